Source: an optimization exercise on an open RTL-to-GDS flow (aim: small area). Production flows keep margins and buffers that such runs may drop. At most, simulation tests tie the RTL to the original design; equivalence was not proved. Runs are listed by start time; runs that overlapped did not see each other's results, and the first one shown may already differ from the original design. The series may have gaps, and a smaller design here may also do less where the tests do not look. For runs 1 and 2, only the layout was checked, not whether the RTL still works. In runs 10 to 12 the design's own scripts or RTL, not TritonCTS, make the clock network. No driver is modelled on the clock port, so clock power and skew are understated where the tree is cut down; a real chip needs a root buffer or a tree. Power figures rest on the tool's default switching activity, not on a simulated workload.

==> design.v <==
module sdram_ctrl #(
    parameter CLK_FREQ_MHZ	= 100,	 
    parameter POWERUP_DELAY	= 200,	 
    parameter REFRESH_MS	= 64,	 
    parameter BURST_LENGTH	= 8,	 
    parameter ROW_WIDTH	    = 13,	 
    parameter COL_WIDTH	    = 9,	 
    parameter BA_WIDTH	    = 2,	 
    parameter tCAC		    = 2,	 
    parameter tRAC		    = 5,	 
    parameter tRP		    = 2,	 
    parameter tRC		    = 7,	 
    parameter tMRD		    = 2	     
)
(
    input			        sdram_rst,
    input			        sdram_clk,
    output	[BA_WIDTH-1:0]	ba_o,
    output		            [12:0]  a_o,
    output			        cs_n_o,
    output			        ras_n_o,
    output			        cas_n_o,
    output			        we_n_o,
    output reg	[15:0]	    dq_o,
    output reg	[1:0]	    dqm_o,
    input		[15:0]	    dq_i,
    output reg	        	dq_oe_o,
    output			        cke_o,
    output			        idle_o,
    input		[31:0]	    adr_i,
    output reg	[31:0]	    adr_o,
    input		[15:0]	    dat_i,
    output reg	[15:0]	    dat_o,
    input		[1:0]	    sel_i,
    input			        acc_i,
    output reg		        ack_o,
    input			        we_i
);
    localparam tRCD = tRAC - tCAC;
    localparam POWERUP_CNT = CLK_FREQ_MHZ*POWERUP_DELAY;
    localparam REFRESH_TIMEOUT = (CLK_FREQ_MHZ*REFRESH_MS*1000)/(1<<ROW_WIDTH);
    localparam
        SEQUENTIAL  = 1'b0,
        INTERLEAVED = 1'b1;
    localparam
        PROGRAMMED_BL   = 1'b0,
        SINGLE_LOCATION = 1'b1;
    localparam [3:0]
        INIT_POWERUP  = 4'h0,
        INIT_PRE      = 4'h1,
        INIT_REF      = 4'h2,
        INIT_PGM_MODE = 4'h3,
        IDLE          = 4'h4,
        READ          = 4'h5,
        WRITE         = 4'h6,
        ACTIVATE      = 4'h7,
        PRE           = 4'h8,
        PRE_ALL       = 4'h9,
        REF           = 4'ha;
    localparam [4:0]
        CMD_NOP      = 5'b10111,
        CMD_BST      = 5'b10110,
        CMD_READ     = 5'b10101,
        CMD_READ_AP  = 5'b11101,
        CMD_WRITE    = 5'b10100,
        CMD_WRITE_AP = 5'b11100,
        CMD_ACT      = 5'b00011,
        CMD_PALL     = 5'b11010,
        CMD_PRE      = 5'b10010,
        CMD_REF      = 5'b00001,
        CMD_SELF     = 5'b00000,
        CMD_MRS      = 5'b10000;
    reg  [3:0]			        state;
    reg  [3:0]			        next_state;
    reg  [31:0]			        cycle_count;
    reg  [31:0]			        next_cycle_count;
    reg  [31:0]			        refresh_count;
    reg  [3:0]			        state_count;
    reg  [ROW_WIDTH-1:0]		row_active[(1<<BA_WIDTH)-1:0];
    reg  [(1<<BA_WIDTH)-1:0]	bank_active;
    reg  [12:0]			        a;
    reg  [BA_WIDTH-1:0]	        ba;
    reg  [4:0]			        cmd;
    reg				            we_r;
    wire [2:0]			        bl;
    wire				        a10;
    wire				        a10_oe;
    wire [BA_WIDTH-1:0]	        curr_bank;
    wire				        curr_bank_active;
    wire [ROW_WIDTH-1:0]        curr_row;
    wire				        curr_row_active;
    assign cs_n_o = 1'b0;
    assign cke_o  = 1'b1;
    assign a_o    = a10_oe ? {a[12:11], a10, a[9:0]} : a;
    assign ba_o   = ba;
    assign {a10_oe,a10,ras_n_o,cas_n_o,we_n_o} = cmd;
    assign bl = (BURST_LENGTH == 0) ? 3'b111 :
            (BURST_LENGTH == 1) ? 3'b000 :
            (BURST_LENGTH == 2) ? 3'b001 :
            (BURST_LENGTH == 4) ? 3'b010 :
            (BURST_LENGTH == 8) ? 3'b011 : 3'b00;
    assign curr_bank = adr_i[(BA_WIDTH+ROW_WIDTH+COL_WIDTH):(ROW_WIDTH+COL_WIDTH+1)];
    assign curr_row = adr_i[(ROW_WIDTH+COL_WIDTH):(COL_WIDTH+1)];
    assign curr_bank_active = bank_active[curr_bank];
    assign curr_row_active = (bank_active[curr_bank] &
                 (row_active[curr_bank] == curr_row));
    assign idle_o = (state == IDLE) | (state == REF) | (state == PRE_ALL);
    always @(posedge sdram_clk) begin
        if (sdram_rst) begin
            dq_oe_o <= 1'b0;
            dq_o <= 0;
            dqm_o <= 2'b11;
            cmd <= CMD_NOP;
            state <= INIT_POWERUP;
            a <= 0;
            ba <= 0;
            ack_o <= 1'b0;
            cycle_count <= 0;
            we_r <= 0;
            bank_active <= 0;
        end else begin
            dq_oe_o <= 1'b0;
            dqm_o <= 2'b11;
            cmd <= CMD_NOP;
            ack_o <= 1'b0;
            refresh_count <= refresh_count + 1;
            cycle_count <= cycle_count + 1;
            case (state)
            INIT_POWERUP: begin
                if (cycle_count > POWERUP_CNT) begin
                    cmd <= CMD_PALL;
                    state <= INIT_PRE;
                    cycle_count <= 0;
                end
            end
            INIT_PRE: begin
                if (cycle_count > tRP) begin
                    cmd <= CMD_REF;
                    state <= INIT_REF;
                    state_count <= 0;
                    cycle_count <= 0;
                end
            end
            INIT_REF: begin
                refresh_count <= 0;
                if (cycle_count > tRC) begin
                    cmd <= CMD_REF;
                    state_count <= state_count + 1;
                    cycle_count <= 0;
                end
                if (state_count == 4'd7 & cycle_count == tRC) begin
                    cmd <= CMD_MRS;
                    state <= INIT_PGM_MODE;
                    ba <= 2'b00;
                    a[12:10] <= 0;  
                    a[9] <= SINGLE_LOCATION;
                    a[8:7] <= 0;  
                    a[6:4] <= tCAC;
                    a[3] <= SEQUENTIAL;
                    a[2:0] <= bl;
                    cycle_count <= 0;
                end
            end
            INIT_PGM_MODE: begin
                if (cycle_count > tMRD)
                    state <= IDLE;
            end
            IDLE: begin
                cycle_count <= 0;
                ba <= curr_bank;
                if (REFRESH_TIMEOUT > 0 && refresh_count >= REFRESH_TIMEOUT) begin
                    refresh_count <= 0;
                    if (|bank_active) begin
                        cmd <= CMD_PALL;
                        state <= PRE_ALL;
                    end else begin
                        cmd <= CMD_REF;
                        state <= REF;
                    end
                end else if (acc_i & curr_row_active) begin
                    a[12:11] <= adr_i[12:11];
                    a[9:0] <= adr_i[10:1];
                    adr_o <= adr_i;
                    if (we_i) begin
                        ack_o <= 1'b1;
                        dqm_o <= ~sel_i;
                        dq_oe_o <= 1'b1;
                        dq_o <= dat_i;
                        cmd <= CMD_WRITE;
                        state <= WRITE;
                    end else begin
                        dqm_o <= 2'b00;
                        cmd <= CMD_READ;
                        state <= READ;
                    end
                end else if (acc_i & curr_bank_active) begin
                    cmd <= CMD_PRE;
                    state <= PRE;
                    we_r <= we_i;
                end else if (acc_i) begin
                    a <= curr_row;
                    cmd <= CMD_ACT;
                    state <= ACTIVATE;
                    we_r <= we_i;
                end
            end
            REF: begin
                if (cycle_count >= tRC-1)
                    state <= IDLE;
            end
            PRE: begin
                if (cycle_count >= tRP-1) begin
                    bank_active[curr_bank] <= 1'b0;
                    a <= curr_row;
                    cmd <= CMD_ACT;
                    state <= ACTIVATE;
                    cycle_count <= 0;
                end
            end
            PRE_ALL: begin
                if (cycle_count >= tRP-1) begin
                    bank_active <= 0;
                    cmd <= CMD_REF;
                    state <= REF;
                    cycle_count <= 0;
                end
            end
            ACTIVATE: begin
                if (cycle_count >= tRCD-1) begin
                    bank_active[curr_bank] <= 1'b1;
                    row_active[curr_bank] <= curr_row;
                    a[12:11] <= adr_i[12:11];
                    a[9:0] <= adr_i[10:1];
                    adr_o <= adr_i;
                    if (we_r) begin
                        ack_o <= 1'b1;
                        dq_oe_o <= 1'b1;
                        dq_o <= dat_i;
                        dqm_o <= ~sel_i;
                        cmd <= CMD_WRITE;
                        state <= WRITE;
                    end else begin
                        dqm_o <= 2'b00;
                        cmd <= CMD_READ;
                        state <= READ;
                    end
                    cycle_count <= 0;
                end
            end
            READ: begin
                dqm_o <= 2'b00;
                if (cycle_count == 0) begin
                    next_cycle_count <= 0;
                    next_state <= IDLE;
                end
                if (cycle_count == tCAC) begin
                    ack_o <= 1'b1;
                    adr_o <= adr_i;
                end
                if (cycle_count >= tCAC) begin
                    dat_o <= dq_i;
                end
                if (cycle_count > tCAC) begin
                    if (BURST_LENGTH == 8)
                        adr_o[3:1] <= adr_o[3:1] + 3'b1;
                    else if (BURST_LENGTH == 4)
                        adr_o[2:1] <= adr_o[2:1] + 2'b1;
                    else if (BURST_LENGTH == 2)
                        adr_o[1] <= adr_o[1] + 1'b1;
                end
                if (cycle_count >= (BURST_LENGTH-1 + tCAC - 2) &
                    next_state != READ)
                    dqm_o <= 2'b11;
                if (cycle_count >= (BURST_LENGTH-1) & next_state == IDLE) begin
                    if (acc_i & curr_row_active & !we_i) begin
                        dqm_o <= 2'b00;
                        ba <= curr_bank;
                        a[12:11] <= adr_i[12:11];
                        a[9:0] <= adr_i[10:1];
                        cmd <= CMD_READ;
                        next_cycle_count <= tCAC - (cycle_count - (BURST_LENGTH-1));
                        next_state <= READ;
                    end else if (acc_i & curr_bank_active) begin
                        we_r <= we_i;
                        cmd <= CMD_PRE;
                        next_cycle_count <= tCAC - (cycle_count - (BURST_LENGTH-1));
                        next_state <= PRE;
                    end else if (acc_i) begin
                        we_r <= we_i;
                        a <= curr_row;
                        cmd <= CMD_ACT;
                        next_cycle_count <= tCAC - (cycle_count - (BURST_LENGTH-1));
                        next_state <= ACTIVATE;
                    end
                end
                if (cycle_count >= (tCAC + BURST_LENGTH-1)) begin
                    cycle_count <= next_cycle_count;
                    state <= next_state;
                    next_state <= IDLE;
                    if (next_state == IDLE) begin
                        cycle_count <= 0;
                        if (acc_i & curr_row_active & we_i) begin
                            ack_o <= 1'b1;
                            ba <= curr_bank;
                            a[12:11] <= adr_i[12:11];
                            a[9:0] <= adr_i[10:1];
                            adr_o <= adr_i;
                            dq_o <= dat_i;
                            dqm_o <= ~sel_i;
                            dq_oe_o <= 1'b1;
                            cmd <= CMD_WRITE;
                        end else if (acc_i & curr_row_active & !we_i) begin
                            ba <= curr_bank;
                            a[12:11] <= adr_i[12:11];
                            a[9:0] <= adr_i[10:1];
                            dqm_o <= 2'b00;
                            cmd <= CMD_READ;
                        end else if (acc_i & curr_bank_active) begin
                            we_r <= we_i;
                            cmd <= CMD_PRE;
                            state <= PRE;
                        end else if (acc_i) begin
                            we_r <= we_i;
                            a <= curr_row;
                            cmd <= CMD_ACT;
                            state <= ACTIVATE;
                        end else begin
                            cmd <= CMD_NOP;
                            state <= IDLE;
                        end
                    end
                end
            end
            WRITE: begin
                cycle_count <= 0;
                if (acc_i & curr_row_active & we_i) begin
                    ack_o <= 1'b1;
                    ba <= curr_bank;
                    a[12:11] <= adr_i[12:11];
                    a[9:0] <= adr_i[10:1];
                    adr_o <= adr_i;
                    dq_o <= dat_i;
                    dqm_o <= ~sel_i;
                    dq_oe_o <= 1'b1;
                    cmd <= CMD_WRITE;
                end else if (acc_i & curr_row_active & !we_i) begin
                    ba <= curr_bank;
                    a[12:11] <= adr_i[12:11];
                    a[9:0] <= adr_i[10:1];
                    dqm_o <= 2'b00;
                    cmd <= CMD_READ;
                    state <= READ;
                end else if (acc_i & curr_bank_active) begin
                    we_r <= we_i;
                    cmd <= CMD_PRE;
                    state <= PRE;
                end else if (acc_i) begin
                    we_r <= we_i;
                    a <= curr_row;
                    cmd <= CMD_ACT;
                    state <= ACTIVATE;
                end else begin
                    cmd <= CMD_NOP;
                    state <= IDLE;
                end
            end
            endcase
        end
    end
endmodule
==> run.sh <==
#!/bin/bash
# synth_recipe.tcl (not shown) runs the flow's synth.tcl, then flattens the netlist and writes it again
# the make line also repeats each setting of config.mk as NAME=value (left out here)
make -C /OpenROAD-flow-scripts/flow DESIGN_CONFIG=/design/flow/config.mk WORK_HOME=/design/flow/orfs CLKGATE_MAP_FILE= SYNTH_SCRIPT=/design/flow/synth_recipe.tcl finish
==> config.mk <==
export PLATFORM = sky130hd
export DESIGN_NAME = sdram_ctrl
export DESIGN_NICKNAME = sdram_ctrl
export VERILOG_FILES = /design/flow/design.v
export SDC_FILE = /design/flow/constraint.sdc
export NUM_CORES = 4
export LEC_CHECK = 0
export CAP_MARGIN = 20
export CORE_MARGIN = 2
export CORE_UTILIZATION = 40
export SLEW_MARGIN = 20
==> constraint.sdc <==
create_clock -name core_clock -period 10.0 [get_ports {sdram_clk}]
set_input_delay 2.0000 -clock core_clock [delete_from_list [all_inputs] [get_ports {sdram_clk}]]
set_output_delay 2.0000 -clock core_clock [all_outputs]
set_load 0.01 [all_outputs]
==> run summary, run 1 <==
largest net degree at the start of global routing=47; ANT cells=0; EDFF count, synth=around 170; Max Root-Sink Buffers=3; CP Max Fanout=32; Die X=around 190 um; share of cells above drive strength 1=between 10% and 20%; I/O pin count=around 160; Max Clock Skew=22.45 ps; # hold bufs at CTS=0; Die H=192.2 um; CTS clk-pin slew, worst paths=approximately 60 ps; grt ovf=0; later-pin clock latency in the skew report=580 ps; synthesis-stage register bit count=253; post-route ant nets=0; Synth area leaders=edfxtp_1 36%, dfxtp_1 11%, nor2_1 4.6%, nand2_1 3.7%, xnor2_1 3.6%; post-CTS resize count=0; clock power share=31.0%; initial core utilization=40.82%; Yosys warnings=1; Pint=between 2 and 2.5 mW; Area Growth Syn to Fin=19.81%; worst slew pin tran=between 900 and 1000 ps; Post-Syn Nets=1511; Syn Area/Cell=approximately 9.9 um^2; P_sw=between 1 and 1.5 mW; drt total wl=40.90 mm; post-synthesis sequential area ratio=between 40% and 50%; Area after DPL=approximately 0.016 mm^2; Synth Flop Type=edfxtp_1; RSZ-0062 raised after global routing=no; status=no timing/DRC/antenna violations; LEAKAGE=roughly 5.7 nW; DR vias/cell=between 5 and 6; ys async rst share=0%; final setup fails=0; Post-Synthesis Cells=1429; H-Tree Level Count=1; leading area contributor after synthesis=edfxtp_1; via count=between 10000 and 15000; fmax=157.6 MHz; Crit Path Class=primary input to flip-flop; design area=0.01698 mm^2; crit path DAT=approximately 6500 ps; Sum Neg Setup Slack=0 ps; initial antenna violation count=0; routed length per instance=20.20 um; post-CTS setup buffers=0; Hold WS=between 400 and 500 ps; 1st-iter DRT viols=~1100; MaxCap Viol Count=0; fin. max-slew vios=0; Final Util=between 40% and 50%; CTS tree=built; cell row count=68; First-pass DRT Iterations=7; # nets final=around 1600; Fin. Hold Viols=0; GP Congestion=about 0.96; PD cells=192.8 mW/mm^2; core area=about 0.035 mm^2; CP startpoint kind=primary input; post-layout min period=6345 ps; vias in the first global route=approximately 11000; crit share post-route=a little under two thirds; type of the worst min-delay path=flip-flop to flip-flop; most frequent cells after synthesis=172 x edfxtp_1, 172 x nor2_1, 140 x nand2_1; crit end category=flip-flop; Seq pwr share=approximately two fifths; Port Buf Inserts=approximately 160; Post-Syn Area=0.01417 mm^2; Yosys cell types=89; Root Buffer=clkbuf_16; fillers=roughly 3200; total CTS buffers=29; TritonCTS Sinks=around 250; Peak VDD IR=0.1247 mV; Synth top area share=about 36%; first-pass GRT wire length=between 60 and 70 mm; Total Routing Usage GR=22.24%; switching portion of total power=around 34%; hpwl dp=~28 mm; DRC viols=0; Critical Path RT=10200 ps; headroom to the max-slew limit=roughly a third; combinational power share=between 20% and 30%; full die area=roughly 0.037 mm^2
[final timing paths]
check                              start                    to  slack, ps  cells past startpoint
max                            adr_i[24]   adr_o[20]$_DFFE_PP_       3650                      8
min                 dq_o[2]$_SDFFE_PP0P_  dq_o[2]$_SDFFE_PP0P_        460                      2
max reg2reg  row_active[3][11]$_DFFE_PP_   adr_o[20]$_DFFE_PP_       5750                      7
min reg2reg         dq_o[2]$_SDFFE_PP0P_  dq_o[2]$_SDFFE_PP0P_        460                      2
[registers in the layout (all words and copies together), names as in the netlist]
name and count:
row_active 52, adr_o 32, cycle_count 32, next_cycle_count 32
refresh_count 32, dat_o 16, dq_o 16, a 13
cmd 5, bank_active 4, next_state 4, state 4
state_count 4, ba 2, dqm_o 2, ack_o 1
dq_oe_o 1, we_r 1
[layout by cell type, fill, tap and decap left out, types with 10 or more instances in the layout]
cell type	Yosys	layout
inv_1	30	29
nand4_1	26	26
o211ai_1	14	14
a21oi_1	53	53
mux2i_1	34	34
ha_1	12	12
or3_1	15	15
a22oi_1	27	27
clkdlybuf4s50_1	0	155
nand2_1	140	138
o21ai_0	93	93
dfxtp_1	81	81
edfxtp_1	172	172
nor4_1	20	19
a211oi_1	19	19
xnor2_1	58	58
mux2_2	28	28
a31oi_1	16	16
xor2_1	40	40
nand3_1	72	72
clkbuf_16	0	29
mux4_2	12	12
nor2_1	172	171
buf_4	19	26
nor3_1	43	39
and3_1	10	10
[kinds of logic (layout without fill, tap and decap cells)]
group	after synthesis	count (layout)	share of synthesized area, %
adders and majority gates	12	12	1.059
and+or+nand+nor	553	553	18.71
AOI/OAI and AO/OA	306	306	14.88
other	2	2	0.05300
muxes	74	74	6.534
buffers and inverters	128	269	4.477
xor gates and xnor gates	101	101	6.401
DFF	253	253	47.89
[per-layer routing]
metal	global-route usage (%)	vias to the layer above	part of all wire (%)
li1	-	5510	-
met1	31.89	5690	45
met2	33.37	530	43
met3	3.947	81	8.0
met4	8.426	0	3.2
met5	0	-	0
[worst max-delay path: stages]
cell and delay (ps):
clkdlybuf4s50_1 1110, mux4_2 430, xnor2_1 250, nand4_2 280
a2111oi_4 900, a31oi_1 310, or3_1 440, nor2_4 780
[per-stage QoR]
step	total power [mW]	std cells	setup WS (ps)
2_1_floorplan	1.946	1429	4142
3_3_place_gp	2.256	1970	3158
3_5_place_dp	2.261	1971	3094
4_1_cts	3.289	2024	3672
5_1_grt	3.444	2025	3368
6_report	3.274	2025	3655
[layout make-up]
class	count	area, um^2	area share [%]
inverter	32	120.1	0.7074
clock inverter	12	98.84	0.5822
multi-input combinational	1048	6819	40.16
clock buffer	41	800.8	4.716
tap	455	569.3	3.353
timing repair buffer	184	1784	10.51
sequential	253	6787	39.97
[power by group through the flow]
stage | registers (mW) | clock network, mW | logic, mW
after floorplan | 1.33 | 0 | 0.620
after global placement | 1.35 | 0 | 0.905
after detailed placement | 1.35 | 0 | 0.910
after CTS | 1.33 | 1.04 | 0.915
after global routing | 1.35 | 1.09 | 1.01
final | 1.33 | 1.02 | 0.925
==> run 2: changes to the inputs <==
==> design.v (replaced) <==
module sdram_ctrl #(
    parameter CLK_FREQ_MHZ	= 100,	 
    parameter POWERUP_DELAY	= 200,	 
    parameter REFRESH_MS	= 64,	 
    parameter BURST_LENGTH	= 8,	 
    parameter ROW_WIDTH	    = 13,	 
    parameter COL_WIDTH	    = 9,	 
    parameter BA_WIDTH	    = 2,	 
    parameter tCAC		    = 2,	 
    parameter tRAC		    = 5,	 
    parameter tRP		    = 2,	 
    parameter tRC		    = 7,	 
    parameter tMRD		    = 2	     
)
(
    input			        sdram_rst,
    input			        sdram_clk,
    output	[BA_WIDTH-1:0]	ba_o,
    output		            [12:0]  a_o,
    output			        cs_n_o,
    output			        ras_n_o,
    output			        cas_n_o,
    output			        we_n_o,
    output reg	[15:0]	    dq_o,
    output reg	[1:0]	    dqm_o,
    input		[15:0]	    dq_i,
    output reg	        	dq_oe_o,
    output			        cke_o,
    output			        idle_o,
    input		[31:0]	    adr_i,
    output reg	[31:0]	    adr_o,
    input		[15:0]	    dat_i,
    output reg	[15:0]	    dat_o,
    input		[1:0]	    sel_i,
    input			        acc_i,
    output reg		        ack_o,
    input			        we_i
);
    localparam [3:0]
        INIT_POWERUP  = 4'b0000,
        INIT_PRE      = 4'b0001,
        INIT_REF      = 4'b0010,
        INIT_PGM_MODE = 4'b0011,
        READ          = 4'b0100,
        WRITE         = 4'b0101,
        ACTIVATE      = 4'b0110,
        PRE           = 4'b0111,
        IDLE          = 4'b1000,
        PRE_ALL       = 4'b1001,
        REF           = 4'b1010;
    localparam [1:0]
        N_IDLE = 2'd0,
        N_READ = 2'd1,
        N_PRE  = 2'd2,
        N_ACT  = 2'd3;
    localparam [4:0]
        CMD_NOP      = 5'b10111,
        CMD_READ     = 5'b10101,
        CMD_WRITE    = 5'b10100,
        CMD_ACT      = 5'b00011,
        CMD_PALL     = 5'b11010,
        CMD_PRE      = 5'b10010,
        CMD_REF      = 5'b00001,
        CMD_MRS      = 5'b10000;
    localparam [10:0] RC_START = 11'd243;
    reg  [3:0]			state;
    reg  [1:0]			next_state;
    reg				next_cc2;
    reg  [3:0]			cc;
    reg  [10:0]			rc;
    reg  [12:0]			row_active[3:0];
    reg  [3:0]			bank_active;
    reg  [12:0]			a;
    reg  [1:0]			ba;
    reg  [4:0]			cmd;
    reg				we_r;
    wire				a10;
    wire				a10_oe;
    wire [1:0]			curr_bank;
    wire				curr_bank_active;
    wire [12:0]			curr_row;
    wire				curr_row_active;
    assign cs_n_o = 1'b0;
    assign cke_o  = 1'b1;
    assign a_o    = a10_oe ? {a[12:11], a10, a[9:0]} : a;
    assign ba_o   = ba;
    assign {a10_oe,a10,ras_n_o,cas_n_o,we_n_o} = cmd;
    assign curr_bank = adr_i[24:23];
    assign curr_row = adr_i[22:10];
    assign curr_bank_active = bank_active[curr_bank];
    assign curr_row_active = curr_bank_active & (row_active[curr_bank] == curr_row);
    assign idle_o = state[3];
    always @(posedge sdram_clk) begin
        if (sdram_rst) begin
            dq_oe_o <= 1'b0;
            dq_o <= 0;
            dqm_o <= 2'b11;
            cmd <= CMD_NOP;
            state <= INIT_POWERUP;
            a <= 0;
            ba <= 0;
            ack_o <= 1'b0;
            cc <= 4'd15;
            rc <= 11'd285;
            bank_active <= 0;
        end else begin
            dq_oe_o <= 1'b0;
            dqm_o <= 2'b11;
            cmd <= CMD_NOP;
            ack_o <= 1'b0;
            rc <= rc + {10'd0, ~rc[10]};
            cc <= cc + 4'd1;
            case (state)
            INIT_POWERUP: begin
                rc <= rc + {10'd0, &cc};
                if (rc[10] & rc[9]) begin
                    cmd <= CMD_PALL;
                    state <= INIT_PRE;
                    cc <= 0;
                end
            end
            INIT_PRE: begin
                if (cc > 2) begin
                    cmd <= CMD_REF;
                    state <= INIT_REF;
                    cc <= 0;
                end
            end
            INIT_REF: begin
                rc <= rc + {10'd0, cc > 7};
                if (cc > 7) begin
                    cmd <= CMD_REF;
                    cc <= 0;
                end
                if (rc[2:0] == 3'd7 & cc == 4'd7) begin
                    cmd <= CMD_MRS;
                    state <= INIT_PGM_MODE;
                    ba <= 2'b00;
                    a <= 13'h0223;
                    cc <= 0;
                    rc <= RC_START;
                end
            end
            INIT_PGM_MODE: begin
                if (cc > 2)
                    state <= IDLE;
            end
            IDLE: begin
                cc <= 0;
                ba <= curr_bank;
                if (rc[10]) begin
                    rc <= RC_START;
                    if (|bank_active) begin
                        cmd <= CMD_PALL;
                        state <= PRE_ALL;
                    end else begin
                        cmd <= CMD_REF;
                        state <= REF;
                    end
                end else if (acc_i & curr_row_active) begin
                    a[12:11] <= adr_i[12:11];
                    a[9:0] <= adr_i[10:1];
                    adr_o <= adr_i;
                    if (we_i) begin
                        ack_o <= 1'b1;
                        dqm_o <= ~sel_i;
                        dq_oe_o <= 1'b1;
                        dq_o <= dat_i;
                        cmd <= CMD_WRITE;
                        state <= WRITE;
                    end else begin
                        dqm_o <= 2'b00;
                        cmd <= CMD_READ;
                        state <= READ;
                    end
                end else if (acc_i & curr_bank_active) begin
                    cmd <= CMD_PRE;
                    state <= PRE;
                    we_r <= we_i;
                end else if (acc_i) begin
                    a <= curr_row;
                    cmd <= CMD_ACT;
                    state <= ACTIVATE;
                    we_r <= we_i;
                end
            end
            REF: begin
                if (cc >= 6)
                    state <= IDLE;
            end
            PRE: begin
                if (cc >= 1) begin
                    bank_active[curr_bank] <= 1'b0;
                    a <= curr_row;
                    cmd <= CMD_ACT;
                    state <= ACTIVATE;
                    cc <= 0;
                end
            end
            PRE_ALL: begin
                if (cc >= 1) begin
                    bank_active <= 0;
                    cmd <= CMD_REF;
                    state <= REF;
                    cc <= 0;
                end
            end
            ACTIVATE: begin
                if (cc >= 2) begin
                    bank_active[curr_bank] <= 1'b1;
                    row_active[curr_bank] <= curr_row;
                    a[12:11] <= adr_i[12:11];
                    a[9:0] <= adr_i[10:1];
                    adr_o <= adr_i;
                    if (we_r) begin
                        ack_o <= 1'b1;
                        dq_oe_o <= 1'b1;
                        dq_o <= dat_i;
                        dqm_o <= ~sel_i;
                        cmd <= CMD_WRITE;
                        state <= WRITE;
                    end else begin
                        dqm_o <= 2'b00;
                        cmd <= CMD_READ;
                        state <= READ;
                    end
                    cc <= 0;
                end
            end
            READ: begin
                dqm_o <= 2'b00;
                if (cc == 0)
                    next_state <= N_IDLE;
                if (cc == 2) begin
                    ack_o <= 1'b1;
                    adr_o <= adr_i;
                end
                if (cc >= 2)
                    dat_o <= dq_i;
                if (cc > 2)
                    adr_o[3:1] <= adr_o[3:1] + 3'b1;
                if (cc >= 7 & next_state != N_READ)
                    dqm_o <= 2'b11;
                if (cc >= 7 & next_state == N_IDLE) begin
                    next_cc2 <= (cc == 7);
                    if (acc_i & curr_row_active & !we_i) begin
                        dqm_o <= 2'b00;
                        ba <= curr_bank;
                        a[12:11] <= adr_i[12:11];
                        a[9:0] <= adr_i[10:1];
                        cmd <= CMD_READ;
                        next_state <= N_READ;
                    end else if (acc_i & curr_bank_active) begin
                        we_r <= we_i;
                        cmd <= CMD_PRE;
                        next_state <= N_PRE;
                    end else if (acc_i) begin
                        we_r <= we_i;
                        a <= curr_row;
                        cmd <= CMD_ACT;
                        next_state <= N_ACT;
                    end
                end
                if (cc >= 9) begin
                    cc <= next_cc2 ? 4'd2 : 4'd1;
                    next_state <= N_IDLE;
                    case (next_state)
                    N_READ: state <= READ;
                    N_PRE:  state <= PRE;
                    N_ACT:  state <= ACTIVATE;
                    default: begin
                        state <= IDLE;
                        cc <= 0;
                        if (acc_i & curr_row_active & we_i) begin
                            ack_o <= 1'b1;
                            ba <= curr_bank;
                            a[12:11] <= adr_i[12:11];
                            a[9:0] <= adr_i[10:1];
                            adr_o <= adr_i;
                            dq_o <= dat_i;
                            dqm_o <= ~sel_i;
                            dq_oe_o <= 1'b1;
                            cmd <= CMD_WRITE;
                        end else if (acc_i & curr_row_active & !we_i) begin
                            ba <= curr_bank;
                            a[12:11] <= adr_i[12:11];
                            a[9:0] <= adr_i[10:1];
                            dqm_o <= 2'b00;
                            cmd <= CMD_READ;
                        end else if (acc_i & curr_bank_active) begin
                            we_r <= we_i;
                            cmd <= CMD_PRE;
                            state <= PRE;
                        end else if (acc_i) begin
                            we_r <= we_i;
                            a <= curr_row;
                            cmd <= CMD_ACT;
                            state <= ACTIVATE;
                        end else begin
                            cmd <= CMD_NOP;
                        end
                    end
                    endcase
                end
            end
            WRITE: begin
                cc <= 0;
                if (acc_i & curr_row_active & we_i) begin
                    ack_o <= 1'b1;
                    ba <= curr_bank;
                    a[12:11] <= adr_i[12:11];
                    a[9:0] <= adr_i[10:1];
                    adr_o <= adr_i;
                    dq_o <= dat_i;
                    dqm_o <= ~sel_i;
                    dq_oe_o <= 1'b1;
                    cmd <= CMD_WRITE;
                end else if (acc_i & curr_row_active & !we_i) begin
                    ba <= curr_bank;
                    a[12:11] <= adr_i[12:11];
                    a[9:0] <= adr_i[10:1];
                    dqm_o <= 2'b00;
                    cmd <= CMD_READ;
                    state <= READ;
                end else if (acc_i & curr_bank_active) begin
                    we_r <= we_i;
                    cmd <= CMD_PRE;
                    state <= PRE;
                end else if (acc_i) begin
                    we_r <= we_i;
                    a <= curr_row;
                    cmd <= CMD_ACT;
                    state <= ACTIVATE;
                end else begin
                    cmd <= CMD_NOP;
                    state <= IDLE;
                end
            end
            default: ;
            endcase
        end
    end
endmodule
==> run summary, run 2 <==
headroom to the max-slew limit=25.69% (-8.3 points); Die X=156.2 um (-19%); Crit Path Class=primary input to flip-flop; DR vias/cell=5.930 (+1.7%); top flop regs=row_active (52), adr_o (32); routed length per instance=20.72 um (+2.6%); initial core utilization=40.78% (-0.046 points); Post-Syn Nets=962 (-36%); Max Root-Sink Buffers=2 (-1); RSZ-0062 raised after global routing=no; # nets final=1081 (-34%); CP startpoint kind=primary input; initial antenna violation count=0 (unchanged); Area Growth Syn to Fin=25.29%; cell row count=55 (-19%); type of the worst min-delay path=flip-flop to flip-flop; later-pin clock latency in the skew report=450 ps (-130 ps); Slowest-stage cell, CP=clkdlybuf4s50_1; Die H=156.2 um (-19%); 1st-iter DRT viols=862 (-25%); Synth Flop Type=edfxtp_1; post-CTS setup buffers=0 (unchanged); Max Clock Skew=19.60 ps (-2.859 ps); post-synthesis sequential area ratio=47.34% (-0.54 points); max reg flops=52 (unchanged); ANT cells=0 (unchanged); crit end category=flip-flop; drt total wl=26.85 mm (-34%); # hold bufs at CTS=0 (unchanged); fin. max-slew vios=0 (unchanged); Yosys cell types=80 (-10%); Largest Register=row_active; Yosys warnings=1 (unchanged); most frequent cells after synthesis=104 x edfxtp_1, 89 x nor2_1, 63 x dfxtp_1; H-Tree Level Count=4 (+3); synthesis-stage register bit count=167 (-34%); reg2reg path depth=9 (+2); CP max stage delay=1090 ps (-20 ps); crit path DAT=6540 ps (about the same); Post-Synthesis Cells=879 (-38%); crit share post-route=63.95% (+0.50 points); Crit. path cell count=10 (+2); commonest non-fill, non-tap cell in the layout=clkdlybuf4s50_1; status=no timing/DRC/antenna violations; core area=0.02271 mm^2 (-35%); CTS tree=built; grt ovf=0 (unchanged); Hold Crit Depth=2 (unchanged); via count=7685 (-35%); fillers=2091 (-35%); Post-Syn Area=0.009260 mm^2 (-35%); worst slew pin tran=1106 ps (+119.1 ps); first-pass GRT wire length=41.74 mm (-36%); largest net degree at the start of global routing=47 (unchanged); total CTS buffers=17 (-41%); GP Congestion=0.9282 (-3.4%); MaxCap Viol Count=0 (unchanged); Sum Neg Setup Slack=0 ps (unchanged); I/O pin count=159 (unchanged); Root Buffer=clkbuf_16; leading area contributor after synthesis=edfxtp_1; post-layout min period=6395 ps (+50.05 ps); Peak VDD IR=0.09651 mV (-23%); LEAKAGE=3.914 nW (-31%); Synth area leaders=edfxtp_1 34%, dfxtp_1 14%, mux2i_1 3.7%, nor2_1 3.6%, mux2_2 3.2%; DRC viols=0 (unchanged); final setup fails=0 (unchanged); multi-input logic area=0.004448 mm^2 (-35%); ys async rst share=0% (unchanged); TritonCTS Sinks=167 (-34%); post-CTS resize count=0 (unchanged); PD cells=215.4 mW/mm^2 (+12%); CP Max Fanout=23 (-28%); EDFF count, synth=104 (-40%); Critical Path RT=10140 ps (-60 ps); commonest cells after routing, fill and taps aside=155 x clkdlybuf4s50_1, 104 x edfxtp_1, 88 x nor2_1; Syn Area/Cell=10.53 um^2 (+6.2%); First-pass DRT Iterations=6 (-1); Top Family by Delay on Critical Path=buffers and inverters; crit path buf inv count=2 (+1); share of cells above drive strength 1=10.39% (about the same); top-count cell post-synth=edfxtp_1; Reg area=0.004384 mm^2 (-35%); Fin. Hold Viols=0 (unchanged); post-route ant nets=0 (unchanged); fmax=156.4 MHz (-0.78%); Total Routing Usage GR=21.99% (-0.25 points); Synth top area share=33.73% (-2.7 points); hpwl dp=17.87 mm (-36%); CTS clk-pin slew, worst paths=70 ps (about the same); Design Power=2.499 mW (-24%); crit-path cells=clkdlybuf4s50_1 > mux4_2 > xor2_1 > nor4_4 > o2111a_1 > nand2_1 > nor2_1 > o21ai_0 > a21oi_4 > buf_16; vias in the first global route=7260 (-36%); full die area=0.02438 mm^2 (-34%); Port Buf Inserts=156 (unchanged)
[run 2: cell types whose count changed after synthesis, moves of 44 or more]
cell and change:
nor2_1 -83, nand3_1 -47, nand2_1 -84, edfxtp_1 -68, o21ai_0 -44, xnor2_1 -44
[run 2: stage by stage]
| step | util, % | std cells | instance area, um^2 | hold slack [ps] | worst slack [ps] |
|---|---|---|---|---|---|
| finish | 51.09 | 1296 | 11600 | 497.6 | 3605 |
| global route | 51.09 | 1296 | 11600 | 535.4 | 3322 |
| CTS | 50.96 | 1295 | 11570 | 500.8 | 3271 |
| detailed placement | 48.13 | 1263 | 10930 | 486.6 | 2807 |
| global placement | 48.10 | 1263 | 10920 | 473.1 | 2964 |
| floorplan | - | 879 | 9260 | 452.3 | 4001 |
[run 2: kinds of logic (layout without fill, tap and decap cells)]
logic type               after synthesis  count (layout)  share of synthesized area, %
AND/OR/NAND/NOR                      253             253                         13.42
multiplexers                          77              77                         10.61
XOR/XNOR                              30              30                         2.837
buffers and inverters                 88             220                         5.053
adder cells (fa/ha/maj)               13              13                         1.757
AO/OA/AOI/OAI                        249             249                         18.90
other                                  2               2                       0.08110
flip-flops                           167             167                         47.35
[run 2: where the power goes]
part	internal, mW	switching [mW]	total, mW
combinational	0.368	0.514	0.882
clock	0.350	0.358	0.708
sequential	0.825	0.0835	0.908
[run 2: final timing paths]
| path | start | slack, ps | endpoint |
|---|---|---|---|
| hold reg to reg | dq_o[0]$_SDFFE_PP0P_ | 500 | dq_o[0]$_SDFFE_PP0P_ |
| hold / removal | dq_o[0]$_SDFFE_PP0P_ | 500 | dq_o[0]$_SDFFE_PP0P_ |
| setup / recovery | adr_i[24] | 3600 | adr_o[23]$_DFFE_PP_ |
| setup reg to reg | row_active[1][2]$_DFFE_PP_ | 5800 | adr_o[23]$_DFFE_PP_ |
[run 2: worst reg2reg max path, stage by stage (launching register included)]
cell,delay (ps)
edfxtp_1,360
mux4_1,530
xor2_1,190
nor4_4,350
o2111a_1,710
nand2_1,620
nor2_1,300
o21ai_0,160
a21oi_4,420
buf_16,240
[run 2: layout make-up]
cell class / count / area share, %
clock buffer: 17 / 3.667
clock inverter: 15 / 1.866
inverter: 12 / 0.3882
multi-input combinational: 624 / 38.34
sequential: 167 / 37.79
tap: 285 / 3.073
timing repair buffer: 176 / 14.88
[run 2: per-layer routing]
metal | GRT usage (%) | vias to the layer above | part of all wire [%]
met3 | 4.944 | 35 | 8.2
met2 | 32.30 | 382 | 43
met5 | 0 | - | 0
met4 | 6.684 | 0 | 1.6
li1 | - | 3587 | -
met1 | 32.24 | 3681 | 47
==> run 3: changes to the inputs <==
==> design.v (replaced) <==
module sdram_ctrl #(
    parameter CLK_FREQ_MHZ	= 100,	 
    parameter POWERUP_DELAY	= 200,	 
    parameter REFRESH_MS	= 64,	 
    parameter BURST_LENGTH	= 8,	 
    parameter ROW_WIDTH	    = 13,	 
    parameter COL_WIDTH	    = 9,	 
    parameter BA_WIDTH	    = 2,	 
    parameter tCAC		    = 2,	 
    parameter tRAC		    = 5,	 
    parameter tRP		    = 2,	 
    parameter tRC		    = 7,	 
    parameter tMRD		    = 2	     
)
(
    input			        sdram_rst,
    input			        sdram_clk,
    output	[BA_WIDTH-1:0]	ba_o,
    output		            [12:0]  a_o,
    output			        cs_n_o,
    output			        ras_n_o,
    output			        cas_n_o,
    output			        we_n_o,
    output reg	[15:0]	    dq_o,
    output reg	[1:0]	    dqm_o,
    input		[15:0]	    dq_i,
    output reg	        	dq_oe_o,
    output			        cke_o,
    output			        idle_o,
    input		[31:0]	    adr_i,
    output reg	[31:0]	    adr_o,
    input		[15:0]	    dat_i,
    output reg	[15:0]	    dat_o,
    input		[1:0]	    sel_i,
    input			        acc_i,
    output reg		        ack_o,
    input			        we_i
);
    localparam [3:0]
        INIT_POWERUP  = 4'b0000,
        INIT_PRE      = 4'b0001,
        INIT_REF      = 4'b0010,
        INIT_PGM_MODE = 4'b0011,
        READ          = 4'b0100,
        WRITE         = 4'b0101,
        ACTIVATE      = 4'b0110,
        PRE           = 4'b0111,
        IDLE          = 4'b1000,
        PRE_ALL       = 4'b1001,
        REF           = 4'b1010;
    reg  [3:0]  state;
    reg  [3:0]  cc;              
    reg  [10:0] rc;
    reg  [1:0]  ns;              
    reg         nc2;             
    reg         we_r;
    reg  [12:0] row_active[3:0];
    reg  [3:0]  bank_active;
    reg  [12:0] a;
    reg  [1:0]  ba;
    reg         ras_n, cas_n, we_n, a10;
    wire s_init  = ~state[3] & ~state[2];
    wire s_pwr   = s_init & ~state[1] & ~state[0];
    wire s_ipre  = s_init & ~state[1] &  state[0];
    wire s_iref  = s_init &  state[1] & ~state[0];
    wire s_ipgm  = s_init &  state[1] &  state[0];
    wire s_read  =  state[2] & ~state[1] & ~state[0];
    wire s_write =  state[2] & ~state[1] &  state[0];
    wire s_act   =  state[2] &  state[1] & ~state[0];
    wire s_pre   =  state[2] &  state[1] &  state[0];
    wire s_idle  =  state[3] & ~state[1] & ~state[0];
    wire s_pall  =  state[3] &  state[0];
    wire s_ref   =  state[3] &  state[1];
    wire c_eq2 = ~cc[2] & cc[1] & ~cc[0];           
    wire c_ge2 = cc[3] | cc[2] | cc[1];             
    wire c_gt2 = c_ge2 & ~c_eq2;                    
    wire c_ge7 = cc[3] | (cc[2] & cc[1] & cc[0]);   
    wire c_9   = cc[3] & cc[0];                     
    wire [1:0]  curr_bank = adr_i[24:23];
    wire [12:0] curr_row = adr_i[22:10];
    wire bact = bank_active[curr_bank];
    wire hit = bact & (row_active[curr_bank] == curr_row);
    wire any_active = |bank_active;
    wire ns_idle   = (ns == 2'd0);
    wire rfsh      = s_idle & rc[10];
    wire rd_end    = s_read & c_9;
    wire disp      = (s_idle & ~rc[10]) | s_write | (rd_end & ns_idle);
    wire chw       = s_read & c_ge7 & ~c_9 & ns_idle;
    wire d_wr      = disp & acc_i & hit & we_i;
    wire d_rd      = disp & acc_i & hit & ~we_i;
    wire d_pre     = disp & acc_i & ~hit & bact;
    wire d_act     = disp & acc_i & ~bact;
    wire ch_rd     = chw & acc_i & hit & ~we_i;
    wire ch_pre    = chw & acc_i & bact & ~(hit & ~we_i);
    wire ch_act    = chw & acc_i & ~bact;
    wire act_done  = s_act & cc[1];
    wire pre_done  = s_pre & (cc[1] | cc[0]);
    wire pall_done = s_pall & (cc[1] | cc[0]);
    wire ref_done  = s_ref & cc[2] & cc[1];
    wire pwr_done  = s_pwr & rc[10] & rc[9];
    wire ipre_done = s_ipre & cc[1] & cc[0];
    wire iref_ref  = s_iref & cc[3];
    wire mrs       = s_iref & (&rc[2:0]) & cc[2] & cc[1] & cc[0];
    wire ipgm_done = s_ipgm & cc[1] & cc[0];
    wire wr_go   = d_wr | (act_done & we_r);
    wire rd_go   = d_rd | (act_done & ~we_r) | ch_rd;
    wire pre_go  = d_pre | ch_pre;
    wire act_go  = d_act | ch_act | pre_done;
    wire pall_go = (rfsh & any_active) | pwr_done;
    wire ref_go  = (rfsh & ~any_active) | pall_done | ipre_done | iref_ref;
    wire dqm_zero = rd_go | (s_read & (~c_ge7 | (ns == 2'd1)));
    wire a10_oe = ras_n | ~we_n;
    assign cs_n_o  = 1'b0;
    assign cke_o   = 1'b1;
    assign ras_n_o = ras_n;
    assign cas_n_o = cas_n;
    assign we_n_o  = we_n;
    assign a_o     = {a[12:11], a10_oe ? a10 : a[10], a[9:0]};
    assign ba_o    = ba;
    assign idle_o  = state[3];
    always @(posedge sdram_clk) begin
        if (sdram_rst) begin
            ras_n <= 1'b1;
            cas_n <= 1'b1;
            we_n <= 1'b1;
            a10 <= 1'b0;
            dq_oe_o <= 1'b0;
            ack_o <= 1'b0;
            dqm_o <= 2'b11;
        end else begin
            ras_n <= ~(act_go | pre_go | pall_go | ref_go | mrs);
            cas_n <= ~(rd_go | wr_go | ref_go | mrs);
            we_n <= ~(wr_go | pre_go | pall_go | mrs);
            a10 <= pall_go;
            dq_oe_o <= wr_go;
            ack_o <= wr_go | (s_read & c_eq2);
            dqm_o <= wr_go ? ~sel_i : {2{~dqm_zero}};
        end
    end
    always @(posedge sdram_clk) begin
        if (sdram_rst)
            dq_o <= 0;
        else if (wr_go)
            dq_o <= dat_i;
    end
    always @(posedge sdram_clk) begin
        if (sdram_rst)
            ba <= 0;
        else if (s_idle | d_wr | d_rd | ch_rd)
            ba <= curr_bank;
    end
    always @(posedge sdram_clk) begin
        if (sdram_rst)
            a <= 0;
        else if (act_go)
            a <= curr_row;
        else if (wr_go | rd_go) begin
            a[12:11] <= adr_i[12:11];
            a[9:0] <= adr_i[10:1];
        end else if (mrs)
            a <= 13'h0223;
    end
    always @(posedge sdram_clk) begin
        if ((disp & acc_i & hit & (s_idle | we_i)) | act_done | (s_read & c_eq2))
            adr_o <= adr_i;
        else if (s_read & c_gt2)
            adr_o[3:1] <= adr_o[3:1] + 3'd1;
    end
    always @(posedge sdram_clk)
        if (s_read & c_ge2)
            dat_o <= dq_i;
    always @(posedge sdram_clk)
        if (disp | chw)
            we_r <= we_i;
    always @(posedge sdram_clk) begin
        if (sdram_rst | pall_done)
            bank_active <= 0;
        else if (pre_done)
            bank_active[curr_bank] <= 1'b0;
        else if (act_done)
            bank_active[curr_bank] <= 1'b1;
    end
    always @(posedge sdram_clk)
        if (act_done)
            row_active[curr_bank] <= curr_row;
    always @(posedge sdram_clk) begin
        if (ch_rd)
            ns <= 2'd1;
        else if (ch_pre)
            ns <= 2'd2;
        else if (ch_act)
            ns <= 2'd3;
        else if (~s_read | c_9)
            ns <= 2'd0;
        if (ns_idle)
            nc2 <= ~cc[3];
    end
    always @(posedge sdram_clk) begin
        if (sdram_rst)
            cc <= 4'd15;
        else if (s_idle | s_write | pwr_done | ipre_done | iref_ref | mrs |
                 pre_done | pall_done | act_done | (rd_end & ns_idle))
            cc <= 4'd0;
        else if (rd_end)
            cc <= {2'b00, nc2, ~nc2};
        else
            cc <= cc + 4'd1;
    end
    always @(posedge sdram_clk) begin
        if (sdram_rst)
            rc <= 11'd285;
        else if (mrs | rfsh)
            rc <= 11'd243;
        else
            rc <= rc + {10'd0, s_pwr ? (&cc) : (~rc[10] | iref_ref)};
    end
    always @(posedge sdram_clk) begin
        if (sdram_rst)
            state <= INIT_POWERUP;
        else if (pwr_done)
            state <= INIT_PRE;
        else if (ipre_done)
            state <= INIT_REF;
        else if (mrs)
            state <= INIT_PGM_MODE;
        else if (ipgm_done | ref_done)
            state <= IDLE;
        else if (rfsh)
            state <= any_active ? PRE_ALL : REF;
        else if (pall_done)
            state <= REF;
        else if (pre_done)
            state <= ACTIVATE;
        else if (act_done)
            state <= we_r ? WRITE : READ;
        else if (rd_end & ~ns_idle)
            state <= (ns == 2'd1) ? READ : (ns == 2'd2) ? PRE : ACTIVATE;
        else if (disp) begin
            if (d_pre)
                state <= PRE;
            else if (d_act)
                state <= ACTIVATE;
            else if (d_wr & ~rd_end)
                state <= WRITE;
            else if (d_rd & ~rd_end)
                state <= READ;
            else
                state <= IDLE;
        end
    end
endmodule
==> run summary, run 3 <==
max reg flops=52 (unchanged); Root Buffer=clkbuf_16; switching portion of total power=26.48% (-12 points); Reg-to-Reg Start=row_active[2][3]$_DFFE_PP_; Worst R2R Setup Slack=6830 ps (+1030 ps); Fin. Hold Viols=0 (unchanged); Synth Flop Type=edfxtp_1; initial antenna violation count=0 (unchanged); CTS clk-pin slew, worst paths=70 ps (about the same); DRC viols=0 (unchanged); leading area contributor after synthesis=edfxtp_1; Placed Cells incl. Taps=866 (-31%); drt total wl=16.35 mm (-39%); H-Tree Level Count=4 (unchanged); # hold bufs at CTS=0 (unchanged); total CTS buffers=17 (unchanged); Design Power=1.826 mW (-27%); Largest Register=row_active; via count=4772 (-38%); CP max stage delay=650 ps (-440 ps); crit path DAT=5080 ps (-1460 ps); Synth area leaders=edfxtp_1 45%, dfxtp_1 19%, mux4_1 4.2%, mux2i_1 3.6%, nor2_1 2.4%; hold_sp=a[10]$_SDFFE_PP0P_; Syn Area/Cell=13.12 um^2 (+25%); full die area=0.01825 mm^2 (-25%); first-pass GRT wire length=25.24 mm (-40%); MaxCap Viol Count=0 (unchanged); hpwl dp=11.62 mm (-35%); Max Clock Skew=10.83 ps (-8.764 ps); Slowest-stage cell, CP=mux4_1; CTS tree=built; EDFF count, synth=102 (-1.9%); top flop regs=row_active (52), adr_o (32); routed length per instance=18.19 um (-12%); crit path buf inv count=3 (+1); later-pin clock latency in the skew report=430 ps (-20 ps); top-count cell post-synth=edfxtp_1; Sum Neg Setup Slack=0 ps (unchanged); ANT cells=0 (unchanged); Area Growth Syn to Fin=33.47%; post-synthesis sequential area ratio=63.20% (+16 points); P_sw=483.4 uW (-49%); Total Routing Usage GR=18.25% (-3.7 points); First-pass DRT Iterations=8 (+2); Crit Path Class=primary input to flip-flop; clock power share=37.3% (+9.0 points); headroom to the max-slew limit=28.97% (+3.3 points); crit end category=flip-flop; Synth top area share=44.56% (+11 points); CP Max Fanout=23 (unchanged); Post-Syn Area=0.006874 mm^2 (-26%); Yosys cell types=60 (-25%); grt ovf=0 (unchanged); status=no timing/DRC/antenna violations; final setup fails=0 (unchanged); Non-Filler Instances=899 (-31%); Die H=135.1 um (-13%); type of the worst min-delay path=flip-flop to flip-flop; combinational power share=17.1% (-18 points); fmax=202.6 MHz (+30%); worst slew pin tran=1065 ps (-40.66 ps); Peak VDD IR=0.1466 mV (+52%); GP Congestion=0.9233 (-0.53%); cell row count=47 (-15%); Critical Path RT=10140 ps (about the same); Post-Syn Nets=600 (-38%); most frequent cells after synthesis=102 x edfxtp_1, 64 x dfxtp_1, 44 x nor2_1; reg2reg end=adr_o[22]$_DFFE_PP_; Final Util=54.94% (+3.8 points); initial core utilization=41.16% (+0.38 points); PD cells=199.0 mW/mm^2 (-7.6%); Die X=135.1 um (-13%); share of cells above drive strength 1=8.689% (-1.7 points); ys async rst share=0% (unchanged); Port Buf Inserts=156 (unchanged); post-route ant nets=0 (unchanged); fin. max-slew vios=0 (unchanged); Yosys warnings=1 (unchanged); post-CTS setup buffers=0 (unchanged); Pint=1.342 mW (-13%); LEAKAGE=3.364 nW (-14%); hold-critical path endpoint=a[10]$_SDFFE_PP0P_; Max Root-Sink Buffers=2 (unchanged); I/O pin count=159 (unchanged); commonest non-fill, non-tap cell in the layout=clkdlybuf4s50_1; post-CTS resize count=0 (unchanged); RSZ-0062 raised after global routing=no; vias in the first global route=4720 (-35%); commonest cells after routing, fill and taps aside=153 x clkdlybuf4s50_1, 102 x edfxtp_1, 64 x dfxtp_1; TritonCTS Sinks=166 (-0.60%); Post-Synthesis Cells=524 (-40%); largest net degree at the start of global routing=59 (+26%); core area=0.01670 mm^2 (-26%); DR vias/cell=5.308 (-10%); 1st-iter DRT viols=346 (-60%); Hold Crit Depth=2 (unchanged); Top Family by Delay on Critical Path=buffers and inverters; Seq pwr share=45.6% (+9.2 points); # nets final=742 (-31%); CP startpoint kind=primary input; post-layout min period=4936 ps (-1459 ps); crit-path cells=buf_2 > mux4_1 > xnor2_1 > nand4_1 > a2111oi_4 > o211ai_1 > and3_1 > clkinv_1 > buf_16; reg2reg path depth=8 (-1); synthesis-stage register bit count=166 (-0.60%); crit share post-route=49.36% (-15 points)
run 3: cell types whose count changed after synthesis, sizes merged, moves of 16 or more:
cell    previous run  this run
nor2              89        44
o21ai             53        11
a21oi             57        28
mux2              31         3
clkbuf            40        16
nand3             26        10
nand2             56        29
run 3: per-layer routing:
layer | GRT usage [%] | vias to the layer above | routed length, um | share of wire (%)
met5 | 0 | - | 0 | 0
met4 | 5.498 | 0 | 201 | 1.2
met3 | 5.068 | 14 | 958 | 5.9
met2 | 30.71 | 155 | 8215 | 50
met1 | 23.06 | 2337 | 6976 | 43
li1 | - | 2266 | - | -
run 3: how the worst max path moves through the flow:
stage	startpoint	to	cells after the start
after floorplan	adr_i[24]	adr_o[0]$_DFFE_PP_	10
after global placement	adr_i[23]	adr_o[11]$_DFFE_PP_	8
after detailed placement	adr_i[23]	adr_o[17]$_DFFE_PP_	8
after CTS	adr_i[23]	adr_o[14]$_DFFE_PP_	8
after global routing	adr_i[23]	a[9]$_SDFFE_PP0P_	8
final	adr_i[23]	adr_o[22]$_DFFE_PP_	9
run 3: layout make-up:
type                    count  area (um^2)
multi-input cells         307         2277
clock buffers              17        425.4
fillers                  1393         7526
repair buffers            163         1619
inverters                  11        41.29
flip-flops and latches    166         4344
well taps                 220        275.3
clock inverters            15        192.7
run 3: through the flow:
step / hold slack [ps] / instance area [um^2] / setup slack [ps]
floorplan: 445.4 / 6874 / 4994
global placement: 463.7 / 8533 / 3486
detailed placement: 469.5 / 8536 / 3343
CTS: 478.2 / 9154 / 3817
global route: 509.4 / 9175 / 4757
finish: 472.4 / 9175 / 5064
run 3: power groups by stage:
stage	Clock, mW	Sequential, mW	Combinational, mW
floorplan	0	0.836	0.192
CTS	0.692	0.832	0.314
global placement	0	0.843	0.307
detailed placement	0	0.847	0.312
global route	0.726	0.840	0.343
finish	0.681	0.833	0.312
run 3: cell families (layout without fill, tap and decap cells):
kind of cell | after synthesis | count (layout) | share of synthesized area [%]
AO/OA/AOI/OAI | 101 | 101 | 10.48
XOR/XNOR | 23 | 23 | 2.930
adder cells (fa/ha/maj) | 6 | 6 | 1.092
buffers and inverters | 51 | 206 | 3.877
flip-flops | 166 | 166 | 63.20
multiplexers | 40 | 40 | 8.773
other | 2 | 2 | 0.1093
AND/OR/NAND/NOR | 135 | 135 | 9.538
run 3: worst register-to-register path: cells and delay by family (launching register included):
kind	cells	cell delay, ps
buffers and inverters	2	490
and+or+nand+nor	2	500
DFF	1	420
muxes	1	470
AOI/OAI and AO/OA	3	1000
==> run 4: changes to the inputs <==
--- a/config.mk
+++ b/config.mk
@@ -7,5 +7,5 @@
 export LEC_CHECK = 0
 export CAP_MARGIN = 20
 export CORE_MARGIN = 2
-export CORE_UTILIZATION = 40
+export CORE_UTILIZATION = 75
 export SLEW_MARGIN = 20
==> run summary, run 4 <==
status=aborted with a tool error; Exit stage=4_1_cts; Stop Error=[ERROR DPL-0038] Utilization greater than 100%, impossible to legalize; I/O pin count=159 (unchanged); Post-Syn Nets=600 (unchanged); Synth top area share=44.56% (unchanged); Port Buf Inserts=156 (unchanged); top-count cell post-synth=edfxtp_1; Die H=99.74 um (-26%); EDFF count, synth=102 (unchanged); Yosys warnings=1 (unchanged); cell row count=34 (-28%); synthesis-stage register bit count=166 (unchanged); leading area contributor after synthesis=edfxtp_1; most frequent cells after synthesis=102 x edfxtp_1, 64 x dfxtp_1, 44 x nor2_1; ys async rst share=0% (unchanged); Area after DPL=0.008402 mm^2 (-1.6%); TritonCTS Sinks=166 (unchanged); total CTS buffers=17 (unchanged); Synth Flop Type=edfxtp_1; Post-Synthesis Cells=524 (unchanged); GP Congestion=1.000 (+8.3%); hpwl dp=15.34 mm (+32%); Root Buffer=clkbuf_8; Syn Area/Cell=13.12 um^2 (unchanged); Die X=99.74 um (-26%); Post-Syn Area=0.006874 mm^2 (unchanged); post-synthesis sequential area ratio=63.20% (unchanged); Synth area leaders=edfxtp_1 45%, dfxtp_1 19%, mux4_1 4.2%, mux2i_1 3.6%, nor2_1 2.4%; H-Tree Level Count=4 (unchanged); Yosys cell types=60 (unchanged); Max Root-Sink Buffers=2 (unchanged); initial core utilization=78.06% (+37 points); Placed Cells incl. Taps=754 (-13%)
-- run 4: cell counts after synthesis --
No cell type changed its count.
-- run 4: cell families after synthesis --
kind of cell | synth area share, %
DFF | 63.20
xor gates and xnor gates | 2.930
and+or+nand+nor | 9.538
AOI/OAI and AO/OA | 10.48
adders and majority gates | 1.092
buffers and inverters | 3.877
other | 0.1093
muxes | 8.773
-- run 4: power by group through the flow --
stage	sequential (mW)	combinational (mW)	clock, mW
after detailed placement	0.852	0.339	0
after global placement	0.843	0.297	0
after floorplan	0.836	0.192	0
-- run 4: worst min-delay path by stage --
stage | start | endpoint | slack [ps] | cells after the start
after detailed placement | dq_o[12]$_SDFFE_PP0P_ | dq_o[12]$_SDFFE_PP0P_ | 500 | 2
after global placement | a[10]$_SDFFE_PP0P_ | a[10]$_SDFFE_PP0P_ | 460 | 2
after floorplan | a[10]$_SDFFE_PP0P_ | a[10]$_SDFFE_PP0P_ | 450 | 2
-- run 4: stage by stage --
| stage | hold WS [ps] | worst slack, ps |
|---|---|---|
| after detailed placement | 495.6 | 3146 |
| after floorplan | 445.4 | 4994 |
| after global placement | 461.3 | 3635 |
==> run 5: changes to the inputs <==
--- a/design.v
+++ b/design.v
@@ -33,7 +33,7 @@
     output reg	[15:0]	    dat_o,
     input		[1:0]	    sel_i,
     input			        acc_i,
-    output reg		        ack_o,
+    output		        ack_o,
     input			        we_i
 );
     localparam [3:0]
@@ -58,7 +58,7 @@
     reg  [3:0]  bank_active;
     reg  [12:0] a;
     reg  [1:0]  ba;
-    reg         ras_n, cas_n, we_n, a10;
+    reg         ras_n, cas_n, we_n;
     wire s_init  = ~state[3] & ~state[2];
     wire s_pwr   = s_init & ~state[1] & ~state[0];
     wire s_ipre  = s_init & ~state[1] &  state[0];
@@ -109,31 +109,27 @@
     wire pall_go = (rfsh & any_active) | pwr_done;
     wire ref_go  = (rfsh & ~any_active) | pall_done | ipre_done | iref_ref;
     wire dqm_zero = rd_go | (s_read & (~c_ge7 | (ns == 2'd1)));
-    wire a10_oe = ras_n | ~we_n;
     assign cs_n_o  = 1'b0;
     assign cke_o   = 1'b1;
     assign ras_n_o = ras_n;
     assign cas_n_o = cas_n;
     assign we_n_o  = we_n;
-    assign a_o     = {a[12:11], a10_oe ? a10 : a[10], a[9:0]};
+    assign a_o     = {a[12:11], ~ras_n & (we_n ? a[10] : cas_n & state[0] & ~state[2]), a[9:0]};
     assign ba_o    = ba;
     assign idle_o  = state[3];
+    assign ack_o   = dq_oe_o | (s_read & ~cc[2] & cc[1] & cc[0]);
     always @(posedge sdram_clk) begin
         if (sdram_rst) begin
             ras_n <= 1'b1;
             cas_n <= 1'b1;
             we_n <= 1'b1;
-            a10 <= 1'b0;
             dq_oe_o <= 1'b0;
-            ack_o <= 1'b0;
             dqm_o <= 2'b11;
         end else begin
             ras_n <= ~(act_go | pre_go | pall_go | ref_go | mrs);
             cas_n <= ~(rd_go | wr_go | ref_go | mrs);
             we_n <= ~(wr_go | pre_go | pall_go | mrs);
-            a10 <= pall_go;
             dq_oe_o <= wr_go;
-            ack_o <= wr_go | (s_read & c_eq2);
             dqm_o <= wr_go ? ~sel_i : {2{~dqm_zero}};
         end
     end
==> flow/run.sh (new file) <==
#!/bin/bash
# Standard ORFS layout with smaller port buffers and small clock buffers
# without dummy loads.
set -euo pipefail
bash standard.sh \
  "BUFFER_PORTS_ARGS=-buffer_cell sky130_fd_sc_hd__buf_1" \
  "CTS_ARGS=-sink_clustering_enable -repair_clock_nets -buf_list {sky130_fd_sc_hd__clkbuf_4 sky130_fd_sc_hd__clkbuf_8} -dont_use_dummy_load" \
  finish > make_finish.log 2>&1
==> standard.sh (new file) <==
#!/bin/bash
# synth_recipe.tcl (not shown) runs the flow's synth.tcl, then flattens the netlist and writes it again
# the make line also repeats each setting of config.mk as NAME=value (left out here)
make -C /OpenROAD-flow-scripts/flow DESIGN_CONFIG=/design/flow/config.mk WORK_HOME=/design/flow/orfs CLKGATE_MAP_FILE= SYNTH_SCRIPT=/design/flow/synth_recipe.tcl "${@:-finish}"
--- a/config.mk
+++ b/config.mk
@@ -7,5 +7,5 @@
 export LEC_CHECK = 0
 export CAP_MARGIN = 20
 export CORE_MARGIN = 2
-export CORE_UTILIZATION = 75
+export CORE_UTILIZATION = 60
 export SLEW_MARGIN = 20
removed: run.sh
==> run summary, run 5 <==
status=no timing/DRC/antenna violations; Yosys warnings=1 (unchanged); Final Util=68.87%; CTS tree=built; hold-critical path endpoint=dq_o[14]$_SDFFE_PP0P_; # nets final=a little under 800; crit end category=flip-flop; First-pass DRT Iterations=6; H-Tree Level Count=4 (unchanged); Crit Path Class=primary input to flip-flop; later-pin clock latency in the skew report=between 400 and 500 ps; Reg-to-Reg Start=state[1]$_SDFFE_PP0P_; adder-cell share of the synthesized area=1.077% (-0.015 points); Peak VDD IR=0.1201 mV; Total Routing Usage GR=about a quarter; Yosys cell types=63 (+5.0%); ys async rst share=0% (unchanged); Max Clock Skew=27.21 ps; Worst R2R Setup Slack=6750 ps; Pint=approximately 1.0 mW; Syn Area/Cell=12.25 um^2 (-6.6%); fillers=between 800 and 900; EDFF count, synth=102 (unchanged); vias in the first global route=4908; DRC viols=0; Design Power=about 1.4 mW; hold_sp=dq_o[14]$_SDFFE_PP0P_; fmax=207.2 MHz; DR vias/cell=5.865; Synth area leaders=edfxtp_1 44%, dfxtp_1 18%, mux4_2 3.9%, nand2_1 3.4%, mux2i_1 3.2%; Largest Register=row_active; reg2reg end=a[9]$_SDFFE_PP0P_; I/O pin count=159 (unchanged); CTS clk-pin slew, worst paths=roughly 70 ps; final setup fails=0; Port Buf Inserts=156 (unchanged); final setup margin=~5200 ps; Root Buffer=clkbuf_8; share of cells above drive strength 1=under 10%; largest net degree at the start of global routing=slightly above 40; core area=~0.011 mm^2; drt total wl=15.62 mm; routed length per instance=about 18 um; Synth top area share=43.94% (-0.62 points); total CTS buffers=17 (unchanged); initial core utilization=61.31% (-17 points); initial antenna violation count=0; multi-input logic area=around 0.0024 mm^2; complex-gate fraction of the synthesized area=10.55% (+0.070 points); dpl ws=4716 ps (+1570 ps); fin. max-slew vios=0; headroom to the max-slew limit=49.63%; top-count cell post-synth=edfxtp_1; Seq pwr share=57.4%; Area Growth Syn to Fin=12.33%; hpwl dp=11.11 mm (-28%); TritonCTS Sinks=164 (-1.2%); commonest non-fill, non-tap cell in the layout=buf_1; Fin. Hold Viols=0; post-route ant nets=0; Hold Crit Depth=2; top flop regs=row_active (52), adr_o (32); post-CTS resize count=0; Sum Neg Setup Slack=0 ps; ANT cells=0; grt ovf=0; post-CTS setup buffers=0; post-layout min period=about 4800 ps; full die area=0.01250 mm^2; RSZ-0062 raised after global routing=no; mux share of post-synthesis cell area=7.198% (-1.6 points); Post-Syn Area=0.006970 mm^2 (+1.4%); largest family of logic cells by synthesized area=simple AND/OR/NAND/NOR gates; Synth Flop Type=edfxtp_1; cell row count=39 (+15%); PD cells=about 180 mW/mm^2; Synth Area in XOR/XNOR=3.141% (+0.21 points); leading area contributor after synthesis=edfxtp_1; switching portion of total power=approximately 28%; CP startpoint kind=primary input; LEAKAGE=approximately 2.7 nW; via count=about 5000; synthesis-stage register bit count=164 (-1.2%); crit share post-route=between 40% and 50%; commonest cells after routing, fill and taps aside=156 x buf_1, 102 x edfxtp_1, 64 x nand2_1; crit path DAT=5010 ps; P_sw=between 400 and 500 uW; first-pass GRT wire length=around 25 mm; Max Root-Sink Buffers=2 (unchanged); post-synthesis sequential area ratio=61.75% (-1.4 points); type of the worst min-delay path=flip-flop to flip-flop; combinational power share=between 10% and 20%; max reg flops=between 50 and 60; Critical Path RT=approximately 10000 ps; Die H=111.8 um (+12%); reg2reg path depth=8; clock power share=a little under a quarter; Post-Syn Nets=645 (+7.5%); CP Max Fanout=35; Die X=111.8 um (+12%); Synth Area in Simple Gates=11.90% (+2.4 points); Reg area=0.004304 mm^2; most frequent cells after synthesis=102 x edfxtp_1, 64 x nand2_1, 62 x dfxtp_1; worst slew pin tran=752.7 ps; MaxCap Viol Count=0; 1st-iter DRT viols=~420; # hold bufs at CTS=0; GP Congestion=0.8903 (-11%); Post-Synthesis Cells=569 (+8.6%)
## run 5: cell types whose count changed after synthesis, moves of 11 or more
cell     change
nor2_1      -14
mux4_2      +11
mux4_1      -11
nand2_1     +35
nand3_1     +14
## run 5: metrics by stage
stage	hold WS, ps	cell area [um^2]	cells
3_3_place_gp	444.3	7589	835
5_1_grt	479.1	7830	852
6_report	459.8	7830	852
2_1_floorplan	448.3	6970	569
3_5_place_dp	450.6	7595	835
4_1_cts	461.9	7829	852
## run 5: critical path, cell delays in order
cell and delay, ps:
buf_1 70, buf_4 320, mux4_2 560, xnor2_1 150
nand4_1 190, a2111o_1 640, o31ai_4 250, buf_4 430
mux2_2 390
## run 5: worst max-delay path by stage
stage | start | to | slack (ps) | depth (start not counted)
after floorplan | adr_i[23] | adr_o[2]$_DFFE_PP_ | 4860 | 7
after global placement | adr_i[23] | adr_o[2]$_DFFE_PP_ | 4820 | 9
after detailed placement | adr_i[23] | adr_o[2]$_DFFE_PP_ | 4720 | 9
after CTS | adr_i[23] | adr_o[2]$_DFFE_PP_ | 5190 | 9
after global routing | adr_i[23] | adr_o[2]$_DFFE_PP_ | 5000 | 9
final | adr_i[23] | adr_o[2]$_DFFE_PP_ | 5170 | 9
## run 5: layer usage
layer	vias to the layer above	part of all wire [%]	global-route usage, %
li1	2355	-	-
met1	2403	40	32.90
met2	215	51	43.31
met3	24	7.6	6.260
met4	0	1.8	7.654
met5	-	0	0
## run 5: cell type report
type                       instances  area share, %
timing repair buffer             166          8.437
inverter                          19         0.9108
tap                              143          2.285
multi-input combinational        343          30.41
sequential                       164          54.97
clock buffer                      17          2.988
## run 5: cells by family after synthesis
group | count (synthesis)
buffers and inverters | 62
muxes | 35
DFF | 164
adders and majority gates | 6
and+or+nand+nor | 172
xor gates and xnor gates | 25
AOI/OAI and AO/OA | 103
other | 2
## run 5: power groups by stage
stage	sequential [mW]	clock (mW)	combinational, mW
floorplan	0.824	0	0.212
global placement	0.838	0	0.261
detailed placement	0.840	0	0.268
CTS	0.825	0.354	0.269
global route	0.833	0.380	0.301
finish	0.828	0.345	0.268
==> run 6: changes to the inputs <==
--- a/config.mk
+++ b/config.mk
@@ -7,5 +7,5 @@
 export LEC_CHECK = 0
 export CAP_MARGIN = 20
 export CORE_MARGIN = 2
-export CORE_UTILIZATION = 60
+export CORE_UTILIZATION = 75
 export SLEW_MARGIN = 20
==> run summary, run 6 <==
status=no timing/DRC/antenna violations; switching portion of total power=28.97% (+0.60 points); clock power share=23.9% (about the same); via count=5242 (+4.9%); MaxCap Viol Count=0 (unchanged); ANT cells=0 (unchanged); post-CTS resize count=0 (unchanged); LEAKAGE=2.715 nW (-0.53%); Area Growth Syn to Fin=11.34%; Pint=1.032 mW (about the same); later-pin clock latency in the skew report=450 ps (about the same); crit share post-route=48.32% (+0.058 points); I/O pin count=159 (unchanged); CP Max Fanout=35 (unchanged); Synth area leaders=edfxtp_1 44%, dfxtp_1 18%, mux4_2 3.9%, nand2_1 3.4%, mux2i_1 3.2%; Sum Neg Setup Slack=0 ps (unchanged); Port Buf Inserts=156 (unchanged); total CTS buffers=17 (unchanged); Peak VDD IR=0.1546 mV (+29%); share of cells above drive strength 1=7.649% (-0.11 points); fillers=503 (-42%); headroom to the max-slew limit=25.96% (-24 points); top flop regs=row_active (52), adr_o (32); Die H=100.4 um (-10%); commonest cells after routing, fill and taps aside=155 x buf_1, 102 x edfxtp_1, 64 x nand2_1; fin. max-slew vios=0 (unchanged); GR Util met3=7.312% (+1.1 points); Root Buffer=clkbuf_8; ys async rst share=0% (unchanged); DRC viols=0 (unchanged); full die area=0.01008 mm^2 (-19%); Seq pwr share=57.0% (-0.4 points); H-Tree Level Count=4 (unchanged); routed length per instance=20.07 um (+9.5%); GP Congestion=1.012 (+14%); drt total wl=16.40 mm (+5.0%); # hold bufs at CTS=0 (unchanged); Synth top area share=43.94% (unchanged); Post-Synthesis Cells=569 (unchanged); DR vias/cell=6.416 (+9.4%); Critical Path RT=10190 ps (about the same); crit path DAT=5030 ps (+20 ps); initial core utilization=76.52% (+15 points); vias in the first global route=5112 (+4.2%); max reg flops=52 (unchanged); # nets final=784 (-0.38%); Max Root-Sink Buffers=2 (unchanged); Yosys warnings=1 (unchanged); fmax=207.0 MHz (-0.12%); top-count cell post-synth=edfxtp_1; largest net degree at the start of global routing=45 (+9.8%); Final Util=85.21% (+16 points); post-CTS setup buffers=0 (unchanged); post-synthesis sequential area ratio=61.75% (unchanged); synthesis-stage register bit count=164 (unchanged); 1st-iter DRT viols=410 (-3.1%); Synth Flop Type=edfxtp_1; leading area contributor after synthesis=edfxtp_1; PD cells=187.2 mW/mm^2 (+1.7%); commonest non-fill, non-tap cell in the layout=buf_1; Syn Area/Cell=12.25 um^2 (unchanged); met2 usage=57.25% (+14 points); EDFF count, synth=102 (unchanged); crit end category=flip-flop; P_sw=420.9 uW (+3.0%); post-layout min period=4832 ps (+5.780 ps); Largest Register=row_active; Post-Syn Area=0.006970 mm^2 (unchanged); final setup fails=0 (unchanged); met1 Use GR=39.75% (+6.8 points); First-pass DRT Iterations=5 (-1); Die X=100.4 um (-10%); core area=0.009109 mm^2 (-20%); Yosys cell types=63 (unchanged); CP startpoint kind=primary input; Reg area=0.004304 mm^2 (unchanged); post-route ant nets=0 (unchanged); multi-input logic area=0.002374 mm^2 (-0.31%); grt ovf=0 (unchanged); Total Routing Usage GR=33.42% (+7.9 points); TritonCTS Sinks=164 (unchanged); first-pass GRT wire length=25.36 mm (+2.1%); CTS tree=built; busiest grt layer=met2; RSZ-0062 raised after global routing=no; most frequent cells after synthesis=102 x edfxtp_1, 64 x nand2_1, 62 x dfxtp_1; hpwl dp=11.64 mm (+4.7%); Crit Path Class=primary input to flip-flop; combinational power share=19.0% (+0.4 points); type of the worst min-delay path=flip-flop to flip-flop; cell row count=35 (-10%); worst slew pin tran=1111 ps (+357.9 ps); initial antenna violation count=0 (unchanged); CTS clk-pin slew, worst paths=80 ps (about the same); Post-Syn Nets=645 (unchanged); Fin. Hold Viols=0 (unchanged); Max Clock Skew=37.63 ps (+10.42 ps)
-- run 6: cell count changes in the layout (fill, tap and decap cells not counted), sizes merged --
cell	before	now
buf	166	162
clkbuf	17	18
clkinv	1	0
inv	18	19
-- run 6: layout make-up --
cell class | instances | share of cell area [%]
Clock buffer | 17 | 3.015
Inverter | 19 | 0.9189
Multi-Input combinational cell | 343 | 30.58
Sequential cell | 164 | 55.46
Tap cell | 111 | 1.789
Timing Repair Buffer | 163 | 8.238
-- run 6: kinds of logic after synthesis --
family,Yosys count,synth area share [%]
fa+ha+maj,6,1.077
buf+inv,62,4.272
other cells,2,0.1077
mux,35,7.198
compound gates,103,10.56
flops,164,61.75
simple gates,172,11.90
xor+xnor,25,3.141
-- run 6: power groups by stage --
stage	Clock (mW)	Combinational (mW)	Sequential [mW]
finish	0.348	0.276	0.829
global route	0.374	0.304	0.834
CTS	0.351	0.274	0.826
detailed placement	0	0.270	0.841
global placement	0	0.255	0.836
floorplan	0	0.212	0.824
-- run 6: critical path, cell delays in order --
cell	delay (ps)
buf_1	70
buf_4	300
mux4_2	570
xnor2_1	160
nand4_1	170
a2111o_1	660
o31ai_4	260
buf_4	430
mux2_2	390
-- run 6: per-layer routing --
layer  wire length [um]  up-vias
met5                  0        -
met4                556        0
met3               1398       56
met2               8538      329
met1               5903     2512
li1                   -     2345
-- run 6: stage by stage --
step / std cells / setup WS (ps) / area (um^2) / power [mW] / hold WS [ps]
after detailed placement: 800 / 4317 / 7526 / 1.111 / 451.1
final: 817 / 5168 / 7761 / 1.453 / 458.1
after global placement: 800 / 4506 / 7521 / 1.091 / 444.0
after floorplan: 569 / 4855 / 6970 / 1.036 / 448.3
after CTS: 817 / 4764 / 7760 / 1.451 / 461.6
after global routing: 817 / 4984 / 7761 / 1.513 / 480.4
-- run 6: path summary, 6_finish.rpt --
kind                                              end                  start  depth (start not counted)  slack (ps)
worst min register to register  dq_o[10]$_SDFFE_PP0P_  dq_o[10]$_SDFFE_PP0P_                          2         460
worst min-delay path            dq_o[10]$_SDFFE_PP0P_  dq_o[10]$_SDFFE_PP0P_                          2         460
worst max register to register      a[0]$_SDFFE_PP0P_  state[1]$_SDFFE_PP0P_                          8        6670
worst max-delay path               adr_o[2]$_DFFE_PP_              adr_i[23]                          9        5170
==> run 7: changes to the inputs <==
--- a/design.v
+++ b/design.v
@@ -24,7 +24,7 @@
     output reg	[15:0]	    dq_o,
     output reg	[1:0]	    dqm_o,
     input		[15:0]	    dq_i,
-    output reg	        	dq_oe_o,
+    output		        	dq_oe_o,
     output			        cke_o,
     output			        idle_o,
     input		[31:0]	    adr_i,
@@ -41,18 +41,20 @@
         INIT_PRE      = 4'b0001,
         INIT_REF      = 4'b0010,
         INIT_PGM_MODE = 4'b0011,
-        READ          = 4'b0100,
         WRITE         = 4'b0101,
         ACTIVATE      = 4'b0110,
         PRE           = 4'b0111,
         IDLE          = 4'b1000,
         PRE_ALL       = 4'b1001,
-        REF           = 4'b1010;
+        REF           = 4'b1010,
+        READ          = 4'b1100,
+        READ_READ     = 4'b1101,
+        READ_PRE      = 4'b1110,
+        READ_ACT      = 4'b1111;
     reg  [3:0]  state;
-    reg  [3:0]  cc;              
+    reg  [3:0]  cc;
     reg  [10:0] rc;
-    reg  [1:0]  ns;              
-    reg         nc2;             
+    reg         rq;              
     reg         we_r;
     reg  [12:0] row_active[3:0];
     reg  [3:0]  bank_active;
@@ -64,14 +66,15 @@
     wire s_ipre  = s_init & ~state[1] &  state[0];
     wire s_iref  = s_init &  state[1] & ~state[0];
     wire s_ipgm  = s_init &  state[1] &  state[0];
-    wire s_read  =  state[2] & ~state[1] & ~state[0];
-    wire s_write =  state[2] & ~state[1] &  state[0];
-    wire s_act   =  state[2] &  state[1] & ~state[0];
-    wire s_pre   =  state[2] &  state[1] &  state[0];
-    wire s_idle  =  state[3] & ~state[1] & ~state[0];
-    wire s_pall  =  state[3] &  state[0];
-    wire s_ref   =  state[3] &  state[1];
-    wire c_eq2 = ~cc[2] & cc[1] & ~cc[0];           
+    wire s_write = ~state[3] & state[2] & ~state[1];
+    wire s_act   = ~state[3] & state[2] &  state[1] & ~state[0];
+    wire s_pre   = ~state[3] & state[2] &  state[1] &  state[0];
+    wire s_idle  =  state[3] & ~state[2] & ~state[1] & ~state[0];
+    wire s_pall  =  state[3] & ~state[2] &  state[0];
+    wire s_ref   =  state[3] & ~state[2] &  state[1];
+    wire s_read  =  state[3] &  state[2];
+    wire [1:0] ns = state[1:0];      
+    wire c_eq2 = ~cc[3] & ~cc[2] & cc[1] & ~cc[0];  
     wire c_ge2 = cc[3] | cc[2] | cc[1];             
     wire c_gt2 = c_ge2 & ~c_eq2;                    
     wire c_ge7 = cc[3] | (cc[2] & cc[1] & cc[0]);   
@@ -81,10 +84,11 @@
     wire bact = bank_active[curr_bank];
     wire hit = bact & (row_active[curr_bank] == curr_row);
     wire any_active = |bank_active;
+    wire tdet      = (rc == 11'd66);
     wire ns_idle   = (ns == 2'd0);
-    wire rfsh      = s_idle & rc[10];
+    wire rfsh      = s_idle & rq;
     wire rd_end    = s_read & c_9;
-    wire disp      = (s_idle & ~rc[10]) | s_write | (rd_end & ns_idle);
+    wire disp      = (s_idle & ~rq) | s_write | (rd_end & ns_idle);
     wire chw       = s_read & c_ge7 & ~c_9 & ns_idle;
     wire d_wr      = disp & acc_i & hit & we_i;
     wire d_rd      = disp & acc_i & hit & ~we_i;
@@ -97,10 +101,10 @@
     wire pre_done  = s_pre & (cc[1] | cc[0]);
     wire pall_done = s_pall & (cc[1] | cc[0]);
     wire ref_done  = s_ref & cc[2] & cc[1];
-    wire pwr_done  = s_pwr & rc[10] & rc[9];
+    wire pwr_done  = s_pwr & tdet & cc[3] & cc[0];
     wire ipre_done = s_ipre & cc[1] & cc[0];
     wire iref_ref  = s_iref & cc[3];
-    wire mrs       = s_iref & (&rc[2:0]) & cc[2] & cc[1] & cc[0];
+    wire mrs       = s_iref & ~rc[4] & cc[2] & cc[1] & cc[0];
     wire ipgm_done = s_ipgm & cc[1] & cc[0];
     wire wr_go   = d_wr | (act_done & we_r);
     wire rd_go   = d_rd | (act_done & ~we_r) | ch_rd;
@@ -116,20 +120,19 @@
     assign we_n_o  = we_n;
     assign a_o     = {a[12:11], ~ras_n & (we_n ? a[10] : cas_n & state[0] & ~state[2]), a[9:0]};
     assign ba_o    = ba;
-    assign idle_o  = state[3];
-    assign ack_o   = dq_oe_o | (s_read & ~cc[2] & cc[1] & cc[0]);
+    assign idle_o  = state[3] & ~state[2];
+    assign ack_o   = dq_oe_o | (s_read & ~cc[3] & ~cc[2] & cc[1] & cc[0]);
+    assign dq_oe_o = ras_n & ~cas_n & ~we_n;
     always @(posedge sdram_clk) begin
         if (sdram_rst) begin
             ras_n <= 1'b1;
             cas_n <= 1'b1;
             we_n <= 1'b1;
-            dq_oe_o <= 1'b0;
             dqm_o <= 2'b11;
         end else begin
             ras_n <= ~(act_go | pre_go | pall_go | ref_go | mrs);
             cas_n <= ~(rd_go | wr_go | ref_go | mrs);
             we_n <= ~(wr_go | pre_go | pall_go | mrs);
-            dq_oe_o <= wr_go;
             dqm_o <= wr_go ? ~sel_i : {2{~dqm_zero}};
         end
     end
@@ -168,47 +171,44 @@
     always @(posedge sdram_clk)
         if (disp | chw)
             we_r <= we_i;
-    always @(posedge sdram_clk) begin
-        if (sdram_rst | pall_done)
-            bank_active <= 0;
-        else if (pre_done)
-            bank_active[curr_bank] <= 1'b0;
-        else if (act_done)
-            bank_active[curr_bank] <= 1'b1;
-    end
+    genvar gb;
+    generate
+        for (gb = 0; gb < 4; gb = gb + 1) begin : g_bank
+            always @(posedge sdram_clk) begin
+                if (sdram_rst | pall_done | (pre_done & (curr_bank == gb)))
+                    bank_active[gb] <= 1'b0;
+                else if (act_done & (curr_bank == gb))
+                    bank_active[gb] <= 1'b1;
+            end
+        end
+    endgenerate
     always @(posedge sdram_clk)
         if (act_done)
             row_active[curr_bank] <= curr_row;
     always @(posedge sdram_clk) begin
-        if (ch_rd)
-            ns <= 2'd1;
-        else if (ch_pre)
-            ns <= 2'd2;
-        else if (ch_act)
-            ns <= 2'd3;
-        else if (~s_read | c_9)
-            ns <= 2'd0;
-        if (ns_idle)
-            nc2 <= ~cc[3];
-    end
-    always @(posedge sdram_clk) begin
-        if (sdram_rst)
-            cc <= 4'd15;
+        if (sdram_rst)
+            cc <= 4'd0;
         else if (s_idle | s_write | pwr_done | ipre_done | iref_ref | mrs |
                  pre_done | pall_done | act_done | (rd_end & ns_idle))
             cc <= 4'd0;
         else if (rd_end)
-            cc <= {2'b00, nc2, ~nc2};
+            cc <= {2'b00, cc[1], ~cc[1]};
+        else if (chw & acc_i & ~cc[3])
+            cc <= 4'd10;
         else
-            cc <= cc + 4'd1;
-    end
-    always @(posedge sdram_clk) begin
-        if (sdram_rst)
-            rc <= 11'd285;
+            cc <= cc + {3'd0, ~s_pwr | tdet};
+    end
+    always @(posedge sdram_clk) begin
+        if (sdram_rst)
+            rc <= 11'd745;
         else if (mrs | rfsh)
-            rc <= 11'd243;
+            rc <= 11'd233;
         else
-            rc <= rc + {10'd0, s_pwr ? (&cc) : (~rc[10] | iref_ref)};
+            rc <= {rc[9:0], rc[10] ^ rc[8]};
+        if (mrs | rfsh)
+            rq <= 1'b0;
+        else if (tdet)
+            rq <= 1'b1;
     end
     always @(posedge sdram_clk) begin
         if (sdram_rst)
@@ -231,6 +231,12 @@
             state <= we_r ? WRITE : READ;
         else if (rd_end & ~ns_idle)
             state <= (ns == 2'd1) ? READ : (ns == 2'd2) ? PRE : ACTIVATE;
+        else if (ch_rd)
+            state <= READ_READ;
+        else if (ch_pre)
+            state <= READ_PRE;
+        else if (ch_act)
+            state <= READ_ACT;
         else if (disp) begin
             if (d_pre)
                 state <= PRE;
==> flow/run.sh (replaced) <==
#!/bin/bash
# The standard layout (standard.sh) with:
#  - the standard flow's synthesis script, but ABC maps for area (flow/abc_area.script)
#  - sky130_fd_sc_hd__buf_1 as the port buffers
#  - a clock tree of clkbuf_4 without dummy loads, with the leaf buffers that
#    drive many flip-flops upsized after CTS (flow/clk_fix.tcl)
# ORFS writes each step's log under orfs/logs; make's output is in make_finish.log.
set -euo pipefail
here=$(pwd)
{
  echo "set ::area_abc_script $here/flow/abc_area.script"
  cat flow/abc_override.tcl
  cat synth_recipe.tcl
} > area_synth.tcl
bash standard.sh \
  "SYNTH_SCRIPT=$here/area_synth.tcl" \
  "BUFFER_PORTS_ARGS=-buffer_cell sky130_fd_sc_hd__buf_1" \
  "CTS_ARGS=-sink_clustering_enable -repair_clock_nets -buf_list sky130_fd_sc_hd__clkbuf_4 -dont_use_dummy_load" \
  "POST_CTS_TCL=$here/flow/clk_fix.tcl" \
  finish > make_finish.log 2>&1
==> flow/abc_area.script (new file) <==
&get -n
&st
&deepsyn -J 200
&dch
&nf -a -R 1000
&put
==> flow/abc_override.tcl (new file) <==
# Run Yosys's abc with an area-oriented ABC script in place of the one the
# ORFS synthesis script passes; everything else in the synthesis is unchanged.
proc abc {args} {
  set i [lsearch -exact $args -script]
  if {$i >= 0} { lset args [expr {$i + 1}] $::area_abc_script }
  yosys abc {*}$args
}
==> flow/clk_fix.tcl (new file) <==
set_propagated_clock [all_clocks]
set cf_limit 0.110
set cf_next [dict create sky130_fd_sc_hd__clkbuf_4 sky130_fd_sc_hd__clkbuf_8 sky130_fd_sc_hd__clkbuf_8 sky130_fd_sc_hd__clkbuf_16]
for {set cf_pass 0} {$cf_pass < 4} {incr cf_pass} {
  estimate_parasitics -placement
  set cf_up {}
  foreach inst [get_cells -filter "ref_name =~ sky130_fd_sc_hd__clkbuf_*"] {
    set out [get_pins -of_objects $inst -filter "direction == output"]
    set leaf 0
    foreach p [get_pins -of_objects [get_nets -of_objects $out] -filter "direction == input"] {
      if {![string match sky130_fd_sc_hd__clkbuf_* [get_property [get_cells -of_objects $p] ref_name]]} { set leaf 1 }
    }
    set slew [get_property $out slew_max]
    set ref [get_property $inst ref_name]
    puts "clk_fix: pass $cf_pass [get_full_name $inst] $ref leaf $leaf estimated slew $slew"
    if {$leaf && $slew > $cf_limit && [dict exists $cf_next $ref]} { lappend cf_up $inst }
  }
  if {[llength $cf_up] == 0} { break }
  foreach inst $cf_up {
    set ref [dict get $cf_next [get_property $inst ref_name]]
    replace_cell $inst $ref
    puts "clk_fix: [get_full_name $inst] -> $ref"
  }
}
detailed_placement
check_placement -verbose
estimate_parasitics -placement
--- a/config.mk
+++ b/config.mk
@@ -7,5 +7,5 @@
 export LEC_CHECK = 0
 export CAP_MARGIN = 20
 export CORE_MARGIN = 2
-export CORE_UTILIZATION = 75
+export CORE_UTILIZATION = 60
 export SLEW_MARGIN = 20
==> run summary, run 7 <==
Synth area leaders=edfxtp_1 50%, dfxtp_1 20%, o22ai_1 3.5%, nor2_1 3.5%, a22o_1 2.6%; crit path DAT=6220 ps (+1190 ps); dpl ws=3727 ps (-590.0 ps); multi-input logic area=0.001669 mm^2 (-30%); worst slew pin tran=1017 ps (-93.76 ps); Post-Syn Nets=544 (-16%); core area=0.009774 mm^2 (+7.3%); leading area contributor after synthesis=edfxtp_1; Die X=104.5 um (+4.1%); headroom to the max-slew limit=31.58% (+5.6 points); initial antenna violation count=0 (unchanged); Placed Cells incl. Taps=748 (-6.5%); DR vias/cell=5.753 (-10%); I/O pin count=159 (unchanged); routed length per instance=17.41 um (-13%); # nets final=708 (-9.7%); Yosys warnings=1 (unchanged); ANT cells=0 (unchanged); adder-cell share of the synthesized area=0.6195% (-0.46 points); later-pin clock latency in the skew report=530 ps (+80 ps); Area Growth Syn to Fin=14.16%; Seq pwr share=63.8% (+6.8 points); status=no timing/DRC/antenna violations; crit-path cells=buf_1 > or2_0 > o22ai_1 > or3_1 > o221ai_1 > nor4b_1 > and3_1 > nor2_1 > and2_0 > nand2b_1 > nor2_1 > a21oi_1 > xor2_1 > nor2_1 > a211oi_1 > nor2_1; Worst R2R Setup Slack=6050 ps (-620 ps); commonest cells after routing, fill and taps aside=156 x buf_1, 101 x edfxtp_1, 60 x dfxtp_1; largest family of logic cells by synthesized area=compound AO/OA/AOI/OAI gates; post-synthesis sequential area ratio=69.87% (+8.1 points); full die area=0.01092 mm^2 (+8.3%); initial core utilization=61.99% (-15 points); final setup margin=4173 ps (-995.1 ps); Reg-to-Reg Start=state[2]$_SDFFE_PP0P_; Fin. Hold Viols=0 (unchanged); largest net degree at the start of global routing=35 (-22%); reg2reg end=state[0]$_SDFFE_PP0P_; hpwl dp=9.368 mm (-20%); CP most frequent cell=nor2_1; fillers=718 (+43%); final setup fails=0 (unchanged); DRC viols=0 (unchanged); Pint=874.6 uW (-15%); max reg flops=52 (unchanged); Reg area=0.004234 mm^2 (-1.6%); vias in the first global route=4339 (-15%); CTS clk-pin slew, worst paths=90 ps (about the same); Largest Register=row_active; PD cells=169.9 mW/mm^2 (-9.2%); most frequent cells after synthesis=101 x edfxtp_1, 60 x dfxtp_1, 56 x nor2_1; Synth top area share=50.05% (+6.1 points); crit path buf inv count=1 (-2); combinational power share=12.7% (-6.3 points); EDFF count, synth=101 (-0.98%); top-count cell post-synth=edfxtp_1; switching portion of total power=25.60% (-3.4 points); CTS tree=built; Syn Area/Cell=12.87 um^2 (+5.0%); Synth Flop Type=edfxtp_1; LEAKAGE=2.253 nW (-17%); fin. max-slew vios=0 (unchanged); CP Max Fanout=16 (-54%); Max Clock Skew=39.72 ps (+2.099 ps); ys async rst share=0% (unchanged); crit share post-route=58.27% (+10 points); commonest non-fill, non-tap cell in the layout=buf_1; Sum Neg Setup Slack=0 ps (unchanged); Yosys cell types=44 (-30%); GP Congestion=0.8710 (-14%); Post-Syn Area=0.006060 mm^2 (-13%); type of the worst min-delay path=flip-flop to flip-flop; Total Routing Usage GR=25.26% (-8.2 points); top flop regs=row_active (52), adr_o (32); Peak VDD IR=0.08827 mV (-43%); Crit Path Class=primary input to flip-flop; complex-gate fraction of the synthesized area=13.38% (+2.8 points); crit end category=flip-flop; Critical path origin=adr_i[24]; Slowest-stage cell, CP=or2_0; grt ovf=0 (unchanged); 1st-iter DRT viols=349 (-15%); mux share of post-synthesis cell area=0.1858% (-7.0 points); Synth Area in XOR/XNOR=1.445% (-1.7 points); P_sw=300.9 uW (-29%); synthesis-stage register bit count=161 (-1.8%); post-layout min period=5827 ps (+995.1 ps); Die H=104.5 um (+4.1%); cell row count=36 (+2.9%); First-pass DRT Iterations=5 (unchanged); Crit. path cell count=16 (+7); reg2reg path depth=15 (+7); clock power share=23.6% (-0.3 points); MaxCap Viol Count=0 (unchanged); Top Family by Delay on Critical Path=simple AND/OR/NAND/NOR gates; Critical Path RT=10390 ps (+200 ps); Non-Filler Instances=766 (-6.2%); TritonCTS Sinks=161 (-1.8%); end point of the critical path=state[0]$_SDFFE_PP0P_; drt total wl=13.34 mm (-19%); Port Buf Inserts=156 (unchanged); via count=4407 (-16%); RSZ-0062 raised after global routing=no; CP max stage delay=800 ps (+140 ps); share of cells above drive strength 1=3.633% (-4.0 points); first-pass GRT wire length=21.25 mm (-16%); CP startpoint kind=primary input; post-route ant nets=0 (unchanged); fmax=171.6 MHz (-17%); Post-Synthesis Cells=471 (-17%); Synth Area in Simple Gates=11.52% (-0.38 points)
run 7: cell types whose count changed after synthesis, sizes merged, moves of 12 or more:
| cell | delta |
|---|---|
| clkinv | +17 |
| mux2i | -22 |
| xnor2 | -14 |
| mux4 | -12 |
| inv | -18 |
| a22o | +18 |
| o22ai | +34 |
| nand2 | -41 |
| nand3 | -17 |
| a21oi | -13 |
| nor2 | +26 |
| clkbuf | -23 |
run 7: per-stage QoR:
| stage | util, % | power [mW] | instance area [um^2] | hold WS (ps) |
|---|---|---|---|---|
| after floorplan | - | 0.8620 | 6060 | 402.0 |
| after global placement | 68.88 | 0.9078 | 6733 | 419.6 |
| after detailed placement | 68.88 | 0.9110 | 6733 | 429.7 |
| after global routing | 70.78 | 1.227 | 6918 | 476.6 |
| final | 70.78 | 1.175 | 6918 | 454.6 |
run 7: kinds of logic after synthesis:
kind of cell / count (synthesis)
adders and majority gates: 3
xor gates and xnor gates: 10
buffers and inverters: 32
other: 2
and+or+nand+nor: 146
AOI/OAI and AO/OA: 116
DFF: 161
muxes: 1
run 7: how the worst min path moves through the flow:
stage,startpoint,to,slack (ps),cells after the start
floorplan,rc[6]$_SDFF_PP1_,rc[7]$_SDFF_PP1_,400,1
global placement,rc[2]$_SDFF_PP0_,rc[3]$_SDFF_PP1_,420,1
detailed placement,rc[6]$_SDFF_PP1_,rc[7]$_SDFF_PP1_,430,1
global route,rc[5]$_SDFF_PP1_,rc[6]$_SDFF_PP1_,480,1
finish,rc[5]$_SDFF_PP1_,rc[6]$_SDFF_PP1_,450,1
run 7: layer usage:
layer / share of wire [%] / track usage [%] / wire length (um)
met4: 1.9 / 10.04 / 257
met5: 0 / 0 / 0
met2: 52 / 42.48 / 6979
met1: 40 / 31.35 / 5325
met3: 5.8 / 6.454 / 776
run 7: power by group through the flow:
stage | logic, mW | registers, mW | clock network [mW]
floorplan | 0.103 | 0.759 | 0
global placement | 0.143 | 0.765 | 0
detailed placement | 0.148 | 0.763 | 0
global route | 0.168 | 0.753 | 0.306
finish | 0.149 | 0.749 | 0.277
run 7: final cells by class:
class	instances	share of cell area, %
well taps	133	2.406
inverters	18	0.9767
multi-input cells	278	24.13
flip-flops and latches	161	61.20
repair buffers	159	9.079
clock buffers	17	2.207
==> run 8: changes to the inputs <==
--- a/config.mk
+++ b/config.mk
@@ -7,5 +7,5 @@
 export LEC_CHECK = 0
 export CAP_MARGIN = 20
 export CORE_MARGIN = 2
-export CORE_UTILIZATION = 60
+export CORE_UTILIZATION = 70
 export SLEW_MARGIN = 20
==> run summary, run 8 <==
status=no timing/DRC/antenna violations; TritonCTS Sinks=161 (unchanged); later-pin clock latency in the skew report=560 ps (+30 ps); mux share of post-synthesis cell area=0.1858% (unchanged); CP Max Fanout=16 (unchanged); crit path DAT=6440 ps (+220 ps); Die H=97.04 um (-7.1%); Non-Filler Instances=738 (-3.7%); drt total wl=14.82 mm (+11%); Sum Neg Setup Slack=0 ps (unchanged); Fin. Hold Viols=0 (unchanged); commonest non-fill, non-tap cell in the layout=buf_1; CTS tree=built; full die area=0.009417 mm^2 (-14%); Design Power=1.193 mW (+1.5%); max reg flops=52 (unchanged); metal3 WL=1.492 mm (+92%); post-route ant nets=0 (unchanged); first-pass GRT wire length=22.69 mm (+6.8%); design area=0.006893 mm^2 (-0.36%); Area Growth Syn to Fin=13.75%; Yosys warnings=1 (unchanged); I/O pin count=159 (unchanged); dpl ws=3779 ps (+52.08 ps); top flop regs=row_active (52), adr_o (32); ys async rst share=0% (unchanged); LEAKAGE=2.258 nW (+0.22%); crit end category=flip-flop; DR vias/cell=6.329 (+10%); 1st-iter DRT viols=546 (+56%); Critical Path RT=10440 ps (+50 ps); Worst R2R Setup Slack=6090 ps (+40 ps); Largest Register=row_active; Crit Path Class=primary input to flip-flop; core area=0.008299 mm^2 (-15%); CP startpoint kind=primary input; worst slew pin tran=1088 ps (+71.41 ps); top-count cell post-synth=edfxtp_1; Max Clock Skew=37.93 ps (-1.796 ps); EDFF count, synth=101 (unchanged); Syn Area/Cell=12.87 um^2 (unchanged); Post-Syn Area=0.006060 mm^2 (unchanged); headroom to the max-slew limit=27.45% (-4.1 points); WL met1=5.214 mm (-2.1%); Port Buf Inserts=156 (unchanged); adder-cell share of the synthesized area=0.6195% (unchanged); Synth area leaders=edfxtp_1 50%, dfxtp_1 20%, o22ai_1 3.5%, nor2_1 3.5%, a22o_1 2.6%; Reg-to-Reg Start=row_active[1][2]$_DFFE_PP_; share of cells above drive strength 1=3.476% (-0.16 points); leading area contributor after synthesis=edfxtp_1; ANT cells=0 (unchanged); # nets final=708 (unchanged); top sig layer=met4; Total Routing Usage GR=31.13% (+5.9 points); type of the worst min-delay path=flip-flop to flip-flop; Synth Flop Type=edfxtp_1; Yosys cell types=44 (unchanged); Hold Crit Depth=1 (unchanged); Critical path origin=adr_i[23]; CTS clk-pin slew, worst paths=100 ps (about the same); fmax=166.7 MHz (-2.9%); most frequent cells after synthesis=101 x edfxtp_1, 60 x dfxtp_1, 56 x nor2_1; routed length per instance=20.08 um (+15%); PD cells=173.1 mW/mm^2 (+1.9%); commonest cells after routing, fill and taps aside=156 x buf_1, 101 x edfxtp_1, 60 x dfxtp_1; Post-Syn Nets=544 (unchanged); Die X=97.04 um (-7.1%); complex-gate fraction of the synthesized area=13.38% (unchanged); Peak VDD IR=0.1412 mV (+60%); Synth Area in Simple Gates=11.52% (unchanged); final setup margin=4000 ps (-173.4 ps); Synth Area in XOR/XNOR=1.445% (unchanged); GP Congestion=0.9428 (+8.2%); largest family of logic cells by synthesized area=compound AO/OA/AOI/OAI gates; vias in the first global route=4471 (+3.0%); initial core utilization=73.01% (+11 points); RSZ-0062 raised after global routing=no; cell row count=33 (-8.3%); post-layout min period=6000 ps (+173.4 ps); met2 routed WL=7.538 mm (+8.0%); hpwl dp=9.941 mm (+6.1%); grt ovf=0 (unchanged); final setup fails=0 (unchanged); via count=4671 (+6.0%); fillers=463 (-36%); end point of the critical path=state[0]$_SDFFE_PP0P_; fin. max-slew vios=0 (unchanged); initial antenna violation count=0 (unchanged); crit share post-route=60.00% (+1.7 points); Synth top area share=50.05% (unchanged); First-pass DRT Iterations=6 (+1); Placed Cells incl. Taps=720 (-3.7%); MaxCap Viol Count=0 (unchanged); largest net degree at the start of global routing=35 (unchanged); reg2reg end=state[0]$_SDFFE_PP0P_; synthesis-stage register bit count=161 (unchanged); Post-Synthesis Cells=471 (unchanged); Area after DPL=0.006698 mm^2 (-0.52%); DRC viols=0 (unchanged); reg2reg path depth=16 (+1); post-synthesis sequential area ratio=69.87% (unchanged)
## run 8: changes by cell type in the layout (fill, tap and decap cells not counted)
cell      change
clkbuf_8      +2
clkbuf_4      -2
nor2_1        +1
nor2_2        -1
## run 8: worst min path at each step
stage                     startpoint          endpoint  slack [ps]
floorplan           rc[6]$_SDFF_PP1_  rc[7]$_SDFF_PP1_         400
global placement    rc[2]$_SDFF_PP0_  rc[3]$_SDFF_PP1_         420
detailed placement  rc[6]$_SDFF_PP1_  rc[7]$_SDFF_PP1_         420
global route        rc[6]$_SDFF_PP1_  rc[7]$_SDFF_PP1_         450
finish              rc[6]$_SDFF_PP1_  rc[7]$_SDFF_PP1_         420
## run 8: critical path, cell delays in order
cell,delay (ps)
buf_1,210
or2_0,870
o22ai_1,310
nor2_1,300
xor2_1,170
nor4_1,70
and4_1,180
and3_1,240
nor2_1,300
and2_0,390
nand2b_1,130
nor2_1,590
a21oi_1,180
xor2_1,160
nor2_1,60
a211oi_1,200
nor2_1,50
## run 8: power by group
group | leakage (nW) | switching [mW] | internal [mW]
clock | 0.0937 | 0.185 | 0.103
sequential | 1.40 | 0.0258 | 0.725
combinational | 0.768 | 0.0991 | 0.0554
## run 8: cells by family after synthesis
| family | after synthesis |
|---|---|
| muxes | 1 |
| AOI/OAI and AO/OA | 116 |
| buffers and inverters | 32 |
| and+or+nand+nor | 146 |
| xor gates and xnor gates | 10 |
| DFF | 161 |
| other | 2 |
| adders and majority gates | 3 |
## run 8: cell type report
cell class / instances / area, um^2 / area share (%)
clock buffer: 17 / 165.2 / 2.396
inverter: 18 / 67.56 / 0.9802
timing repair buffer: 159 / 628.1 / 9.112
sequential: 161 / 4234 / 61.43
tap: 105 / 131.4 / 1.906
multi-input combinational: 278 / 1667 / 24.18
## run 8: through the flow
| step | utilization [%] | hold WS (ps) |
|---|---|---|
| floorplan | - | 402.0 |
| global placement | 80.70 | 420.9 |
| detailed placement | 80.70 | 424.9 |
| global route | 83.05 | 453.5 |
| finish | 83.05 | 420.2 |
## run 8: metal layers
layer | up-vias | track usage [%]
li1 | 2106 | -
met1 | 2151 | 37.22
met2 | 359 | 52.40
met3 | 55 | 8.960
met4 | 0 | 14.30
met5 | - | 0
==> run 9: changes to the inputs <==
--- a/config.mk
+++ b/config.mk
@@ -5,7 +5,7 @@
 export SDC_FILE = /design/flow/constraint.sdc
 export NUM_CORES = 4
 export LEC_CHECK = 0
-export CAP_MARGIN = 20
+export CAP_MARGIN = 0
 export CORE_MARGIN = 2
-export CORE_UTILIZATION = 70
-export SLEW_MARGIN = 20
+export CORE_UTILIZATION = 60
+export SLEW_MARGIN = 0
==> run summary, run 9 <==
EDFF count, synth=101 (unchanged); LEAKAGE=2.242 nW (-0.72%); DR vias/cell=5.784 (-8.6%); CTS tree=built; Synth Flop Type=edfxtp_1; Total Routing Usage GR=25.26% (-5.9 points); top-count cell post-synth=edfxtp_1; post-layout min period=5870 ps (-130.3 ps); Seq pwr share=63.7% (+0.8 points); status=no timing/DRC/antenna violations; Sum Neg Setup Slack=0 ps (unchanged); Placed Cells incl. Taps=748 (+3.9%); routed length per instance=17.61 um (-12%); Max Clock Skew=36.34 ps (-1.593 ps); core area=0.009774 mm^2 (+18%); share of cells above drive strength 1=3.165% (-0.31 points); Post-Syn Area=0.006060 mm^2 (unchanged); combinational power share=12.7% (-0.3 points); final setup margin=4130 ps (+130.3 ps); first-pass GRT wire length=21.25 mm (-6.3%); Critical Path RT=10400 ps (-40 ps); drt total wl=13.47 mm (-9.1%); later-pin clock latency in the skew report=530 ps (-30 ps); Yosys warnings=1 (unchanged); First-pass DRT Iterations=6 (unchanged); full die area=0.01092 mm^2 (+16%); synthesis-stage register bit count=161 (unchanged); crit path DAT=6270 ps (-170 ps); Synth area leaders=edfxtp_1 50%, dfxtp_1 20%, o22ai_1 3.5%, nor2_1 3.5%, a22o_1 2.6%; Post-Syn Nets=544 (unchanged); most frequent cells after synthesis=101 x edfxtp_1, 60 x dfxtp_1, 56 x nor2_1; Area after DPL=0.006733 mm^2 (+0.52%); Synth top area share=50.05% (unchanged); MaxCap Viol Count=0 (unchanged); type of the worst min-delay path=flip-flop to flip-flop; commonest cells after routing, fill and taps aside=156 x buf_1, 101 x edfxtp_1, 60 x dfxtp_1; CP startpoint kind=primary input; Port Buf Inserts=156 (unchanged); design area=0.006885 mm^2 (-0.11%); Design Power=1.177 mW (-1.3%); post-route ant nets=0 (unchanged); I/O pin count=159 (unchanged); initial antenna violation count=0 (unchanged); P_sw=302.5 uW (-2.5%); PD cells=170.9 mW/mm^2 (-1.2%); switching portion of total power=25.70% (-0.31 points); Die H=104.5 um (+7.7%); CTS clk-pin slew, worst paths=90 ps (about the same); largest net degree at the start of global routing=35 (unchanged); crit share post-route=58.70% (-1.3 points); leading area contributor after synthesis=edfxtp_1; vias in the first global route=4339 (-3.0%); final setup fails=0 (unchanged); TritonCTS Sinks=161 (unchanged); top flop regs=row_active (52), adr_o (32); Final Util=70.44% (-13 points); Area Growth Syn to Fin=13.63%; DRC viols=0 (unchanged); initial core utilization=61.99% (-11 points); Peak VDD IR=0.08864 mV (-37%); headroom to the max-slew limit=21.09% (-6.4 points); Pint=874.5 uW (-0.94%); 1st-iter DRT viols=343 (-37%); Fin. Hold Viols=0 (unchanged); cell row count=36 (+9.1%); max reg flops=52 (unchanged); CP Max Fanout=16 (unchanged); Crit Path Class=primary input to flip-flop; worst slew pin tran=1179 ps (+90.96 ps); Hold WS=454.2 ps (+34.02 ps); multi-input logic area=0.001664 mm^2 (-0.15%); Yosys cell types=44 (unchanged); hpwl dp=9.368 mm (-5.8%); grt ovf=0 (unchanged); dpl ws=3727 ps (-52.08 ps); ANT cells=0 (unchanged); # nets final=707 (-0.14%); ys async rst share=0% (unchanged); commonest non-fill, non-tap cell in the layout=buf_1; Largest Register=row_active; crit end category=flip-flop; fmax=170.4 MHz (+2.2%); Non-Filler Instances=765 (+3.7%); Post-Synthesis Cells=471 (unchanged); Die X=104.5 um (+7.7%); Reg area=0.004234 mm^2 (unchanged); post-synthesis sequential area ratio=69.87% (unchanged); GP Congestion=0.8710 (-7.6%); clock power share=23.6% (-0.5 points); RSZ-0062 raised after global routing=no; fin. max-slew vios=0 (unchanged); Syn Area/Cell=12.87 um^2 (unchanged); via count=4425 (-5.3%); fillers=720 (+56%)
## run 9: cell counts after synthesis
No cell type changed its count.
## run 9: cell type report
class,instances,area share [%]
clock buffer,17,2.217
timing repair buffer,158,8.723
multi-input combinational,278,24.17
sequential,161,61.49
tap,133,2.417
inverter,18,0.9813
## run 9: path summary, 6_finish.rpt
check	slack, ps	depth (start not counted)	endpoint	from
max	4130	16	state[0]$_SDFFE_PP0P_	adr_i[24]
min	450	1	rc[6]$_SDFF_PP1_	rc[5]$_SDFF_PP1_
max reg2reg	5980	15	state[0]$_SDFFE_PP0P_	state[2]$_SDFFE_PP0P_
min reg2reg	450	1	rc[6]$_SDFF_PP1_	rc[5]$_SDFF_PP1_
## run 9: power by group through the flow
stage | combinational (mW) | clock [mW] | sequential [mW]
after floorplan | 0.103 | 0 | 0.759
after global routing | 0.168 | 0.306 | 0.753
final | 0.149 | 0.278 | 0.750
after global placement | 0.143 | 0 | 0.765
after detailed placement | 0.148 | 0 | 0.763
## run 9: cells by family after synthesis
group                      after synthesis  share of synthesized area [%]
adders and majority gates                3                         0.6195
and+or+nand+nor                        146                          11.52
buffers and inverters                   32                          2.849
other                                    2                         0.1239
AOI/OAI and AO/OA                      116                          13.38
xor gates and xnor gates                10                          1.445
DFF                                    161                          69.87
muxes                                    1                         0.1858
## run 9: worst max-delay path, stage by stage
cell and delay [ps]:
buf_1 210, or2_0 800, o22ai_1 230, or3_1 430, o221ai_1 100, nor4b_1 100, and3_1 230, nor2_1 300
and2_0 440, nand2b_1 130, nor2_1 630, a21oi_1 180, xor2_1 170, nor2_1 60, a211oi_1 200, nor2_1 50
## run 9: per-layer routing
| layer | vias to the layer above | track usage [%] | share of wire (%) |
|---|---|---|---|
| li1 | 2105 | - | - |
| met1 | 2109 | 31.35 | 40 |
| met2 | 186 | 42.48 | 51 |
| met3 | 25 | 6.454 | 6.7 |
| met4 | 0 | 10.04 | 1.9 |
| met5 | - | 0 | 0 |
==> run 10: changes to the inputs <==
==> flow/run.sh (replaced) <==
#!/bin/bash
# The standard layout (standard.sh) with:
#  - the standard flow's synthesis script, but ABC maps for area (flow/abc_area.script)
#  - sky130_fd_sc_hd__buf_1 as the port buffers
#  - after CTS, a balanced two-level clock tree of clkbuf_4 in place of the
#    one CTS built, with leaf buffers whose slew is high upsized
#    (flow/clk_hook.tcl)
# ORFS writes each step's log under orfs/logs; make's output is in make_finish.log.
set -euo pipefail
here=$(pwd)
{
  echo "set ::area_abc_script $here/flow/abc_area.script"
  cat flow/abc_override.tcl
  cat synth_recipe.tcl
} > area_synth.tcl
bash standard.sh \
  "SYNTH_SCRIPT=$here/area_synth.tcl" \
  "BUFFER_PORTS_ARGS=-buffer_cell sky130_fd_sc_hd__buf_1" \
  "CTS_ARGS=-sink_clustering_enable -repair_clock_nets -buf_list sky130_fd_sc_hd__clkbuf_4 -dont_use_dummy_load" \
  "POST_CTS_TCL=$here/flow/clk_hook.tcl" \
  finish > make_finish.log 2>&1
==> flow/abc_area.script (replaced) <==
&get -n
&st
&deepsyn -J 200
&dch -f
&nf -a -R 1000
&st
&dch
&nf -a -R 1000
&put
==> flow/clk_hook.tcl (new file) <==
# POST_CTS_TCL hook: rebuild the clock tree (flow/clk_tree.tcl), then upsize
# any leaf buffer whose slew is high (flow/clk_fix.tcl).
set ct_levels 4
set ct_leaf sky130_fd_sc_hd__clkbuf_4
set ct_root sky130_fd_sc_hd__clkbuf_4
source [file join [file dirname [info script]] clk_tree.tcl]
source [file join [file dirname [info script]] clk_fix.tcl]
==> flow/clk_tree.tcl (new file) <==
# Replace the clock tree CTS built with a balanced two-level one: the
# flip-flops are split by placement into 2^ct_levels groups of nearly equal
# size (halves alternately by x and by y); each group gets a ct_leaf buffer
# at its centroid, and a ct_root buffer at the centre of all flip-flops
# drives the leaves from the clock port. Then the placement is legalized.
set ct_block [ord::get_db_block]
set ct_port_net [$ct_block findNet sdram_clk]
set ct_master [[ord::get_db] findMaster $ct_leaf]
# flip-flops and their clock pins
set ct_sinks {}
foreach inst [$ct_block getInsts] {
  set ck [$inst findITerm CLK]
  if {$ck eq "NULL" || $ck eq ""} { continue }
  set bb [$inst getBBox]
  lappend ct_sinks [list $inst [expr {([$bb xMin] + [$bb xMax]) / 2}] [expr {([$bb yMin] + [$bb yMax]) / 2}]]
}
puts "clk_tree: [llength $ct_sinks] flip-flops"
# remove the clock buffers CTS inserted, and their nets
set ct_old_nets {}
foreach inst [$ct_block getInsts] {
  if {[string match sky130_fd_sc_hd__clkbuf_* [[$inst getMaster] getName]] && [string match clkbuf_* [$inst getName]]} {
    foreach it [$inst getITerms] {
      set n [$it getNet]
      if {$n ne "NULL" && $n ne "" && [$n getName] ne "sdram_clk"} { lappend ct_old_nets $n }
      $it disconnect
    }
    odb::dbInst_destroy $inst
  }
}
foreach s $ct_sinks { [[lindex $s 0] findITerm CLK] disconnect }
foreach n [lsort -unique $ct_old_nets] { if {[llength [$n getITerms]] == 0} { odb::dbNet_destroy $n } }
# split the flip-flops in halves, alternately by x and by y, ct_levels times
set ct_groups [list $ct_sinks]
for {set l 0} {$l < $ct_levels} {incr l} {
  set idx [expr {$l % 2 == 0 ? 1 : 2}]
  set ng {}
  foreach g $ct_groups {
    set srt [lsort -integer -index $idx $g]
    set h [expr {[llength $srt] / 2}]
    lappend ng [lrange $srt 0 [expr {$h - 1}]] [lrange $srt $h end]
  }
  set ct_groups $ng
}
# the root buffer, if any, at the centre of all flip-flops
set ct_feed $ct_port_net
if {$ct_root ne ""} {
  set sx 0; set sy 0
  foreach s $ct_sinks { incr sx [lindex $s 1]; incr sy [lindex $s 2] }
  set rb [odb::dbInst_create $ct_block [[ord::get_db] findMaster $ct_root] clkbuf_flat_root]
  $rb setLocation [expr {$sx / [llength $ct_sinks]}] [expr {$sy / [llength $ct_sinks]}]
  $rb setPlacementStatus PLACED
  set ct_feed [odb::dbNet_create $ct_block clknet_flat_root]
  $ct_feed setSigType CLOCK
  [$rb findITerm A] connect $ct_port_net
  [$rb findITerm X] connect $ct_feed
}
set ct_i 0
foreach g $ct_groups {
  set sx 0; set sy 0
  foreach s $g { incr sx [lindex $s 1]; incr sy [lindex $s 2] }
  set cx [expr {$sx / [llength $g]}]; set cy [expr {$sy / [llength $g]}]
  set buf [odb::dbInst_create $ct_block $ct_master clkbuf_flat_$ct_i]
  $buf setLocation $cx $cy
  $buf setPlacementStatus PLACED
  set net [odb::dbNet_create $ct_block clknet_flat_$ct_i]
  $net setSigType CLOCK
  [$buf findITerm A] connect $ct_feed
  [$buf findITerm X] connect $net
  foreach s $g { [[lindex $s 0] findITerm CLK] connect $net }
  puts "clk_tree: clkbuf_flat_$ct_i drives [llength $g] flip-flops at ($cx, $cy)"
  incr ct_i
}
detailed_placement
check_placement -verbose
set_propagated_clock [all_clocks]
estimate_parasitics -placement
foreach inst [get_cells clkbuf_flat_*] {
  puts "clk_tree: [get_full_name $inst] estimated slew [get_property [get_pins -of_objects $inst -filter {direction == output}] slew_max]"
}
==> run summary, run 10 <==
CP startpoint kind=primary input; Port Buf Inserts=156 (unchanged); LEAKAGE=2.211 nW (-1.4%); TritonCTS Sinks=161 (unchanged); RSZ-0062 raised after global routing=no; EDFF count, synth=101 (unchanged); Critical path origin=adr_i[23]; CP Max Fanout=34 (+18); hpwl dp=9.856 mm (+5.2%); crit path DAT=6010 ps (-260 ps); GP Congestion=0.9701 (+11%); Placed Cells incl. Taps=749 (+0.13%); 1st-iter DRT viols=281 (-18%); Yosys warnings=1 (unchanged); Post-Syn Area=0.006050 mm^2 (-0.17%); share of cells above drive strength 1=3.160% (-0.0050 points); Post-Syn Nets=545 (+0.18%); dpl ws=3752 ps (+24.95 ps); DR vias/cell=5.863 (+1.4%); core area=0.009774 mm^2 (unchanged); leading area contributor after synthesis=edfxtp_1; commonest non-fill, non-tap cell in the layout=buf_1; Synth Flop Type=edfxtp_1; Yosys cell types=47 (+6.8%); Critical Path RT=10340 ps (-60 ps); routed length per instance=18.09 um (+2.7%); commonest cells after routing, fill and taps aside=156 x buf_1, 101 x edfxtp_1, 60 x dfxtp_1; first-pass GRT wire length=22.05 mm (+3.8%); Die H=104.4 um (about the same); most frequent cells after synthesis=101 x edfxtp_1, 60 x dfxtp_1, 58 x nor2_1; final setup margin=4328 ps (+197.5 ps); full die area=0.01090 mm^2 (-0.16%); Max Clock Skew=41.44 ps (+5.106 ps); Synth top area share=50.13% (+0.083 points); vias in the first global route=4457 (+2.7%); drt total wl=13.85 mm (+2.9%); largest net degree at the start of global routing=35 (unchanged); status=no timing/DRC/antenna violations; ANT cells=0 (unchanged); end point of the critical path=adr_o[2]$_DFFE_PP_; post-synthesis sequential area ratio=69.99% (+0.12 points); Crit Path Class=primary input to flip-flop; # nets final=708 (+0.14%); final setup fails=0 (unchanged); post-layout min period=5672 ps (-197.5 ps); Hold WS=453.6 ps (-0.6520 ps); initial core utilization=61.89% (-0.10 points); Die X=104.4 um (about the same); top flop regs=row_active (52), adr_o (32); Non-Filler Instances=766 (+0.13%); post-route ant nets=0 (unchanged); synthesis-stage register bit count=161 (unchanged); Synth area leaders=edfxtp_1 50%, dfxtp_1 20%, nor2_1 3.6%, o22ai_1 3.4%, a22o_1 2.5%; reg2reg path depth=12 (-3); via count=4491 (+1.5%); First-pass DRT Iterations=5 (-1); fin. max-slew vios=0 (unchanged); MaxCap Viol Count=0 (unchanged); worst slew pin tran=1104 ps (-75.60 ps); Syn Area/Cell=12.82 um^2 (-0.38%); CTS clk-pin slew, worst paths=100 ps (about the same); fmax=176.3 MHz (+3.5%); Post-Synthesis Cells=472 (+0.21%); Total Routing Usage GR=25.21% (-0.055 points); DRC viols=0 (unchanged); Fin. Hold Viols=0 (unchanged); Largest Register=row_active; fillers=742 (+3.1%); type of the worst min-delay path=flip-flop to flip-flop; Design Power=1.229 mW (+4.4%); crit end category=flip-flop; ys async rst share=0% (unchanged); headroom to the max-slew limit=26.15% (+5.1 points); Sum Neg Setup Slack=0 ps (unchanged); Area Growth Syn to Fin=13.34%; later-pin clock latency in the skew report=580 ps (+50 ps); crit share post-route=56.72% (-2.0 points); PD cells=179.3 mW/mm^2 (+4.9%); initial antenna violation count=0 (unchanged); Worst R2R Setup Slack=6520 ps (+540 ps); max reg flops=52 (unchanged); grt ovf=0 (unchanged); top-count cell post-synth=edfxtp_1; Reg-to-Reg Start=row_active[1][9]$_DFFE_PP_; Peak VDD IR=0.1144 mV (+29%); cell row count=36 (unchanged); I/O pin count=159 (unchanged); reg2reg end=adr_o[2]$_DFFE_PP_
run 10: per-layer routing:
metal,global-route usage [%],up-vias,part of all wire (%)
li1,-,2124,-
met2,44.35,188,51
met1,32.55,2143,39
met3,3.258,36,6.6
met5,0,-,0
met4,7.915,0,2.8
run 10: power by group:
group          leakage, nW  switching [mW]  total (mW)  internal (mW)
combinational        0.734           0.122       0.194         0.0718
sequential            1.40          0.0346       0.770          0.735
clock               0.0808           0.184       0.265         0.0816
run 10: cells by family after synthesis:
| family | Yosys count | share of synthesized area, % |
|---|---|---|
| DFF | 161 | 69.99 |
| and+or+nand+nor | 149 | 11.75 |
| AOI/OAI and AO/OA | 115 | 13.22 |
| buffers and inverters | 33 | 2.916 |
| xor gates and xnor gates | 6 | 0.8687 |
| adders and majority gates | 3 | 0.6205 |
| muxes | 3 | 0.5171 |
| other | 2 | 0.1241 |
run 10: critical path: stages:
cell	delay [ps]
buf_1	230
or2_0	830
o22ai_1	160
nor2_1	140
clkinv_1	90
o2bb2ai_1	130
a221oi_1	210
o2111ai_1	150
nor4_1	210
nand4_1	210
nor2_1	210
nor2_1	120
o21ai_4	920
mux2_1	380
run 10: how the worst min path moves through the flow:
stage,from,endpoint,slack [ps],depth (start not counted)
3_5_place_dp,rc[6]$_SDFF_PP1_,rc[7]$_SDFF_PP1_,430,1
5_1_grt,rc[3]$_SDFF_PP1_,rc[4]$_SDFF_PP0_,490,1
6_report,rc[6]$_SDFF_PP1_,rc[7]$_SDFF_PP1_,450,1
2_1_floorplan,rc[6]$_SDFF_PP1_,rc[7]$_SDFF_PP1_,410,1
3_3_place_gp,rc[6]$_SDFF_PP1_,rc[7]$_SDFF_PP1_,420,1
run 10: area by class of cell:
| class | instances | area, um^2 | area share (%) |
|---|---|---|---|
| sequential | 161 | 4234 | 61.75 |
| tap | 133 | 166.4 | 2.427 |
| buffer | 17 | 133.9 | 1.953 |
| inverter | 19 | 71.32 | 1.040 |
| timing repair buffer | 158 | 600.6 | 8.759 |
| multi-input combinational | 278 | 1650 | 24.07 |
run 10: through the flow:
stage / util, % / area, um^2
3_5_place_dp: 68.78 / 6723
3_3_place_gp: 68.78 / 6723
6_report: 70.15 / 6857
2_1_floorplan: - / 6050
5_1_grt: 70.15 / 6857
==> run 11: changes to the inputs <==
--- a/config.mk
+++ b/config.mk
@@ -7,5 +7,5 @@
 export LEC_CHECK = 0
 export CAP_MARGIN = 0
 export CORE_MARGIN = 2
-export CORE_UTILIZATION = 60
+export CORE_UTILIZATION = 75
 export SLEW_MARGIN = 0
==> run summary, run 11 <==
post-route ant nets=0 (unchanged); crit path DAT=6810 ps (+800 ps); MaxCap Viol Count=0 (unchanged); crit end category=flip-flop; DRC viols=0 (unchanged); fin. max-slew vios=0 (unchanged); first-pass GRT wire length=25.46 mm (+15%); drt total wl=16.82 mm (+21%); dpl ws=3278 ps (-473.8 ps); Synth Area in Simple Gates=11.75% (unchanged); I/O pin count=159 (unchanged); Max Clock Skew=14.34 ps (-27.10 ps); fmax=151.7 MHz (-14%); complex-gate fraction of the synthesized area=13.22% (unchanged); CP max stage delay=1010 ps (+90 ps); later-pin clock latency in the skew report=550 ps (-30 ps); Post-Synthesis Cells=472 (unchanged); Synth Flop Type=edfxtp_1; CTS clk-pin slew, worst paths=100 ps (about the same); initial antenna violation count=0 (unchanged); Synth area leaders=edfxtp_1 50%, dfxtp_1 20%, nor2_1 3.6%, o22ai_1 3.4%, a22o_1 2.5%; max reg flops=52 (unchanged); Slowest-stage cell, CP=o21ai_4; crit share post-route=65.94% (+9.2 points); most frequent cells after synthesis=101 x edfxtp_1, 60 x dfxtp_1, 58 x nor2_1; routed length per instance=22.88 um (+26%); commonest cells after routing, fill and taps aside=156 x buf_1, 101 x edfxtp_1, 60 x dfxtp_1; met2 usage=66.43% (+22 points); # nets final=708 (unchanged); top-count cell post-synth=edfxtp_1; CP Max Fanout=34 (unchanged); design area=0.006812 mm^2 (-0.66%); crit-path cells=buf_1 > or2_0 > o22ai_1 > nor2_1 > clkinv_1 > o2bb2ai_1 > a221oi_1 > o2111ai_1 > nor4_1 > nand4_1 > nor2_1 > nor2_1 > o21ai_4 > o21ai_0; Area Growth Syn to Fin=12.60%; Yosys cell types=47 (unchanged); final setup fails=0 (unchanged); Crit Path Class=primary input to flip-flop; EDFF count, synth=101 (unchanged); Sum Neg Setup Slack=0 ps (unchanged); ANT cells=0 (unchanged); synthesis-stage register bit count=161 (unchanged); full die area=0.008800 mm^2 (-19%); leading area contributor after synthesis=edfxtp_1; top flop regs=row_active (52), adr_o (32); type of the worst min-delay path=flip-flop to flip-flop; Top Family by Delay on Critical Path=compound AO/OA/AOI/OAI gates; hpwl dp=11.71 mm (+19%); initial core utilization=77.88% (+16 points); grt ovf=0 (unchanged); share of cells above drive strength 1=3.160% (unchanged); TritonCTS Sinks=161 (unchanged); Synth Area in XOR/XNOR=0.8687% (unchanged); Design Power=1.237 mW (+0.65%); Synth top area share=50.13% (unchanged); adder-cell share of the synthesized area=0.6205% (unchanged); Total Routing Usage GR=38.47% (+13 points); worst slew pin tran=1316 ps (+211.9 ps); Critical Path RT=10210 ps (-130 ps); commonest non-fill, non-tap cell in the layout=buf_1; Post-Syn Area=0.006050 mm^2 (unchanged); CP startpoint kind=primary input; Port Buf Inserts=156 (unchanged); busiest grt layer=met2; CP most frequent cell=nor2_1; final setup margin=3406 ps (-921.6 ps); reg2reg path depth=12 (unchanged); Post-Syn Nets=545 (unchanged); Hold Crit Depth=1 (unchanged); ys async rst share=0% (unchanged); status=no timing/DRC/antenna violations; DR vias/cell=6.837 (+17%); via count=5025 (+12%); Fin. Hold Viols=0 (unchanged); GR Util met3=6.421% (+3.2 points); met1 Use GR=49.46% (+17 points); First-pass DRT Iterations=5 (unchanged); PD cells=181.7 mW/mm^2 (+1.3%); Peak VDD IR=0.1552 mV (+36%); Syn Area/Cell=12.82 um^2 (unchanged); mux share of post-synthesis cell area=0.5171% (unchanged); Crit. path cell count=14 (unchanged); headroom to the max-slew limit=11.49% (-15 points); Largest Register=row_active; vias in the first global route=4657 (+4.5%); post-layout min period=6594 ps (+921.6 ps); Die H=93.81 um (-10%); Final Util=87.69% (+18 points); GP Congestion=0.9405 (-3.1%); Area after DPL=0.006684 mm^2 (-0.58%); Non-Filler Instances=735 (-4.0%); 1st-iter DRT viols=752 (+170%); crit path buf inv count=2 (unchanged); Die X=93.81 um (-10%); largest net degree at the start of global routing=35 (unchanged); Hold WS=454.6 ps (+1.017 ps); LEAKAGE=2.208 nW (-0.12%); post-synthesis sequential area ratio=69.99% (unchanged); cell row count=32 (-11%); largest family of logic cells by synthesized area=compound AO/OA/AOI/OAI gates; core area=0.007767 mm^2 (-21%); Yosys warnings=1 (unchanged); RSZ-0062 raised after global routing=no; Placed Cells incl. Taps=718 (-4.1%)
run 11: per-layer routing:
| metal | wire, um | up-vias |
|---|---|---|
| li1 | - | 2118 |
| met5 | 0 | - |
| met3 | 1980 | 99 |
| met1 | 5437 | 2315 |
| met2 | 8597 | 493 |
| met4 | 800 | 0 |
run 11: path summary, 6_finish.rpt:
check | from | to | slack [ps]
setup reg to reg | row_active[0][9]$_DFFE_PP_ | adr_o[3]$_DFFE_PP_ | 5710
hold reg to reg | rc[6]$_SDFF_PP1_ | rc[7]$_SDFF_PP1_ | 450
setup / recovery | adr_i[24] | adr_o[3]$_DFFE_PP_ | 3410
hold / removal | rc[6]$_SDFF_PP1_ | rc[7]$_SDFF_PP1_ | 450
run 11: cell type report:
cell class / count / area [um^2]
buffer: 17 / 127.6
fill: 349 / 955.9
inverter: 19 / 71.32
multi-input combinational: 278 / 1650
sequential: 161 / 4234
tap: 102 / 127.6
timing repair buffer: 158 / 600.6
run 11: cell families after synthesis:
logic type / after synthesis
flops: 161
simple gates: 149
compound gates: 115
buf+inv: 33
xor+xnor: 6
fa+ha+maj: 3
mux: 3
other cells: 2
run 11: power by group:
group	switching, mW	total [mW]	internal (mW)	leakage [nW]
clock	0.181	0.259	0.0776	0.0782
combinational	0.134	0.205	0.0716	0.734
sequential	0.0379	0.773	0.735	1.40
total	0.353	1.24	0.884	2.21
==> run 12: changes to the inputs <==
--- a/config.mk
+++ b/config.mk
@@ -7,5 +7,5 @@
 export LEC_CHECK = 0
 export CAP_MARGIN = 0
 export CORE_MARGIN = 2
-export CORE_UTILIZATION = 75
+export CORE_UTILIZATION = 70
 export SLEW_MARGIN = 0
==> run summary, run 12 <==
1st-iter DRT viols=466 (-38%); TritonCTS Sinks=161 (unchanged); Total Routing Usage GR=31.30% (-7.2 points); crit path DAT=6550 ps (-260 ps); First-pass DRT Iterations=6 (+1); CP startpoint kind=primary input; post-synthesis sequential area ratio=69.99% (unchanged); crit-path cells=buf_1 > or2_0 > o22ai_1 > nor2_1 > clkinv_1 > o2bb2ai_1 > a221oi_1 > o2111ai_1 > nor4_1 > nand4_1 > nor2_1 > nor2_1 > o21ai_4 > mux2_1; initial core utilization=72.89% (-5.0 points); headroom to the max-slew limit=22.96% (+11 points); RSZ-0062 raised after global routing=no; combinational power share=15.9% (-0.7 points); MaxCap Viol Count=0 (unchanged); Critical Path RT=10340 ps (+130 ps); first-pass GRT wire length=23.54 mm (-7.5%); CP max stage delay=960 ps (-50 ps); Area Growth Syn to Fin=12.76%; post-layout min period=6213 ps (-381.2 ps); vias in the first global route=4694 (+0.79%); Top Family by Delay on Critical Path=compound AO/OA/AOI/OAI gates; ANT cells=0 (unchanged); CP most frequent cell=nor2_1; Final Util=82.20% (-5.5 points); Crit Path Class=primary input to flip-flop; DRC viols=0 (unchanged); Slowest-stage cell, CP=o21ai_4; most frequent cells after synthesis=101 x edfxtp_1, 60 x dfxtp_1, 58 x nor2_1; drt total wl=15.13 mm (-10%); fmax=161.0 MHz (+6.1%); Syn Area/Cell=12.82 um^2 (unchanged); hpwl dp=10.30 mm (-12%); # nets final=708 (unchanged); crit path buf inv count=2 (unchanged); P_sw=349.9 uW (-0.89%); post-route ant nets=0 (unchanged); leading area contributor after synthesis=edfxtp_1; Area after DPL=0.006688 mm^2 (about the same); CP Max Fanout=34 (unchanged); DR vias/cell=6.354 (-7.1%); later-pin clock latency in the skew report=580 ps (+30 ps); top-count cell post-synth=edfxtp_1; grt ovf=0 (unchanged); ys async rst share=0% (unchanged); full die area=0.009402 mm^2 (+6.8%); I/O pin count=159 (unchanged); clock power share=21.9% (+1.0 points); initial antenna violation count=0 (unchanged); switching portion of total power=28.25% (-0.28 points); Peak VDD IR=0.1359 mV (-12%); Port Buf Inserts=156 (unchanged); max reg flops=52 (unchanged); Largest Register=row_active; Seq pwr share=62.2% (-0.3 points); Pint=888.5 uW (+0.47%); Synth top area share=50.13% (unchanged); Fin. Hold Viols=0 (unchanged); crit end category=flip-flop; Yosys cell types=47 (unchanged); status=no timing/DRC/antenna violations; LEAKAGE=2.211 nW (+0.12%); cell row count=33 (+3.1%); Placed Cells incl. Taps=721 (+0.42%); Yosys warnings=1 (unchanged); core area=0.008299 mm^2 (+6.8%); Sum Neg Setup Slack=0 ps (unchanged); Synth Flop Type=edfxtp_1; EDFF count, synth=101 (unchanged); Worst R2R Setup Slack=6010 ps (+300 ps); via count=4689 (-6.7%); type of the worst min-delay path=flip-flop to flip-flop; Die X=96.97 um (+3.4%); commonest non-fill, non-tap cell in the layout=buf_1; Non-Filler Instances=738 (+0.41%); share of cells above drive strength 1=3.160% (unchanged); Post-Synthesis Cells=472 (unchanged); largest net degree at the start of global routing=35 (unchanged); Max Clock Skew=38.18 ps (+23.85 ps); Post-Syn Nets=545 (unchanged); top flop regs=row_active (52), adr_o (32); routed length per instance=20.50 um (-10%); Die H=96.97 um (+3.4%); commonest cells after routing, fill and taps aside=156 x buf_1, 101 x edfxtp_1, 60 x dfxtp_1; Post-Syn Area=0.006050 mm^2 (unchanged); Synth area leaders=edfxtp_1 50%, dfxtp_1 20%, nor2_1 3.6%, o22ai_1 3.4%, a22o_1 2.5%; synthesis-stage register bit count=161 (unchanged); design area=0.006822 mm^2 (+0.15%); fin. max-slew vios=0 (unchanged); CTS clk-pin slew, worst paths=110 ps (about the same); GP Congestion=1.006 (+6.9%); PD cells=181.5 mW/mm^2 (about the same); fillers=455 (+30%); final setup fails=0 (unchanged); worst slew pin tran=1151 ps (-164.2 ps); crit share post-route=62.13% (-3.8 points)
run 12: cell counts after synthesis:
No cell type changed its count.
run 12: layout make-up:
type,count,area (um^2),share of cell area [%]
inverters,19,71.32,1.045
multi-input cells,278,1650,24.19
repair buffers,158,600.6,8.804
plain buffers,17,133.9,1.963
flip-flops and latches,161,4234,62.07
well taps,105,131.4,1.926
run 12: power groups by stage:
| stage | registers [mW] | logic, mW | clock network [mW] |
|---|---|---|---|
| global placement | 0.783 | 0.186 | 0 |
| detailed placement | 0.783 | 0.192 | 0 |
| global route | 0.774 | 0.219 | 0.293 |
| finish | 0.770 | 0.197 | 0.271 |
| floorplan | 0.777 | 0.138 | 0 |
run 12: per-layer routing:
layer | wire (um) | GRT usage [%] | vias to the layer above
met4 | 501 | 12.46 | 0
met3 | 1326 | 5.419 | 54
met5 | 0 | 0 | -
met1 | 5396 | 38.23 | 2224
li1 | - | - | 2116
met2 | 7901 | 55.45 | 295
run 12: stage by stage:
step	hold slack, ps	worst slack, ps	power (mW)
5_1_grt	489.5	3581	1.286
2_1_floorplan	406.5	3179	0.9141
6_report	457.8	3787	1.238
3_3_place_gp	421.2	3997	0.9683
3_5_place_dp	426.9	3565	0.9753
run 12: path summary, 6_finish.rpt:
path	start	to	cells past startpoint
max	adr_i[23]	adr_o[2]$_DFFE_PP_	14
min	rc[2]$_SDFF_PP0_	rc[3]$_SDFF_PP1_	1
max reg2reg	row_active[0][9]$_DFFE_PP_	adr_o[2]$_DFFE_PP_	12
min reg2reg	rc[2]$_SDFF_PP0_	rc[3]$_SDFF_PP1_	1
run 12: cell families (layout without fill, tap and decap cells):
group / Yosys count / after routing / synth area share, %
AO/OA/AOI/OAI: 115 / 115 / 13.22
XOR/XNOR: 6 / 6 / 0.8687
adder cells (fa/ha/maj): 3 / 3 / 0.6205
buffers and inverters: 33 / 194 / 2.916
flip-flops: 161 / 161 / 69.99
multiplexers: 3 / 3 / 0.5171
other: 2 / 2 / 0.1241
AND/OR/NAND/NOR: 149 / 149 / 11.75

[port drivers added, routing unchanged]
In the flow no input, the clock included, has a driving cell. The finished layouts below were timed again as built, in two steps. Step 1, drivers: a clkbuf_16 drives sdram_clk and a buf_2 each remaining input, both assumed. Step 2, shift: input delay + t, output delay - t, t = (earliest + latest rising clock arrival at the registers) / 2. This alone moves slack from input paths to output paths. Slacks: ideal / step 1 / step 2; pairs: ideal / step 1.
run	shift t [ns]	setup slack, ns	worst data-port slew with drivers (ns)
run 1	0.619	3.655 / 3.669 / 3.050	0.05
run 2	0.483	3.605 / 3.624 / 3.141	0.05
run 3	0.467	5.064 / 5.082 / 4.615	0.05
run 5	0.462	5.174 / 5.188 / 4.726	0.04
run 6	0.468	5.168 / 5.174 / 4.706	0.06
run 7	0.540	4.173 / 4.180 / 3.640	0.04
run 8	0.568	4.000 / 4.004 / 3.436	0.05
run 9	0.540	4.130 / 4.137 / 3.597	0.04
run 10	0.591	4.328 / 4.334 / 3.743	0.04
run 11	0.580	3.406 / 3.417 / 2.837	0.05
run 12	0.599	3.787 / 3.792 / 3.193	0.05
After both steps setup and hold are still met in every run listed. For run 1, which loses most, drivers alone change the setup slack by +0.014 ns; drivers and shift together by -0.605 ns.
